This design comes from an exercise in tuning for small area, a short achievable clock period and few clock cycles per item on the open sky130 flow, not from production work.
Only simulation tests tie the RTL to the original design; equivalence was not proved.
Runs are listed by start time; runs that overlapped did not see each other's results, and the first one shown may already differ from the original design.
The series may have gaps, and a smaller design here may also do less where the tests do not look.

==> flow/run.sh <==
#!/bin/bash
# synth_recipe.tcl (not shown) runs the flow's synth.tcl, then flattens the netlist and writes it again
# the make line also repeats each setting of config.mk as NAME=value (left out here)
make -C /OpenROAD-flow-scripts/flow DESIGN_CONFIG=/design/flow/config.mk WORK_HOME=/design/flow/orfs CLKGATE_MAP_FILE= SYNTH_SCRIPT=/design/flow/synth_recipe.tcl finish
==> flow/config.mk <==
export PLATFORM = sky130hd
export DESIGN_NAME = SCPU
export DESIGN_NICKNAME = SCPU
export VERILOG_FILES = /design/flow/design.v
export SDC_FILE = /design/flow/constraint.sdc
export NUM_CORES = 4
export LEC_CHECK = 0
export CAP_MARGIN = 40
export CORE_MARGIN = 2
export CORE_UTILIZATION = 40
export SLEW_MARGIN = 40
==> flow/constraint.sdc <==
create_clock -name core_clock -period 7.5 [get_ports {clk}]
set_input_delay 1.5000 -clock core_clock [delete_from_list [all_inputs] [get_ports {clk}]]
set_output_delay 1.5000 -clock core_clock [all_outputs]
set_load 0.01 [all_outputs]
==> flow/design.v <==
module SCPU(
    clk,
    rst_n,
    in_valid,
    instruction,
    MEM_out,
    busy,
    out_valid,
    out0,
    out1,
    out2,
    out3,
    out4,
    out5,
    out6,
    out7,
    out8,
    out9,
    out10,
    out11,
    out12,
    out13,
    out14,
    out15,
    WEN,
    ADDR,
    MEM_in
);
input clk, rst_n, in_valid;
input [18:0] instruction;
output busy;
output reg out_valid;
output reg signed [15:0] out0, out1, out2, out3, out4, out5, out6, out7,
                         out8, out9, out10, out11, out12, out13, out14, out15;
input signed [15:0] MEM_out;
output reg WEN;
output reg signed [15:0] MEM_in;    
output reg [12:0] ADDR;             
localparam OP_R    = 3'b000;
localparam OP_MULT = 3'b001;
localparam OP_BEQ  = 3'b010;
localparam OP_ADDI = 3'b011;
localparam OP_SUBI = 3'b100;
localparam OP_SW   = 3'b101;
localparam OP_LW   = 3'b110;
localparam OP_SLT  = 3'b111;
reg signed [15:0] Reg [0:15];
reg        wb_en_d, wb_en_l;
reg  [3:0] wb_d, wb_l;
reg [15:0] wb_val_d, wb_val_l;
function [15:0] rd_reg;
    input [3:0] idx;
    begin
        rd_reg = Reg[idx];
        if (wb_en_d && wb_d == idx) rd_reg = wb_val_d;
        if (wb_en_l && wb_l == idx) rd_reg = wb_val_l;
    end
endfunction
wire [2:0] opcode = instruction[18:16];
wire [3:0] rs     = instruction[15:12];
wire [3:0] rt     = instruction[11:8];
reg        IFID_valid;
reg [18:0] IFID_inst;
reg signed [15:0] IFIDrs_value, IFIDrt_value;
reg  [1:0] DH_counter;
wire [2:0] IFID_opcode = IFID_inst[18:16];
wire [3:0] IFID_rs     = IFID_inst[15:12];
wire [3:0] IFID_rt     = IFID_inst[11:8];
wire [3:0] IFID_rd     = IFID_inst[7:4];
wire [3:0] IFID_rl     = IFID_inst[3:0];
wire [3:0] IFID_func   = IFID_inst[3:0];
wire [7:0] IFID_imm    = IFID_inst[7:0];
reg        IDEX_valid;
reg  [2:0] IDEX_opcode;
reg  [3:0] IDEX_rt, IDEX_rd, IDEX_rl;
reg signed [31:0] IDEX_ALUresult;
reg        EXMEM_valid;
reg  [2:0] EXMEM_opcode;
reg  [3:0] EXMEM_rt, EXMEM_rd, EXMEM_rl;
reg signed [31:0] EXMEM_ALUresult;
reg        MEMWB_valid;
function writes;
    input [2:0] op;
    input [3:0] t, d, l, r;
    begin
        case (op)
            OP_R:                   writes = (d == r);
            OP_MULT, OP_BEQ, OP_SLT: writes = (d == r) || (l == r);
            OP_ADDI, OP_SUBI, OP_LW: writes = (t == r);
            default:                writes = 1'b0;
        endcase
    end
endfunction
wire IFID_go = IFID_valid && DH_counter == 2'd0;    
assign busy  = IFID_valid && DH_counter != 2'd0;     
wire accept  = in_valid && !busy;
wire dep2 = IFID_go &&
            (writes(IFID_opcode, IFID_rt, IFID_rd, IFID_rl, rs) ||
             writes(IFID_opcode, IFID_rt, IFID_rd, IFID_rl, rt));
wire dep1 = IDEX_valid &&
            (writes(IDEX_opcode, IDEX_rt, IDEX_rd, IDEX_rl, rs) ||
             writes(IDEX_opcode, IDEX_rt, IDEX_rd, IDEX_rl, rt));
reg signed [31:0] ALUresult;
wire signed [15:0] simm = {{8{IFID_imm[7]}}, IFID_imm};
wire [12:0] mem_addr = IFIDrs_value[12:0] + {5'd0, IFID_imm};
always @(*) begin
    ALUresult = 32'sd0;
    case (IFID_opcode)
        OP_R: begin
            case (IFID_func)
                4'b0000: ALUresult = IFIDrs_value & IFIDrt_value;
                4'b0001: ALUresult = IFIDrs_value | IFIDrt_value;
                4'b0010: ALUresult = IFIDrs_value ^ IFIDrt_value;
                4'b0011: ALUresult = IFIDrs_value + IFIDrt_value;
                4'b0100: ALUresult = IFIDrs_value - IFIDrt_value;
                default: ALUresult = 32'sd0;
            endcase
        end
        OP_MULT: ALUresult = IFIDrs_value * IFIDrt_value;
        OP_BEQ:  ALUresult = (IFIDrs_value == IFIDrt_value) ? 32'sd1 : 32'sd0;
        OP_SLT:  ALUresult = (IFIDrs_value <  IFIDrt_value) ? 32'sd1 : 32'sd0;
        OP_ADDI: ALUresult = IFIDrs_value + simm;
        OP_SUBI: ALUresult = IFIDrs_value - simm;
        default: ALUresult = 32'sd0;
    endcase
end
always @(*) begin
    wb_en_d  = 1'b0;
    wb_en_l  = 1'b0;
    wb_d     = EXMEM_rd;
    wb_l     = EXMEM_rl;
    wb_val_d = EXMEM_ALUresult[15:0];
    wb_val_l = EXMEM_ALUresult[15:0];
    if (EXMEM_valid) begin
        case (EXMEM_opcode)
            OP_R: begin
                wb_en_d = 1'b1;
            end
            OP_MULT: begin
                wb_en_d  = 1'b1;
                wb_en_l  = 1'b1;
                wb_val_d = EXMEM_ALUresult[31:16];
            end
            OP_BEQ, OP_SLT: begin
                wb_en_d  = 1'b1;
                wb_en_l  = 1'b1;
                wb_val_d = {15'd0,  EXMEM_ALUresult[0]};
                wb_val_l = {15'd0, ~EXMEM_ALUresult[0]};
            end
            OP_ADDI, OP_SUBI: begin
                wb_en_l = 1'b1;
                wb_l    = EXMEM_rt;
            end
            OP_LW: begin
                wb_en_l  = 1'b1;
                wb_l     = EXMEM_rt;
                wb_val_l = MEM_out;
            end
            default: ;
        endcase
    end
end
integer i;
always @(posedge clk or negedge rst_n) begin
    if (!rst_n) begin
        IFID_valid      <= 1'b0;
        IFID_inst       <= 19'd0;
        IFIDrs_value    <= 16'sd0;
        IFIDrt_value    <= 16'sd0;
        DH_counter      <= 2'd0;
        IDEX_valid      <= 1'b0;
        IDEX_opcode     <= 3'd0;
        IDEX_rt         <= 4'd0;
        IDEX_rd         <= 4'd0;
        IDEX_rl         <= 4'd0;
        IDEX_ALUresult  <= 32'sd0;
        EXMEM_valid     <= 1'b0;
        EXMEM_opcode    <= 3'd0;
        EXMEM_rt        <= 4'd0;
        EXMEM_rd        <= 4'd0;
        EXMEM_rl        <= 4'd0;
        EXMEM_ALUresult <= 32'sd0;
        MEMWB_valid     <= 1'b0;
        out_valid       <= 1'b0;
        WEN             <= 1'b1;
        ADDR            <= 13'd0;
        MEM_in          <= 16'sd0;
        for (i = 0; i < 16; i = i + 1) Reg[i] <= 16'sd0;
        out0  <= 0; out1  <= 0; out2  <= 0; out3  <= 0;
        out4  <= 0; out5  <= 0; out6  <= 0; out7  <= 0;
        out8  <= 0; out9  <= 0; out10 <= 0; out11 <= 0;
        out12 <= 0; out13 <= 0; out14 <= 0; out15 <= 0;
    end
    else begin
        if (accept) begin
            IFID_valid   <= 1'b1;
            IFID_inst    <= instruction;
            IFIDrs_value <= rd_reg(rs);
            IFIDrt_value <= rd_reg(rt);
            DH_counter   <= dep2 ? 2'd2 : (dep1 ? 2'd1 : 2'd0);
        end
        else if (busy) begin
            IFIDrs_value <= rd_reg(IFID_rs);
            IFIDrt_value <= rd_reg(IFID_rt);
            DH_counter   <= DH_counter - 2'd1;
        end
        else begin
            IFID_valid   <= 1'b0;
        end
        IDEX_valid     <= IFID_go;
        IDEX_opcode    <= IFID_opcode;
        IDEX_rt        <= IFID_rt;
        IDEX_rd        <= IFID_rd;
        IDEX_rl        <= IFID_rl;
        IDEX_ALUresult <= ALUresult;
        WEN            <= 1'b1;
        if (IFID_go && IFID_opcode == OP_SW) begin
            WEN    <= 1'b0;              
            ADDR   <= mem_addr;
            MEM_in <= IFIDrt_value;
        end
        if (IFID_go && IFID_opcode == OP_LW) begin
            ADDR   <= mem_addr;
        end
        EXMEM_valid     <= IDEX_valid;
        EXMEM_opcode    <= IDEX_opcode;
        EXMEM_rt        <= IDEX_rt;
        EXMEM_rd        <= IDEX_rd;
        EXMEM_rl        <= IDEX_rl;
        EXMEM_ALUresult <= IDEX_ALUresult;
        MEMWB_valid <= EXMEM_valid;
        if (wb_en_d) Reg[wb_d] <= wb_val_d;
        if (wb_en_l) Reg[wb_l] <= wb_val_l;
        out_valid <= MEMWB_valid;
        out0  <= Reg[0];  out1  <= Reg[1];  out2  <= Reg[2];  out3  <= Reg[3];
        out4  <= Reg[4];  out5  <= Reg[5];  out6  <= Reg[6];  out7  <= Reg[7];
        out8  <= Reg[8];  out9  <= Reg[9];  out10 <= Reg[10]; out11 <= Reg[11];
        out12 <= Reg[12]; out13 <= Reg[13]; out14 <= Reg[14]; out15 <= Reg[15];
    end
end
endmodule
==> results of run 1 <==
==> worst max-delay path, cell delays in order (launching register included) <==
cell       delay (ns)
dfrtp_1          0.51
inv_1            0.58
nor2_1           0.13
fa_1             0.56
fa_1             0.44
fa_1             0.52
fa_1             0.51
fa_1             0.55
inv_1            0.07
fa_1             0.53
inv_1            0.07
ha_1             0.35
a21o_1           0.22
a21o_1           0.18
a2111oi_0        0.40
or3_1            0.21
o21ai_0          0.12
a311oi_1         0.30
o41ai_2          0.14
xor2_1           0.15
a21o_1           0.19
==> placed cells by master (no fill, tap or decap), types with 15 or more instances in the layout <==
| cell type | instances |
|---|---|
| a21o_1 | 27 |
| xor2_1 | 42 |
| o21ai_0 | 417 |
| nor2b_1 | 29 |
| a221oi_1 | 62 |
| fa_1 | 266 |
| a22o_1 | 68 |
| o21a_1 | 15 |
| xnor2_1 | 95 |
| diode_2 | 24 |
| buf_4 | 233 |
| dfrtp_1 | 692 |
| nor2_1 | 311 |
| mux2_2 | 40 |
| mux2i_1 | 77 |
| clkbuf_16 | 78 |
| o22a_1 | 20 |
| ha_1 | 165 |
| a211oi_1 | 31 |
| clkbuf_8 | 16 |
| a21oi_1 | 192 |
| nand3_1 | 74 |
| a31oi_1 | 29 |
| nand4_1 | 65 |
| o22ai_1 | 42 |
| clkbuf_1 | 19 |
| a222oi_1 | 34 |
| and3_1 | 22 |
| a22oi_1 | 250 |
| nand2_1 | 572 |
| o211ai_1 | 268 |
| nor3_1 | 44 |
| inv_1 | 369 |
| clkdlybuf4s50_1 | 316 |
| nand2b_1 | 25 |
==> final timing paths <==
kind	end	slack, ns	cells past startpoint	start
worst max register to register	IDEX_ALUresult[30]	0.65	20	IFIDrt_value[6]
worst max-delay path	IDEX_ALUresult[30]	0.65	20	IFIDrt_value[6]
worst min register to register	EXMEM_ALUresult[16]	0.35	0	IDEX_ALUresult[16]
worst min-delay path	EXMEM_ALUresult[16]	0.35	0	IDEX_ALUresult[16]
max in group asynchronous	Reg[15][13]	5.16	4	rst_n
min in group asynchronous	Reg[12][8]	0.81	1	rst_n
==> Yosys cell counts, drive strengths merged (53+ instances only) <==
cell    count  area, um2
dfrtp     693      17300
nand2     578       2170
o21ai     426       2140
inv       370       1390
clkbuf    338       1270
nor2      331       1240
o211ai    268       2010
fa        266       5330
a22oi     251       1880
a21oi     192        961
ha        165       2060
xnor2      95        832
buf        94        455
mux2i      82        846
nand3      74        370
a22o       68        596
nand4      65        407
a221oi     64        573
nor3       53        270
==> flip-flops by register name (all words and copies together) (netlist names), 19 cells and up <==
register         flops
IFID_inst           19
IDEX_ALUresult      32
Reg                256
EXMEM_ALUresult     32
==> cell type report <==
| cell class | count | area [um2] |
|---|---|---|
| Fill cell | 11200 | 61800 |
| Multi-Input combinational cell | 3627 | 27600 |
| Sequential cell | 694 | 17400 |
| Timing Repair Buffer | 567 | 5200 |
| Clock buffer | 113 | 2240 |
| Tap cell | 1536 | 1920 |
| Inverter | 384 | 1440 |
| Clock inverter | 28 | 509 |
| Antenna cell | 24 | 60.1 |
==> through the flow <==
step / setup slack (ns) / hold WS, ns
after floorplan: 1.29 / 0.331
after global placement: 0.796 / 0.332
after detailed placement: 0.782 / 0.335
after CTS: 0.760 / 0.348
after global routing: 0.421 / 0.355
final: 0.650 / 0.347
==> logic make-up after synthesis <==
family | count (synthesis) | share of synthesized area
AO/OA/AOI/OAI | 1627 | 0.233
AND/OR/NAND/NOR | 1307 | 0.127
buffers and inverters | 816 | 0.0665
flip-flops | 694 | 0.365
adder cells (fa/ha/maj) | 433 | 0.156
XOR/XNOR | 137 | 0.0252
multiplexers | 123 | 0.0275
==> metal layers <==
layer / track usage / up-vias / routed length [um] / share of wire
met2: 0.637 / 3731 / 113000 / 0.42
met5: 0 / - / 27 / 0.00010
li1: - / 18800 / - / -
met1: 0.537 / 23600 / 99100 / 0.37
met3: 0.139 / 1112 / 30900 / 0.12
met4: 0.322 / 4 / 24700 / 0.092
==> impl_metrics.env, run 1 <==
export IMPL_status="no timing/DRC/antenna violations"
export IMPL_core_area_um2=118000
export IMPL_async_reset_ff_frac=1.00
export IMPL_place_area_um2=53500
export IMPL_root_buffer="clkbuf_16"
export IMPL_nNetsFinal=5821
export IMPL_syn_area_um2=47600
export IMPL_path_class="reg -> reg"
export IMPL_ys_seq_area_frac=0.365
export IMPL_gp_congestion=1.13
export IMPL_final_util=0.477
export IMPL_port_buffers=325
export IMPL_cp_start_kind="flip-flop"
export IMPL_route_detailed_drc=0
export IMPL_wl_per_cell_um=38.4
export IMPL_skew_ns=0.0586
export IMPL_die_w_um=349
export IMPL_viasPerCell=6.78
export IMPL_dpl_hpwl_um=197000
export IMPL_worstSkewPairLatency_ns=0.70
export IMPL_worstPathMaxFanout=15
export IMPL_synth_seq_cells=694
export IMPL_critPathArrivalTime_ns=7.43
export IMPL_cts_buffer_depth=3
export IMPL_grt_pass1_vias=45300
export IMPL_layout_drive_gt1_share=0.0987
export IMPL_initial_core_util=0.403
export IMPL_grt_overflow_total=0
export IMPL_max_cap_violations=0
export IMPL_drtAntennaViolNets=0
export IMPL_fin_cells=6973
export IMPL_cts_hold_repair_buffers=0
export IMPL_hold_viol=0
export IMPL_cts_buffers=78
export IMPL_vias=47300
export IMPL_grt_usage=0.435
export IMPL_grt_pass1_wl_um=371000
export IMPL_drt_iter0_drc=7179
export IMPL_setup_viol_count_final=0
export IMPL_ys_types=95
export IMPL_drt_pass1_iterations=8
export IMPL_grt_max_degree=103
export IMPL_drt_total_wl_um=268000
export IMPL_stdcell_area_um2=56300
export IMPL_hold_class="reg -> reg"
export IMPL_synthCells=5137
export IMPL_dp_cells=6808
export IMPL_cp_required_ns=8.08
export IMPL_die_area_um2=122000
export IMPL_relSlewSlack=0.325
export IMPL_cts_setup_buffers=0
export IMPL_finalCritPeriodShare=0.913
export IMPL_finalMaxSlewViolations=0
export IMPL_rsz0062_at_grt="false"
export IMPL_setup_tns_final_ns=0
export IMPL_cts_sinks=694
export IMPL_yosys_warnings=2
export IMPL_fp_row_count=126
export IMPL_cts_tree="yes"
export IMPL_fin_crit_ns=6.85
export IMPL_antenna_found_initial=20
export IMPL_synth_ff_type="dfrtp_1"
export IMPL_clk_pin_slew_ns=0.06
export IMPL_htree_levels=3
export IMPL_die_y_um=349
export IMPL_ios=326
export IMPL_synth_edf_count=0
export IMPL_endpoint_kind="flip-flop"
export IMPL_synth_avg_cell_area_um2=9.27
export IMPL_synth_nets=5606
export IMPL_cts_resized=0
export IMPL_fmaxAchievable_ghz=0.146
export IMPL_area_growth_pct=18.3
export IMPL_tightest_slew_ns=1.01
Testbench counts, summed over its fixed seeds: cycles 22,220, instructions 16,000.
Power of run 1 is not shown: default switching activity piles up to over one toggle a cycle in this logic, so the estimate is an artifact.
==> inputs of run 2 (changes only) <==
==> flow/design.v (replaced) <==
module SCPU(
    clk,
    rst_n,
    in_valid,
    instruction,
    MEM_out,
    busy,
    out_valid,
    out0,
    out1,
    out2,
    out3,
    out4,
    out5,
    out6,
    out7,
    out8,
    out9,
    out10,
    out11,
    out12,
    out13,
    out14,
    out15,
    WEN,
    ADDR,
    MEM_in
);
input clk, rst_n, in_valid;
input [18:0] instruction;
output busy;
output reg out_valid;
output signed [15:0] out0, out1, out2, out3, out4, out5, out6, out7,
                     out8, out9, out10, out11, out12, out13, out14, out15;
input signed [15:0] MEM_out;
output reg WEN;
output signed [15:0] MEM_in;    
output reg [12:0] ADDR;         
localparam OP_R    = 3'b000;
localparam OP_MULT = 3'b001;
localparam OP_BEQ  = 3'b010;
localparam OP_ADDI = 3'b011;
localparam OP_SUBI = 3'b100;
localparam OP_SW   = 3'b101;
localparam OP_LW   = 3'b110;
localparam OP_SLT  = 3'b111;
reg [255:0] RF;
assign out0  = RF[ 0*16 +: 16]; assign out1  = RF[ 1*16 +: 16];
assign out2  = RF[ 2*16 +: 16]; assign out3  = RF[ 3*16 +: 16];
assign out4  = RF[ 4*16 +: 16]; assign out5  = RF[ 5*16 +: 16];
assign out6  = RF[ 6*16 +: 16]; assign out7  = RF[ 7*16 +: 16];
assign out8  = RF[ 8*16 +: 16]; assign out9  = RF[ 9*16 +: 16];
assign out10 = RF[10*16 +: 16]; assign out11 = RF[11*16 +: 16];
assign out12 = RF[12*16 +: 16]; assign out13 = RF[13*16 +: 16];
assign out14 = RF[14*16 +: 16]; assign out15 = RF[15*16 +: 16];
function wr_l;
    input [2:0] op;
    wr_l = (op != OP_SW);
endfunction
function [3:0] dst_l;
    input [18:0] w;
    case (w[18:16])
        OP_R:                     dst_l = w[7:4];
        OP_MULT, OP_BEQ, OP_SLT:  dst_l = w[3:0];
        default:                  dst_l = w[11:8];
    endcase
endfunction
function wr_d;
    input [2:0] op;
    wr_d = (op == OP_MULT) || (op == OP_BEQ) || (op == OP_SLT);
endfunction
function uses_rt;
    input [2:0] op;
    uses_rt = (op == OP_R) || (op == OP_MULT) || (op == OP_BEQ) ||
              (op == OP_SLT) || (op == OP_SW);
endfunction
function is_mem;
    input [2:0] op;
    is_mem = (op == OP_SW) || (op == OP_LW);
endfunction
function is_slow;
    input [2:0] op;
    is_slow = (op == OP_MULT) || (op == OP_LW);
endfunction
reg        ir_v;
reg [18:0] ir;
reg        stall;             
reg        ex_v;
reg        ex_wl, ex_wd;      
reg  [3:0] ex_dl, ex_dd;
reg        ex_mult, ex_load;
reg        ex_sub, ex_and, ex_or, ex_xor, ex_arith, ex_cmp, ex_slt;
reg [15:0] A, B;
reg        wb_v;
reg        wb_wl, wb_wd;
reg  [3:0] wb_dl, wb_dd;
reg        wb_mult, wb_load;
reg [15:0] wb_res;
reg [31:0] wb_s, wb_c;        
assign busy   = stall;
assign MEM_in = B;
wire accept = in_valid && !stall;
wire [2:0] ir_op = ir[18:16];
wire [3:0] ir_rs = ir[15:12];
wire [3:0] ir_rt = ir[11:8];
wire [7:0] ir_imm = ir[7:0];
wire [3:0] ir_func = ir[3:0];
wire       ir_wl = ir_v && wr_l(ir_op);
wire       ir_wd = ir_v && wr_d(ir_op);
wire [3:0] ir_dl = dst_l(ir);
wire [3:0] ir_dd = ir[7:4];
wire [15:0] ex_vl;
wire        ex_c;
wire [15:0] ex_vd = {15'd0, ex_c};
wire [31:0] prod = wb_s + wb_c;
wire [15:0] wb_vl = wb_mult ? prod[15:0] : (wb_load ? MEM_out : wb_res);
wire [15:0] wb_vd = wb_mult ? prod[31:16] : {15'd0, ~wb_res[0]};
function [15:0] rf_rd;
    input [255:0] rf;
    input [3:0] idx;
    rf_rd = rf[idx*16 +: 16];
endfunction
wire [15:0] rf_rs = rf_rd(RF, ir_rs);
wire [15:0] rf_rt = rf_rd(RF, ir_rt);
wire ex_l_rs = ex_wl && ex_dl == ir_rs;
wire ex_d_rs = ex_wd && ex_dd == ir_rs;
wire wb_l_rs = wb_wl && wb_dl == ir_rs;
wire wb_d_rs = wb_wd && wb_dd == ir_rs;
wire ex_l_rt = ex_wl && ex_dl == ir_rt;
wire ex_d_rt = ex_wd && ex_dd == ir_rt;
wire wb_l_rt = wb_wl && wb_dl == ir_rt;
wire wb_d_rt = wb_wd && wb_dd == ir_rt;
wire [15:0] val_rs = ex_l_rs ? ex_vl : ex_d_rs ? ex_vd :
                     wb_l_rs ? wb_vl : wb_d_rs ? wb_vd : rf_rs;
wire [15:0] val_rt = ex_l_rt ? ex_vl : ex_d_rt ? ex_vd :
                     wb_l_rt ? wb_vl : wb_d_rt ? wb_vd : rf_rt;
wire [15:0] adr_rs = wb_l_rs ? (wb_load ? MEM_out : wb_res) :
                     wb_d_rs ? {15'd0, ~wb_res[0]} : rf_rs;
wire go = ir_v && !stall;
wire [2:0] in_op = instruction[18:16];
wire [3:0] in_rs = instruction[15:12];
wire [3:0] in_rt = instruction[11:8];
wire ir_w_inrs = (ir_wl && ir_dl == in_rs) || (ir_wd && ir_dd == in_rs);
wire ir_w_inrt = (ir_wl && ir_dl == in_rt) || (ir_wd && ir_dd == in_rt);
wire ex_w_inrs = (ex_wl && ex_dl == in_rs) || (ex_wd && ex_dd == in_rs);
wire ir_slow   = is_slow(ir_op);
wire haz_new = (ir_w_inrs && (ir_slow || is_mem(in_op))) ||
               (ir_w_inrt && ir_slow && uses_rt(in_op)) ||
               (ex_w_inrs && ex_mult && is_mem(in_op));
wire haz_hold = is_mem(ir_op) && ex_mult && (ex_l_rs || ex_d_rs);
wire stall_next = stall ? haz_hold : (accept && haz_new);
wire [15:0] Bx  = B ^ {16{ex_sub}};
wire [15:0] sum = A + Bx + {15'd0, ex_sub};
wire        eq  = (A == B);
wire        lt  = (A[15] ^ B[15]) ? A[15] : sum[15];
assign      ex_c = ex_slt ? lt : eq;
assign ex_vl = ({16{ex_and}}   & (A & B)) |
               ({16{ex_or}}    & (A | B)) |
               ({16{ex_xor}}   & (A ^ B)) |
               ({16{ex_arith}} & sum) |
               {15'd0, ex_cmp & ~ex_c};
wire [16:0] bx = {B, 1'b0};
wire [31:0] pp [0:8];
wire  [7:0] bneg;
genvar gi;
generate
    for (gi = 0; gi < 8; gi = gi + 1) begin : g_booth
        wire [2:0] t   = bx[2*gi+2 : 2*gi];
        wire       one = t[1] ^ t[0];
        wire       two = (t[2] & ~t[1] & ~t[0]) | (~t[2] & t[1] & t[0]);
        wire       neg = t[2] & ~(t[1] & t[0]);
        wire [16:0] m  = ({17{one}} & {A[15], A}) | ({17{two}} & {A, 1'b0});
        wire [16:0] e  = m ^ {17{neg}};
        wire [31:0] r  = {15'd0, ~e[16], e[15:0]};
        assign bneg[gi] = neg;
        if (gi == 0) begin : g_first
            assign pp[gi] = r;
        end else begin : g_rest
            assign pp[gi] = (r << (2*gi)) | ({31'd0, bneg[gi-1]} << (2*gi-2));
        end
    end
endgenerate
assign pp[8] = 32'hAAAB0000 | ({31'd0, bneg[7]} << 14);
function [63:0] csa;
    input [31:0] x, y, z;
    reg [31:0] s, c;
    begin
        s = x ^ y ^ z;
        c = (x & y) | (x & z) | (y & z);
        csa = {c[30:0], 1'b0, s};
    end
endfunction
wire [63:0] l1a = csa(pp[0], pp[1], pp[2]);
wire [63:0] l1b = csa(pp[3], pp[4], pp[5]);
wire [63:0] l1c = csa(pp[6], pp[7], pp[8]);
wire [63:0] l2a = csa(l1a[31:0], l1a[63:32], l1b[31:0]);
wire [63:0] l2b = csa(l1b[63:32], l1c[31:0], l1c[63:32]);
wire [63:0] l3a = csa(l2a[31:0], l2a[63:32], l2b[31:0]);
wire [63:0] l4a = csa(l3a[31:0], l3a[63:32], l2b[63:32]);
always @(posedge clk or negedge rst_n) begin
    if (!rst_n) begin
        ir_v      <= 1'b0;
        stall     <= 1'b0;
        ex_v      <= 1'b0;
        ex_wl     <= 1'b0;
        ex_wd     <= 1'b0;
        wb_v      <= 1'b0;
        wb_wl     <= 1'b0;
        wb_wd     <= 1'b0;
        out_valid <= 1'b0;
        WEN       <= 1'b1;
    end
    else begin
        if (accept)      ir_v <= 1'b1;
        else if (!stall) ir_v <= 1'b0;
        stall     <= stall_next;
        ex_v      <= go;
        ex_wl     <= go && ir_wl;
        ex_wd     <= go && ir_wd;
        wb_v      <= ex_v;
        wb_wl     <= ex_wl;
        wb_wd     <= ex_wd;
        out_valid <= wb_v;
        WEN       <= !(go && ir_op == OP_SW);
    end
end
always @(posedge clk) begin
    if (accept) ir <= instruction;
    ex_dl    <= ir_dl;
    ex_dd    <= ir_dd;
    ex_mult  <= ir_op == OP_MULT;
    ex_load  <= ir_op == OP_LW;
    ex_sub   <= ir_op == OP_SUBI || ir_op == OP_BEQ || ir_op == OP_SLT ||
                (ir_op == OP_R && ir_func == 4'd4);
    ex_and   <= ir_op == OP_R && ir_func == 4'd0;
    ex_or    <= ir_op == OP_R && ir_func == 4'd1;
    ex_xor   <= ir_op == OP_R && ir_func == 4'd2;
    ex_arith <= ir_op == OP_ADDI || ir_op == OP_SUBI ||
                (ir_op == OP_R && (ir_func == 4'd3 || ir_func == 4'd4));
    ex_cmp   <= ir_op == OP_BEQ || ir_op == OP_SLT;
    ex_slt   <= ir_op == OP_SLT;
    A        <= val_rs;
    B        <= (ir_op == OP_ADDI || ir_op == OP_SUBI) ?
                {{8{ir_imm[7]}}, ir_imm} : val_rt;
    ADDR     <= adr_rs[12:0] + {5'd0, ir_imm};
    wb_dl    <= ex_dl;
    wb_dd    <= ex_dd;
    wb_mult  <= ex_mult;
    wb_load  <= ex_load;
    wb_res   <= ex_vl;
    wb_s     <= l4a[31:0];
    wb_c     <= l4a[63:32];
end
genvar gr;
generate
    for (gr = 0; gr < 16; gr = gr + 1) begin : g_rf
        always @(posedge clk or negedge rst_n) begin
            if (!rst_n)
                RF[gr*16 +: 16] <= 16'd0;
            else if (wb_wl && wb_dl == gr)
                RF[gr*16 +: 16] <= wb_vl;
            else if (wb_wd && wb_dd == gr)
                RF[gr*16 +: 16] <= wb_vd;
        end
    end
endgenerate
endmodule
==> impl_metrics.env, run 2 <==
export IMPL_ios=326
export IMPL_synth_seq_cells=432
export IMPL_core_area_um2=77200
export IMPL_htree_levels=2
export IMPL_ys_types=86
export IMPL_rsz0062_at_grt="false"
export IMPL_regMostFlops="RF"
export IMPL_viasPerCell=6.29
export IMPL_synth_nets=3616
export IMPL_synthCells=3351
export IMPL_route_detailed_drc=0
export IMPL_gp_congestion=0.969
export IMPL_die_w_um=283
export IMPL_grt_pass1_vias=27900
export IMPL_relSlewSlack=0.394
export IMPL_synth_edf_count=19
export IMPL_multi_input_area_um2=19500
export IMPL_setup_viol_count_final=0
export IMPL_cts_hold_repair_buffers=0
export IMPL_r2r_start="ir[15]"
export IMPL_finalCritPeriodShare=0.593
export IMPL_finalMaxSlewViolations=0
export IMPL_drt_total_wl_um=136000
export IMPL_grt_max_degree=108
export IMPL_synth_common_cells="nand2_1, a21oi_1, nor2_1"
export IMPL_cts_tree="yes"
export IMPL_slowest_stage="edfxtp_1"
export IMPL_yosysTopAreaCellShare=0.213
export IMPL_seq_area_um2=10200
export IMPL_grt_usage=0.331
export IMPL_cpPeakStageDelay_ns=0.73
export IMPL_grt_overflow_total=0
export IMPL_nNetsFinal=3811
export IMPL_skew_ns=0.0423
export IMPL_layout_drive_gt1_share=0.125
export IMPL_hold_class="reg -> reg"
export IMPL_worstHoldStart="ex_load"
export IMPL_synth_ff_type="dfrtp_1"
export IMPL_worstPathMaxFanout=19
export IMPL_cts_resized=0
export IMPL_r2r_slack_ns=3.06
export IMPL_yosys_top_cells_area="dfrtp_1, mux4_2, dfxtp_1, ha_1, fa_1"
export IMPL_port_buffers=325
export IMPL_crit_path_frequent_cell="nor2_1"
export IMPL_syn_area_um2=31100
export IMPL_yosysTopAreaCell="dfrtp_1"
export IMPL_whs_endpoint="wb_load"
export IMPL_cp_num_buf_inv=1
export IMPL_wl_per_cell_um=29.4
export IMPL_vias=29100
export IMPL_fillers=7219
export IMPL_root_buffer="clkbuf_16"
export IMPL_layout_common_cells="nand2_1, clkdlybuf4s50_1, a21oi_1, nor2_1, dfrtp_1"
export IMPL_status="no timing/DRC/antenna violations"
export IMPL_drtAntennaViolNets=0
export IMPL_cp_required_ns=7.98
export IMPL_reg2reg_depth=17
export IMPL_clk_pin_slew_ns=0.06
export IMPL_tightest_slew_ns=0.908
export IMPL_drt_iter0_drc=3652
export IMPL_max_cap_violations=0
export IMPL_cts_buffers=50
export IMPL_synth_most_common_cell="nand2_1"
export IMPL_min_path_cells=0
export IMPL_fin_crit_ns=4.44
export IMPL_reg_top3="RF (256), wb_s (32), wb_c (27)"
export IMPL_worstSkewPairLatency_ns=0.65
export IMPL_cts_sinks=432
export IMPL_cp_start_kind="flip-flop"
export IMPL_setup_tns_final_ns=0
export IMPL_synth_avg_cell_area_um2=9.29
export IMPL_grt_pass1_wl_um=198000
export IMPL_area_growth_pct=19.9
export IMPL_cp_cell_sequence="buf_4 > mux4_2 > mux4_2 > nor2_1 > a211oi_1 > a21o_1 > ha_1 > fa_1 > a21oi_1 > nor2_1 > nor2_1 > o21ai_0 > o21ai_0 > nand2b_1 > a21oi_1 > nor2_1 > xor2_1"
export IMPL_async_reset_ff_frac=0.616
export IMPL_antenna_found_initial=4
export IMPL_cts_setup_buffers=0
export IMPL_path_class="reg -> reg"
export IMPL_crit_family="compound AO/OA/AOI/OAI gates"
export IMPL_critPathArrivalTime_ns=4.92
export IMPL_die_area_um2=80100
export IMPL_fp_row_count=102
export IMPL_fmaxAchievable_ghz=0.225
export IMPL_cts_buffer_depth=3
export IMPL_drt_pass1_iterations=7
export IMPL_endpoint_kind="flip-flop"
export IMPL_largest_register_ffs=256
export IMPL_initial_core_util=0.403
export IMPL_final_common_cell="nand2_1"
export IMPL_ys_seq_area_frac=0.327
export IMPL_dpl_hpwl_um=97300
export IMPL_hold_viol=0
export IMPL_r2r_end="ADDR[10]"
export IMPL_die_y_um=283
export IMPL_yosys_warnings=1
[run 2: cell types whose count changed after synthesis, moves of 83 or more]
cell / delta
clkbuf_1: -123
dfxtp_1: +147
o211ai_1: -232
a22oi_1: -105
nand2_1: -150
o21ai_0: -279
a21oi_1: +96
fa_1: -181
dfrtp_1: -428
mux4_2: +160
xor2_1: +83
inv_1: -200
[run 2: cells by family (layout without fill, tap and decap cells)]
kind of cell	after synthesis	count (layout)	synth area share
simple gates	905	905	0.122
fa+ha+maj	227	227	0.112
compound gates	895	895	0.185
flops	432	432	0.327
mux	199	199	0.129
buf+inv	450	685	0.0573
other cells	0	3	0
xor+xnor	243	243	0.0689
[run 2: final cells by class]
cell class,instances,share of cell area
Inverter,170,0.0171
Antenna cell,3,0.000201
Clock buffer,64,0.0371
Clock inverter,28,0.00781
Sequential cell,432,0.273
Timing Repair Buffer,423,0.108
Multi-Input combinational cell,2469,0.522
Tap cell,1040,0.0349
[run 2: through the flow]
step                setup slack [ns]  instance area, um2  utilization  hold WS [ns]  std cells
floorplan                       3.49               31100            -         0.310       3351
global placement                3.03               35400        0.458         0.318       4528
detailed placement              3.05               35600        0.461         0.321       4532
CTS                             3.08               37300        0.483         0.336       4624
global route                    2.71               37300        0.483         0.353       4626
finish                          3.06               37300        0.483         0.332       4629
[run 2: layer usage]
layer  share of wire  vias to the layer above  global-route usage
met5         0.00095                        -              0.0101
met4           0.056                        4               0.157
met3            0.12                      449               0.103
met2            0.44                     2074               0.500
met1            0.38                    14200               0.432
li1                -                    12400                   -
[run 2: how the worst max path moves through the flow]
stage | depth (start not counted) | slack, ns | start | end
after global placement | 14 | 3.03 | MEM_out[0] | ADDR[10]
after detailed placement | 14 | 3.05 | MEM_out[0] | ADDR[10]
after CTS | 17 | 3.08 | ir[15] | ADDR[10]
after global routing | 17 | 2.71 | ir[12] | ADDR[10]
after floorplan | 19 | 3.49 | ir[12] | ADDR[10]
final | 17 | 3.06 | ir[15] | ADDR[10]
Testbench counts for the RTL of run 2, summed over its fixed seeds: cycles 16,887, instructions 16,000.
Power of run 2 is left out for the same reason.
==> inputs of run 3 (changes only) <==
--- a/flow/design.v
+++ b/flow/design.v
@@ -82,8 +82,32 @@
     input [2:0] op;
     is_slow = (op == OP_MULT) || (op == OP_LW);
 endfunction
+function is_mult;
+    input [2:0] op;
+    is_mult = (op == OP_MULT);
+endfunction
+function [31:0] ks_add;
+    input [31:0] a, b;
+    input        cin;
+    reg   [31:0] g, p, p0;
+    integer d, i;
+    begin
+        p0 = a ^ b;
+        g  = (a & b) | {31'd0, p0[0] & cin};
+        p  = p0;
+        for (d = 1; d < 32; d = d * 2) begin
+            for (i = 31; i >= d; i = i - 1) begin
+                g[i] = g[i] | (p[i] & g[i-d]);
+                p[i] = p[i] & p[i-d];
+            end
+        end
+        ks_add = p0 ^ {g[30:0], cin};
+    end
+endfunction
 reg        ir_v;
 reg [18:0] ir;
+reg [15:0] rs_oh, rt_oh;      
+reg  [3:0] h_rs, h_rt;
 reg        stall;             
 reg        ex_v;
 reg        ex_wl, ex_wd;      
@@ -91,6 +115,7 @@
 reg        ex_mult, ex_load;
 reg        ex_sub, ex_and, ex_or, ex_xor, ex_arith, ex_cmp, ex_slt;
 reg [15:0] A, B;
+reg  [7:0] bk_one, bk_two, bk_neg;    
 reg        wb_v;
 reg        wb_wl, wb_wd;
 reg  [3:0] wb_dl, wb_dd;
@@ -112,45 +137,71 @@
 wire [15:0] ex_vl;
 wire        ex_c;
 wire [15:0] ex_vd = {15'd0, ex_c};
-wire [31:0] prod = wb_s + wb_c;
-wire [15:0] wb_vl = wb_mult ? prod[15:0] : (wb_load ? MEM_out : wb_res);
+wire [31:0] prod = ks_add(wb_s, wb_c, 1'b0);
+wire [15:0] wb_ld = wb_load ? MEM_out : wb_res;       
+wire [15:0] wb_vl = wb_mult ? prod[15:0] : wb_ld;
 wire [15:0] wb_vd = wb_mult ? prod[31:16] : {15'd0, ~wb_res[0]};
+wire s_exl_rs = h_rs[3];
+wire s_exd_rs = !h_rs[3] && h_rs[2];
+wire s_wbl_rs = !h_rs[3] && !h_rs[2] && h_rs[1];
+wire s_wbd_rs = !h_rs[3] && !h_rs[2] && !h_rs[1] && h_rs[0];
+wire s_rf_rs  = !(|h_rs);
+wire s_exl_rt = h_rt[3];
+wire s_exd_rt = !h_rt[3] && h_rt[2];
+wire s_wbl_rt = !h_rt[3] && !h_rt[2] && h_rt[1];
+wire s_wbd_rt = !h_rt[3] && !h_rt[2] && !h_rt[1] && h_rt[0];
+wire s_rf_rt  = !(|h_rt);
 function [15:0] rf_rd;
     input [255:0] rf;
-    input [3:0] idx;
-    rf_rd = rf[idx*16 +: 16];
+    input [15:0] oh;
+    integer k;
+    begin
+        rf_rd = 16'd0;
+        for (k = 0; k < 16; k = k + 1)
+            rf_rd = rf_rd | (rf[k*16 +: 16] & {16{oh[k]}});
+    end
 endfunction
-wire [15:0] rf_rs = rf_rd(RF, ir_rs);
-wire [15:0] rf_rt = rf_rd(RF, ir_rt);
-wire ex_l_rs = ex_wl && ex_dl == ir_rs;
-wire ex_d_rs = ex_wd && ex_dd == ir_rs;
-wire wb_l_rs = wb_wl && wb_dl == ir_rs;
-wire wb_d_rs = wb_wd && wb_dd == ir_rs;
-wire ex_l_rt = ex_wl && ex_dl == ir_rt;
-wire ex_d_rt = ex_wd && ex_dd == ir_rt;
-wire wb_l_rt = wb_wl && wb_dl == ir_rt;
-wire wb_d_rt = wb_wd && wb_dd == ir_rt;
-wire [15:0] val_rs = ex_l_rs ? ex_vl : ex_d_rs ? ex_vd :
-                     wb_l_rs ? wb_vl : wb_d_rs ? wb_vd : rf_rs;
-wire [15:0] val_rt = ex_l_rt ? ex_vl : ex_d_rt ? ex_vd :
-                     wb_l_rt ? wb_vl : wb_d_rt ? wb_vd : rf_rt;
-wire [15:0] adr_rs = wb_l_rs ? (wb_load ? MEM_out : wb_res) :
-                     wb_d_rs ? {15'd0, ~wb_res[0]} : rf_rs;
+wire [15:0] rf_rs = rf_rd(RF, rs_oh);
+wire [15:0] rf_rt = rf_rd(RF, rt_oh);
+wire [15:0] slow_rs = ({16{s_rf_rs}}  & rf_rs) |
+                      ({16{s_wbl_rs & !wb_mult}} & wb_ld) |
+                      {15'd0, s_wbd_rs & !wb_mult & ~wb_res[0]};
+wire [15:0] slow_rt = ({16{s_rf_rt}}  & rf_rt) |
+                      ({16{s_wbl_rt & !wb_mult}} & wb_ld) |
+                      {15'd0, s_wbd_rt & !wb_mult & ~wb_res[0]};
+wire [15:0] val_rs = slow_rs |
+                     ({16{s_exl_rs}} & ex_vl) | ({16{s_exd_rs}} & ex_vd) |
+                     ({16{s_wbl_rs & wb_mult}} & prod[15:0]) |
+                     ({16{s_wbd_rs & wb_mult}} & prod[31:16]);
+wire [15:0] val_rt = slow_rt |
+                     ({16{s_exl_rt}} & ex_vl) | ({16{s_exd_rt}} & ex_vd) |
+                     ({16{s_wbl_rt & wb_mult}} & prod[15:0]) |
+                     ({16{s_wbd_rt & wb_mult}} & prod[31:16]);
+wire [15:0] adr_rs = ({16{s_rf_rs}}  & rf_rs) |
+                     ({16{s_wbl_rs}} & wb_res) |
+                     {15'd0, s_wbd_rs & ~wb_res[0]};
+wire [31:0] adr_sum = ks_add({19'd0, adr_rs[12:0]}, {24'd0, ir_imm}, 1'b0);
 wire go = ir_v && !stall;
 wire [2:0] in_op = instruction[18:16];
 wire [3:0] in_rs = instruction[15:12];
 wire [3:0] in_rt = instruction[11:8];
-wire ir_w_inrs = (ir_wl && ir_dl == in_rs) || (ir_wd && ir_dd == in_rs);
-wire ir_w_inrt = (ir_wl && ir_dl == in_rt) || (ir_wd && ir_dd == in_rt);
-wire ex_w_inrs = (ex_wl && ex_dl == in_rs) || (ex_wd && ex_dd == in_rs);
-wire ir_slow   = is_slow(ir_op);
-wire haz_new = (ir_w_inrs && (ir_slow || is_mem(in_op))) ||
-               (ir_w_inrt && ir_slow && uses_rt(in_op)) ||
-               (ex_w_inrs && ex_mult && is_mem(in_op));
-wire haz_hold = is_mem(ir_op) && ex_mult && (ex_l_rs || ex_d_rs);
+wire [3:0] hn_rs = {ir_wl && ir_dl == in_rs, ir_wd && ir_dd == in_rs,
+                    ex_wl && ex_dl == in_rs, ex_wd && ex_dd == in_rs};
+wire [3:0] hn_rt = {ir_wl && ir_dl == in_rt, ir_wd && ir_dd == in_rt,
+                    ex_wl && ex_dl == in_rt, ex_wd && ex_dd == in_rt};
+wire [3:0] hh_rs = {2'b00, h_rs[3:2]};
+wire [3:0] hh_rt = {2'b00, h_rt[3:2]};
+wire ir_slow = ir_v && is_slow(ir_op);
+wire haz_new = ((|hn_rs[3:2]) && (ir_slow || is_mem(in_op))) ||
+               ((|hn_rt[3:2]) && ((ir_slow && uses_rt(in_op)) || is_mult(in_op))) ||
+               ((|hn_rs[1:0]) && (ex_mult || ex_load) && is_mem(in_op)) ||
+               ((|hn_rt[1:0]) && ex_mult && is_mult(in_op));
+wire haz_hold = ((|h_rs[3:2]) && (ex_mult || ex_load) && is_mem(ir_op)) ||
+                ((|h_rt[3:2]) && ex_mult && is_mult(ir_op));
 wire stall_next = stall ? haz_hold : (accept && haz_new);
 wire [15:0] Bx  = B ^ {16{ex_sub}};
-wire [15:0] sum = A + Bx + {15'd0, ex_sub};
+wire [31:0] sum32 = ks_add({16'd0, A}, {16'd0, Bx}, ex_sub);
+wire [15:0] sum = sum32[15:0];
 wire        eq  = (A == B);
 wire        lt  = (A[15] ^ B[15]) ? A[15] : sum[15];
 assign      ex_c = ex_slt ? lt : eq;
@@ -159,44 +210,265 @@
                ({16{ex_xor}}   & (A ^ B)) |
                ({16{ex_arith}} & sum) |
                {15'd0, ex_cmp & ~ex_c};
-wire [16:0] bx = {B, 1'b0};
-wire [31:0] pp [0:8];
-wire  [7:0] bneg;
+wire [16:0] bx = {slow_rt, 1'b0};
+wire  [7:0] bn_one, bn_two, bn_neg;
 genvar gi;
 generate
     for (gi = 0; gi < 8; gi = gi + 1) begin : g_booth
-        wire [2:0] t   = bx[2*gi+2 : 2*gi];
-        wire       one = t[1] ^ t[0];
-        wire       two = (t[2] & ~t[1] & ~t[0]) | (~t[2] & t[1] & t[0]);
-        wire       neg = t[2] & ~(t[1] & t[0]);
-        wire [16:0] m  = ({17{one}} & {A[15], A}) | ({17{two}} & {A, 1'b0});
-        wire [16:0] e  = m ^ {17{neg}};
-        wire [31:0] r  = {15'd0, ~e[16], e[15:0]};
-        assign bneg[gi] = neg;
-        if (gi == 0) begin : g_first
-            assign pp[gi] = r;
-        end else begin : g_rest
-            assign pp[gi] = (r << (2*gi)) | ({31'd0, bneg[gi-1]} << (2*gi-2));
-        end
+        wire [2:0] t = bx[2*gi+2 : 2*gi];
+        assign bn_one[gi] = t[1] ^ t[0];
+        assign bn_two[gi] = (t[2] & ~t[1] & ~t[0]) | (~t[2] & t[1] & t[0]);
+        assign bn_neg[gi] = t[2] & ~(t[1] & t[0]);
     end
 endgenerate
-assign pp[8] = 32'hAAAB0000 | ({31'd0, bneg[7]} << 14);
-function [63:0] csa;
-    input [31:0] x, y, z;
-    reg [31:0] s, c;
-    begin
-        s = x ^ y ^ z;
-        c = (x & y) | (x & z) | (y & z);
-        csa = {c[30:0], 1'b0, s};
-    end
+wire [16:0] pp0_m = ({17{bk_one[0]}} & {A[15], A}) | ({17{bk_two[0]}} & {A, 1'b0});
+wire [16:0] pp0 = pp0_m ^ {17{bk_neg[0]}};
+wire [16:0] pp1_m = ({17{bk_one[1]}} & {A[15], A}) | ({17{bk_two[1]}} & {A, 1'b0});
+wire [16:0] pp1 = pp1_m ^ {17{bk_neg[1]}};
+wire [16:0] pp2_m = ({17{bk_one[2]}} & {A[15], A}) | ({17{bk_two[2]}} & {A, 1'b0});
+wire [16:0] pp2 = pp2_m ^ {17{bk_neg[2]}};
+wire [16:0] pp3_m = ({17{bk_one[3]}} & {A[15], A}) | ({17{bk_two[3]}} & {A, 1'b0});
+wire [16:0] pp3 = pp3_m ^ {17{bk_neg[3]}};
+wire [16:0] pp4_m = ({17{bk_one[4]}} & {A[15], A}) | ({17{bk_two[4]}} & {A, 1'b0});
+wire [16:0] pp4 = pp4_m ^ {17{bk_neg[4]}};
+wire [16:0] pp5_m = ({17{bk_one[5]}} & {A[15], A}) | ({17{bk_two[5]}} & {A, 1'b0});
+wire [16:0] pp5 = pp5_m ^ {17{bk_neg[5]}};
+wire [16:0] pp6_m = ({17{bk_one[6]}} & {A[15], A}) | ({17{bk_two[6]}} & {A, 1'b0});
+wire [16:0] pp6 = pp6_m ^ {17{bk_neg[6]}};
+wire [16:0] pp7_m = ({17{bk_one[7]}} & {A[15], A}) | ({17{bk_two[7]}} & {A, 1'b0});
+wire [16:0] pp7 = pp7_m ^ {17{bk_neg[7]}};
+wire ds0 = pp0[10] ^ pp1[8];
+wire dc0 = pp0[10] & pp1[8];
+wire ds1 = pp0[11] ^ pp1[9];
+wire dc1 = pp0[11] & pp1[9];
+wire ds2 = pp0[12] ^ pp1[10] ^ pp2[8];
+wire dc2 = (pp0[12] & pp1[10]) | (pp0[12] & pp2[8]) | (pp1[10] & pp2[8]);
+wire ds3 = pp3[6] ^ pp4[4];
+wire dc3 = pp3[6] & pp4[4];
+wire ds4 = pp0[13] ^ pp1[11] ^ pp2[9];
+wire dc4 = (pp0[13] & pp1[11]) | (pp0[13] & pp2[9]) | (pp1[11] & pp2[9]);
+wire ds5 = pp3[7] ^ pp4[5];
+wire dc5 = pp3[7] & pp4[5];
+wire ds6 = pp0[14] ^ pp1[12] ^ pp2[10];
+wire dc6 = (pp0[14] & pp1[12]) | (pp0[14] & pp2[10]) | (pp1[12] & pp2[10]);
+wire ds7 = pp3[8] ^ pp4[6] ^ pp5[4];
+wire dc7 = (pp3[8] & pp4[6]) | (pp3[8] & pp5[4]) | (pp4[6] & pp5[4]);
+wire ds8 = pp6[2] ^ pp7[0];
+wire dc8 = pp6[2] & pp7[0];
+wire ds9 = pp0[15] ^ pp1[13] ^ pp2[11];
+wire dc9 = (pp0[15] & pp1[13]) | (pp0[15] & pp2[11]) | (pp1[13] & pp2[11]);
+wire ds10 = pp3[9] ^ pp4[7] ^ pp5[5];
+wire dc10 = (pp3[9] & pp4[7]) | (pp3[9] & pp5[5]) | (pp4[7] & pp5[5]);
+wire ds11 = pp6[3] ^ pp7[1];
+wire dc11 = pp6[3] & pp7[1];
+wire ds12 = pp0[16] ^ pp1[14] ^ pp2[12];
+wire dc12 = (pp0[16] & pp1[14]) | (pp0[16] & pp2[12]) | (pp1[14] & pp2[12]);
+wire ds13 = pp3[10] ^ pp4[8] ^ pp5[6];
+wire dc13 = (pp3[10] & pp4[8]) | (pp3[10] & pp5[6]) | (pp4[8] & pp5[6]);
+wire ds14 = pp6[4] ^ pp7[2];
+wire dc14 = pp6[4] & pp7[2];
+wire ds15 = pp0[16] ^ pp1[15] ^ pp2[13];
+wire dc15 = (pp0[16] & pp1[15]) | (pp0[16] & pp2[13]) | (pp1[15] & pp2[13]);
+wire ds16 = pp3[11] ^ pp4[9] ^ pp5[7];
+wire dc16 = (pp3[11] & pp4[9]) | (pp3[11] & pp5[7]) | (pp4[9] & pp5[7]);
+wire ds17 = pp6[5] ^ pp7[3];
+wire dc17 = pp6[5] & pp7[3];
+wire ds18 = ~pp0[16] ^ ~pp1[16] ^ pp2[14];
+wire dc18 = (~pp0[16] & ~pp1[16]) | (~pp0[16] & pp2[14]) | (~pp1[16] & pp2[14]);
+wire ds19 = pp3[12] ^ pp4[10] ^ pp5[8];
+wire dc19 = (pp3[12] & pp4[10]) | (pp3[12] & pp5[8]) | (pp4[10] & pp5[8]);
+wire ds20 = pp6[6] ^ pp7[4];
+wire dc20 = pp6[6] & pp7[4];
+wire ds21 = 1'b1 ^ pp2[15] ^ pp3[13];
+wire dc21 = (1'b1 & pp2[15]) | (1'b1 & pp3[13]) | (pp2[15] & pp3[13]);
+wire ds22 = pp4[11] ^ pp5[9] ^ pp6[7];
+wire dc22 = (pp4[11] & pp5[9]) | (pp4[11] & pp6[7]) | (pp5[9] & pp6[7]);
+wire ds23 = ~pp2[16] ^ pp3[14] ^ pp4[12];
+wire dc23 = (~pp2[16] & pp3[14]) | (~pp2[16] & pp4[12]) | (pp3[14] & pp4[12]);
+wire ds24 = 1'b1 ^ pp3[15];
+wire dc24 = 1'b1 & pp3[15];
+wire ds25 = pp0[6] ^ pp1[4];
+wire dc25 = pp0[6] & pp1[4];
+wire ds26 = pp0[7] ^ pp1[5];
+wire dc26 = pp0[7] & pp1[5];
+wire ds27 = pp0[8] ^ pp1[6] ^ pp2[4];
+wire dc27 = (pp0[8] & pp1[6]) | (pp0[8] & pp2[4]) | (pp1[6] & pp2[4]);
+wire ds28 = pp3[2] ^ pp4[0];
+wire dc28 = pp3[2] & pp4[0];
+wire ds29 = pp0[9] ^ pp1[7] ^ pp2[5];
+wire dc29 = (pp0[9] & pp1[7]) | (pp0[9] & pp2[5]) | (pp1[7] & pp2[5]);
+wire ds30 = pp3[3] ^ pp4[1];
+wire dc30 = pp3[3] & pp4[1];
+wire ds31 = pp2[6] ^ pp3[4] ^ pp4[2];
+wire dc31 = (pp2[6] & pp3[4]) | (pp2[6] & pp4[2]) | (pp3[4] & pp4[2]);
+wire ds32 = pp5[0] ^ bk_neg[5] ^ ds0;
+wire dc32 = (pp5[0] & bk_neg[5]) | (pp5[0] & ds0) | (bk_neg[5] & ds0);
+wire ds33 = pp2[7] ^ pp3[5] ^ pp4[3];
+wire dc33 = (pp2[7] & pp3[5]) | (pp2[7] & pp4[3]) | (pp3[5] & pp4[3]);
+wire ds34 = pp5[1] ^ ds1 ^ dc0;
+wire dc34 = (pp5[1] & ds1) | (pp5[1] & dc0) | (ds1 & dc0);
+wire ds35 = pp5[2] ^ pp6[0] ^ bk_neg[6];
+wire dc35 = (pp5[2] & pp6[0]) | (pp5[2] & bk_neg[6]) | (pp6[0] & bk_neg[6]);
+wire ds36 = ds2 ^ ds3 ^ dc1;
+wire dc36 = (ds2 & ds3) | (ds2 & dc1) | (ds3 & dc1);
+wire ds37 = pp5[3] ^ pp6[1] ^ ds4;
+wire dc37 = (pp5[3] & pp6[1]) | (pp5[3] & ds4) | (pp6[1] & ds4);
+wire ds38 = ds5 ^ dc2 ^ dc3;
+wire dc38 = (ds5 & dc2) | (ds5 & dc3) | (dc2 & dc3);
+wire ds39 = bk_neg[7] ^ ds6 ^ ds7;
+wire dc39 = (bk_neg[7] & ds6) | (bk_neg[7] & ds7) | (ds6 & ds7);
+wire ds40 = ds8 ^ dc4 ^ dc5;
+wire dc40 = (ds8 & dc4) | (ds8 & dc5) | (dc4 & dc5);
+wire ds41 = ds9 ^ ds10 ^ ds11;
+wire dc41 = (ds9 & ds10) | (ds9 & ds11) | (ds10 & ds11);
+wire ds42 = dc6 ^ dc7 ^ dc8;
+wire dc42 = (dc6 & dc7) | (dc6 & dc8) | (dc7 & dc8);
+wire ds43 = ds12 ^ ds13 ^ ds14;
+wire dc43 = (ds12 & ds13) | (ds12 & ds14) | (ds13 & ds14);
+wire ds44 = dc9 ^ dc10 ^ dc11;
+wire dc44 = (dc9 & dc10) | (dc9 & dc11) | (dc10 & dc11);
+wire ds45 = ds15 ^ ds16 ^ ds17;
+wire dc45 = (ds15 & ds16) | (ds15 & ds17) | (ds16 & ds17);
+wire ds46 = dc12 ^ dc13 ^ dc14;
+wire dc46 = (dc12 & dc13) | (dc12 & dc14) | (dc13 & dc14);
+wire ds47 = ds18 ^ ds19 ^ ds20;
+wire dc47 = (ds18 & ds19) | (ds18 & ds20) | (ds19 & ds20);
+wire ds48 = dc15 ^ dc16 ^ dc17;
+wire dc48 = (dc15 & dc16) | (dc15 & dc17) | (dc16 & dc17);
+wire ds49 = pp7[5] ^ ds21 ^ ds22;
+wire dc49 = (pp7[5] & ds21) | (pp7[5] & ds22) | (ds21 & ds22);
+wire ds50 = dc18 ^ dc19 ^ dc20;
+wire dc50 = (dc18 & dc19) | (dc18 & dc20) | (dc19 & dc20);
+wire ds51 = pp5[10] ^ pp6[8] ^ pp7[6];
+wire dc51 = (pp5[10] & pp6[8]) | (pp5[10] & pp7[6]) | (pp6[8] & pp7[6]);
+wire ds52 = ds23 ^ dc21 ^ dc22;
+wire dc52 = (ds23 & dc21) | (ds23 & dc22) | (dc21 & dc22);
+wire ds53 = pp4[13] ^ pp5[11] ^ pp6[9];
+wire dc53 = (pp4[13] & pp5[11]) | (pp4[13] & pp6[9]) | (pp5[11] & pp6[9]);
+wire ds54 = pp7[7] ^ ds24 ^ dc23;
+wire dc54 = (pp7[7] & ds24) | (pp7[7] & dc23) | (ds24 & dc23);
+wire ds55 = ~pp3[16] ^ pp4[14] ^ pp5[12];
+wire dc55 = (~pp3[16] & pp4[14]) | (~pp3[16] & pp5[12]) | (pp4[14] & pp5[12]);
+wire ds56 = pp6[10] ^ pp7[8] ^ dc24;
+wire dc56 = (pp6[10] & pp7[8]) | (pp6[10] & dc24) | (pp7[8] & dc24);
+wire ds57 = 1'b1 ^ pp4[15] ^ pp5[13];
+wire dc57 = (1'b1 & pp4[15]) | (1'b1 & pp5[13]) | (pp4[15] & pp5[13]);
+wire ds58 = pp6[11] ^ pp7[9];
+wire dc58 = pp6[11] & pp7[9];
+wire ds59 = ~pp4[16] ^ pp5[14] ^ pp6[12];
+wire dc59 = (~pp4[16] & pp5[14]) | (~pp4[16] & pp6[12]) | (pp5[14] & pp6[12]);
+wire ds60 = 1'b1 ^ pp5[15];
+wire dc60 = 1'b1 & pp5[15];
+wire ds61 = pp0[4] ^ pp1[2];
+wire dc61 = pp0[4] & pp1[2];
+wire ds62 = pp0[5] ^ pp1[3];
+wire dc62 = pp0[5] & pp1[3];
+wire ds63 = pp2[2] ^ pp3[0] ^ bk_neg[3];
+wire dc63 = (pp2[2] & pp3[0]) | (pp2[2] & bk_neg[3]) | (pp3[0] & bk_neg[3]);
+wire ds64 = pp2[3] ^ pp3[1] ^ ds26;
+wire dc64 = (pp2[3] & pp3[1]) | (pp2[3] & ds26) | (pp3[1] & ds26);
+wire ds65 = bk_neg[4] ^ ds27 ^ ds28;
+wire dc65 = (bk_neg[4] & ds27) | (bk_neg[4] & ds28) | (ds27 & ds28);
+wire ds66 = ds29 ^ ds30 ^ dc27;
+wire dc66 = (ds29 & ds30) | (ds29 & dc27) | (ds30 & dc27);
+wire ds67 = ds31 ^ ds32 ^ dc29;
+wire dc67 = (ds31 & ds32) | (ds31 & dc29) | (ds32 & dc29);
+wire ds68 = ds33 ^ ds34 ^ dc31;
+wire dc68 = (ds33 & ds34) | (ds33 & dc31) | (ds34 & dc31);
+wire ds69 = ds35 ^ ds36 ^ dc33;
+wire dc69 = (ds35 & ds36) | (ds35 & dc33) | (ds36 & dc33);
+wire ds70 = ds37 ^ ds38 ^ dc35;
+wire dc70 = (ds37 & ds38) | (ds37 & dc35) | (ds38 & dc35);
+wire ds71 = ds39 ^ ds40 ^ dc37;
+wire dc71 = (ds39 & ds40) | (ds39 & dc37) | (ds40 & dc37);
+wire ds72 = ds41 ^ ds42 ^ dc39;
+wire dc72 = (ds41 & ds42) | (ds41 & dc39) | (ds42 & dc39);
+wire ds73 = ds43 ^ ds44 ^ dc41;
+wire dc73 = (ds43 & ds44) | (ds43 & dc41) | (ds44 & dc41);
+wire ds74 = ds45 ^ ds46 ^ dc43;
+wire dc74 = (ds45 & ds46) | (ds45 & dc43) | (ds46 & dc43);
+wire ds75 = ds47 ^ ds48 ^ dc45;
+wire dc75 = (ds47 & ds48) | (ds47 & dc45) | (ds48 & dc45);
+wire ds76 = ds49 ^ ds50 ^ dc47;
+wire dc76 = (ds49 & ds50) | (ds49 & dc47) | (ds50 & dc47);
+wire ds77 = ds51 ^ ds52 ^ dc49;
+wire dc77 = (ds51 & ds52) | (ds51 & dc49) | (ds52 & dc49);
+wire ds78 = ds53 ^ ds54 ^ dc51;
+wire dc78 = (ds53 & ds54) | (ds53 & dc51) | (ds54 & dc51);
+wire ds79 = ds55 ^ ds56 ^ dc53;
+wire dc79 = (ds55 & ds56) | (ds55 & dc53) | (ds56 & dc53);
+wire ds80 = ds57 ^ ds58 ^ dc55;
+wire dc80 = (ds57 & ds58) | (ds57 & dc55) | (ds58 & dc55);
+wire ds81 = pp7[10] ^ ds59 ^ dc57;
+wire dc81 = (pp7[10] & ds59) | (pp7[10] & dc57) | (ds59 & dc57);
+wire ds82 = pp6[13] ^ pp7[11] ^ ds60;
+wire dc82 = (pp6[13] & pp7[11]) | (pp6[13] & ds60) | (pp7[11] & ds60);
+wire ds83 = ~pp5[16] ^ pp6[14] ^ pp7[12];
+wire dc83 = (~pp5[16] & pp6[14]) | (~pp5[16] & pp7[12]) | (pp6[14] & pp7[12]);
+wire ds84 = 1'b1 ^ pp6[15];
+wire dc84 = 1'b1 & pp6[15];
+wire ds85 = pp0[2] ^ pp1[0];
+wire dc85 = pp0[2] & pp1[0];
+wire ds86 = pp0[3] ^ pp1[1];
+wire dc86 = pp0[3] & pp1[1];
+wire ds87 = pp2[0] ^ bk_neg[2] ^ ds61;
+wire dc87 = (pp2[0] & bk_neg[2]) | (pp2[0] & ds61) | (bk_neg[2] & ds61);
+wire ds88 = pp2[1] ^ ds62 ^ dc61;
+wire dc88 = (pp2[1] & ds62) | (pp2[1] & dc61) | (ds62 & dc61);
+wire ds89 = ds25 ^ ds63 ^ dc62;
+wire dc89 = (ds25 & ds63) | (ds25 & dc62) | (ds63 & dc62);
+wire ds90 = dc25 ^ ds64 ^ dc63;
+wire dc90 = (dc25 & ds64) | (dc25 & dc63) | (ds64 & dc63);
+wire ds91 = dc26 ^ ds65 ^ dc64;
+wire dc91 = (dc26 & ds65) | (dc26 & dc64) | (ds65 & dc64);
+wire ds92 = dc28 ^ ds66 ^ dc65;
+wire dc92 = (dc28 & ds66) | (dc28 & dc65) | (ds66 & dc65);
+wire ds93 = dc30 ^ ds67 ^ dc66;
+wire dc93 = (dc30 & ds67) | (dc30 & dc66) | (ds67 & dc66);
+wire ds94 = dc32 ^ ds68 ^ dc67;
+wire dc94 = (dc32 & ds68) | (dc32 & dc67) | (ds68 & dc67);
+wire ds95 = dc34 ^ ds69 ^ dc68;
+wire dc95 = (dc34 & ds69) | (dc34 & dc68) | (ds69 & dc68);
+wire ds96 = dc36 ^ ds70 ^ dc69;
+wire dc96 = (dc36 & ds70) | (dc36 & dc69) | (ds70 & dc69);
+wire ds97 = dc38 ^ ds71 ^ dc70;
+wire dc97 = (dc38 & ds71) | (dc38 & dc70) | (ds71 & dc70);
+wire ds98 = dc40 ^ ds72 ^ dc71;
+wire dc98 = (dc40 & ds72) | (dc40 & dc71) | (ds72 & dc71);
+wire ds99 = dc42 ^ ds73 ^ dc72;
+wire dc99 = (dc42 & ds73) | (dc42 & dc72) | (ds73 & dc72);
+wire ds100 = dc44 ^ ds74 ^ dc73;
+wire dc100 = (dc44 & ds74) | (dc44 & dc73) | (ds74 & dc73);
+wire ds101 = dc46 ^ ds75 ^ dc74;
+wire dc101 = (dc46 & ds75) | (dc46 & dc74) | (ds75 & dc74);
+wire ds102 = dc48 ^ ds76 ^ dc75;
+wire dc102 = (dc48 & ds76) | (dc48 & dc75) | (ds76 & dc75);
+wire ds103 = dc50 ^ ds77 ^ dc76;
+wire dc103 = (dc50 & ds77) | (dc50 & dc76) | (ds77 & dc76);
+wire ds104 = dc52 ^ ds78 ^ dc77;
+wire dc104 = (dc52 & ds78) | (dc52 & dc77) | (ds78 & dc77);
+wire ds105 = dc54 ^ ds79 ^ dc78;
+wire dc105 = (dc54 & ds79) | (dc54 & dc78) | (ds79 & dc78);
+wire ds106 = dc56 ^ ds80 ^ dc79;
+wire dc106 = (dc56 & ds80) | (dc56 & dc79) | (ds80 & dc79);
+wire ds107 = dc58 ^ ds81 ^ dc80;
+wire dc107 = (dc58 & ds81) | (dc58 & dc80) | (ds81 & dc80);
+wire ds108 = dc59 ^ ds82 ^ dc81;
+wire dc108 = (dc59 & ds82) | (dc59 & dc81) | (ds82 & dc81);
+wire ds109 = dc60 ^ ds83 ^ dc82;
+wire dc109 = (dc60 & ds83) | (dc60 & dc82) | (ds83 & dc82);
+wire ds110 = pp7[13] ^ ds84 ^ dc83;
+wire dc110 = (pp7[13] & ds84) | (pp7[13] & dc83) | (ds84 & dc83);
+wire ds111 = ~pp6[16] ^ pp7[14] ^ dc84;
+wire dc111 = (~pp6[16] & pp7[14]) | (~pp6[16] & dc84) | (pp7[14] & dc84);
+wire ds112 = 1'b1 ^ pp7[15];
+wire dc112 = 1'b1 & pp7[15];
+wire [31:0] mt_s = {1'b1, ~pp7[16], ds112, ds111, ds110, ds109, ds108, ds107, ds106, ds105, ds104, ds103, ds102, ds101, ds100, ds99, ds98, ds97, ds96, ds95, ds94, ds93, ds92, ds91, ds90, ds89, ds88, ds87, ds86, bk_neg[1], pp0[1], pp0[0]};
+wire [31:0] mt_c = {1'b0, dc112, dc111, dc110, dc109, dc108, dc107, dc106, dc105, dc104, dc103, dc102, dc101, dc100, dc99, dc98, dc97, dc96, dc95, dc94, dc93, dc92, dc91, dc90, dc89, dc88, dc87, dc86, dc85, ds85, 1'b0, bk_neg[0]};
+function [15:0] onehot;
+    input [3:0] idx;
+    onehot = 16'd1 << idx;
 endfunction
-wire [63:0] l1a = csa(pp[0], pp[1], pp[2]);
-wire [63:0] l1b = csa(pp[3], pp[4], pp[5]);
-wire [63:0] l1c = csa(pp[6], pp[7], pp[8]);
-wire [63:0] l2a = csa(l1a[31:0], l1a[63:32], l1b[31:0]);
-wire [63:0] l2b = csa(l1b[63:32], l1c[31:0], l1c[63:32]);
-wire [63:0] l3a = csa(l2a[31:0], l2a[63:32], l2b[31:0]);
-wire [63:0] l4a = csa(l3a[31:0], l3a[63:32], l2b[63:32]);
 always @(posedge clk or negedge rst_n) begin
     if (!rst_n) begin
         ir_v      <= 1'b0;
@@ -225,7 +497,17 @@
     end
 end
 always @(posedge clk) begin
-    if (accept) ir <= instruction;
+    if (!stall) begin
+        ir    <= instruction;
+        rs_oh <= onehot(in_rs);
+        rt_oh <= onehot(in_rt);
+        h_rs  <= hn_rs;
+        h_rt  <= hn_rt;
+    end
+    else begin
+        h_rs  <= hh_rs;
+        h_rt  <= hh_rt;
+    end
     ex_dl    <= ir_dl;
     ex_dd    <= ir_dd;
     ex_mult  <= ir_op == OP_MULT;
@@ -242,14 +524,17 @@
     A        <= val_rs;
     B        <= (ir_op == OP_ADDI || ir_op == OP_SUBI) ?
                 {{8{ir_imm[7]}}, ir_imm} : val_rt;
-    ADDR     <= adr_rs[12:0] + {5'd0, ir_imm};
+    bk_one   <= bn_one;
+    bk_two   <= bn_two;
+    bk_neg   <= bn_neg;
+    ADDR     <= adr_sum[12:0];
     wb_dl    <= ex_dl;
     wb_dd    <= ex_dd;
     wb_mult  <= ex_mult;
     wb_load  <= ex_load;
     wb_res   <= ex_vl;
-    wb_s     <= l4a[31:0];
-    wb_c     <= l4a[63:32];
+    wb_s     <= mt_s;
+    wb_c     <= mt_c;
 end
 genvar gr;
 generate
==> flow/flow/run.sh (new file) <==
#!/bin/bash
# Standard ORFS layout (standard.sh), with the port buffers taken from
# the plain buffer family (buf_1) so that the resizer may size them freely.
set -euo pipefail
bash standard.sh "BUFFER_PORTS_ARGS=-buffer_cell sky130_fd_sc_hd__buf_1" finish > orfs_make.log 2>&1
==> flow/standard.sh (new file) <==
#!/bin/bash
# synth_recipe.tcl (not shown) runs the flow's synth.tcl, then flattens the netlist and writes it again
# the make line also repeats each setting of config.mk as NAME=value (left out here)
make -C /OpenROAD-flow-scripts/flow DESIGN_CONFIG=/design/flow/config.mk WORK_HOME=/design/flow/orfs CLKGATE_MAP_FILE= SYNTH_SCRIPT=/design/flow/synth_recipe.tcl "${@:-finish}"
--- a/flow/config.mk
+++ b/flow/config.mk
@@ -7,5 +7,6 @@
 export LEC_CHECK = 0
 export CAP_MARGIN = 40
 export CORE_MARGIN = 2
-export CORE_UTILIZATION = 40
+export CORE_UTILIZATION = 55
+export SETUP_SLACK_MARGIN = 4.3
 export SLEW_MARGIN = 40
removed: flow/run.sh
==> impl_metrics.env, run 3 <==
export IMPL_ys_types=89
export IMPL_yosysTopAreaCellShare=0.209
export IMPL_regMostFlops="RF"
export IMPL_gp_congestion=1.06
export IMPL_wl_per_cell_um=36.5
export IMPL_grt_pass1_wl_um=230000
export IMPL_drtAntennaViolNets=0
export IMPL_die_y_um=244
export IMPL_yosys_warnings=1
export IMPL_core_area_um2=57400
export IMPL_whs_endpoint="wb_v"
export IMPL_vias=35200
export IMPL_ios=326
export IMPL_die_area_um2=59700
export IMPL_postLayoutSetupSlackWorst_ns=4.13
export IMPL_max_cap_violations=0
export IMPL_htree_levels=2
export IMPL_setup_tns_final_ns=0
export IMPL_initial_core_util=0.554
export IMPL_cts_tree="yes"
export IMPL_synth_seq_cells=494
export IMPL_fillers=4530
export IMPL_reg_top3="RF (256), wb_s (31), wb_c (30)"
export IMPL_synth_common_cells="nor2_1, a22oi_1, clkbuf_1"
export IMPL_fin_crit_ns=3.37
export IMPL_layout_common_cells="nor2_1, buf_1, a22oi_1, dfrtp_1, nand2_1"
export IMPL_rsz0062_at_grt="true"
export IMPL_worstHoldStart="ex_v"
export IMPL_clk_pin_slew_ns=0.06
export IMPL_async_reset_ff_frac=0.538
export IMPL_antenna_found_initial=8
export IMPL_root_buffer="clkbuf_16"
export IMPL_cp_required_ns=8.06
export IMPL_yosysTopAreaCell="dfrtp_1"
export IMPL_path_class="reg -> reg"
export IMPL_grt_max_degree=76
export IMPL_dpl_hpwl_um=115000
export IMPL_port_buffers=325
export IMPL_setup_viol_count_final=0
export IMPL_reg2reg_depth=12
export IMPL_cts_hold_repair_buffers=0
export IMPL_cts_buffers=55
export IMPL_critPathArrivalTime_ns=3.93
export IMPL_worstSkewPairLatency_ns=0.68
export IMPL_min_path_cells=0
export IMPL_nNetsFinal=4065
export IMPL_area_growth_pct=17.9
export IMPL_hold_viol=0
export IMPL_cts_sinks=494
export IMPL_final_common_cell="nor2_1"
export IMPL_drt_iter0_drc=5907
export IMPL_relSlewSlack=0.380
export IMPL_endpoint_kind="flip-flop"
export IMPL_finalMaxSlewViolations=0
export IMPL_synthCells=3535
export IMPL_hold_class="reg -> reg"
export IMPL_r2r_slack_ns=4.13
export IMPL_viasPerCell=7.57
export IMPL_tightest_slew_ns=0.920
export IMPL_die_w_um=244
export IMPL_ys_seq_area_frac=0.368
export IMPL_synth_most_common_cell="nor2_1"
export IMPL_drt_total_wl_um=170000
export IMPL_cp_start_kind="flip-flop"
export IMPL_fp_row_count=88
export IMPL_status="no timing/DRC/antenna violations"
export IMPL_synth_nets=3772
export IMPL_grt_overflow_total=0
export IMPL_route_detailed_drc=0
export IMPL_layout_drive_gt1_share=0.137
export IMPL_yosys_top_cells_area="dfrtp_1, dfxtp_1, a22oi_1, fa_1, a221oi_1"
export IMPL_synth_ff_type="dfrtp_1"
export IMPL_fmaxAchievable_ghz=0.297
export IMPL_largest_register_ffs=256
export IMPL_finalCritPeriodShare=0.449
export IMPL_grt_usage=0.535
export IMPL_worstPathMaxFanout=5
export IMPL_r2r_start="rs_oh[0]"
export IMPL_synth_avg_cell_area_um2=8.99
export IMPL_syn_area_um2=31800
export IMPL_final_util=0.653
export IMPL_r2r_end="ADDR[12]"
export IMPL_grt_pass1_vias=32500
export IMPL_synth_edf_count=47
export IMPL_drt_pass1_iterations=7
export IMPL_cts_buffer_depth=3
export IMPL_skew_ns=0.0438
export IMPL_dpl_worst_slack_ns=3.68
## run 3: cell types whose count changed after synthesis, sizes merged, moves of 56 or more
cell,change
nand2,-176
mux4,-160
nor2,+97
a21oi,-56
a22oi,+170
a221oi,+163
clkbuf,+67
## run 3: area by class of cell
class,count,area (um2),area share
inverters,145,547,0.0146
clock inverters,26,243,0.00648
well taps,765,957,0.0256
diodes,7,17.5,0.000468
flip-flops and latches,494,11800,0.314
multi-input cells,2581,19100,0.509
clock buffers,77,1570,0.0419
repair buffers,551,3270,0.0872
## run 3: logic make-up after synthesis
kind of cell,share of synthesized area
buffers and inverters,0.0566
and+or+nand+nor,0.129
AOI/OAI and AO/OA,0.262
xor gates and xnor gates,0.0646
DFF,0.368
muxes,0.0204
adders and majority gates,0.0990
## run 3: worst max-delay path, stage by stage (launching register included)
cell	delay [ns]
edfxtp_1	0.43
buf_12	0.16
buf_4	0.16
buf_4	0.18
a221oi_2	0.54
a31oi_1	0.36
a21o_1	0.25
ha_1	0.43
nand2_1	0.11
o21ai_2	0.17
and3_4	0.22
nand3_2	0.08
xnor2_1	0.14
## run 3: timing repair
item / in CTS / in global routing
pin swaps: 23 / 38
gates cloned: 0 / 4
resized for setup: 103 / 110
endpoints found under the setup margin: 173 / 254
setup buffers: 39 / 61
## run 3: worst max path at each step
stage             start        to  slack [ns]
3_5_place_dp     ex_sub      B[6]        3.68
3_3_place_gp   rs_oh[1]  ADDR[11]        3.72
6_report       rs_oh[0]  ADDR[12]        4.13
4_1_cts          ex_sub      B[6]        4.25
5_1_grt        rs_oh[0]  ADDR[12]        4.14
2_1_floorplan      A[3]  wb_s[14]        4.26
## run 3: through the flow
step                      hold WS, ns  area, um2  std cells
after detailed placement        0.339      33800       4430
final                           0.353      37500       4646
after floorplan                 0.329      31800       3535
after global placement          0.337      33600       4427
after CTS                       0.353      36300       4572
after global routing            0.355      37400       4641
## run 3: per-layer routing
| metal | up-vias | GRT usage | part of all wire |
|---|---|---|---|
| li1 | 13500 | - | - |
| met2 | 3668 | 0.751 | 0.40 |
| met1 | 16800 | 0.658 | 0.34 |
| met3 | 1164 | 0.231 | 0.17 |
| met5 | - | 0.0147 | 0.0011 |
| met4 | 14 | 0.372 | 0.094 |
Testbench counts for the RTL of run 3, summed over its fixed seeds: cycles 17,116, instructions 16,000.
Power of run 3 is not shown: the default activity estimate is doubtful for this run.
==> inputs of run 4 (changes only) <==
--- a/flow/config.mk
+++ b/flow/config.mk
@@ -8,5 +8,7 @@
 export CAP_MARGIN = 40
 export CORE_MARGIN = 2
 export CORE_UTILIZATION = 55
+export CTS_CLUSTER_DIAMETER = 80
+export CTS_CLUSTER_SIZE = 24
 export SETUP_SLACK_MARGIN = 4.3
 export SLEW_MARGIN = 40
==> impl_metrics.env, run 4 <==
export IMPL_yosysTopAreaCell="dfrtp_1"
export IMPL_drt_total_wl_um=167000
export IMPL_cp_start_kind="flip-flop"
export IMPL_synth_common_cells="nor2_1, a22oi_1, clkbuf_1"
export IMPL_final_common_cell="nor2_1"
export IMPL_route_detailed_drc=0
export IMPL_die_y_um=244
export IMPL_multi_input_area_um2=19000
export IMPL_synth_nets=3772
export IMPL_cts_tree="yes"
export IMPL_synth_edf_count=47
export IMPL_r2r_slack_ns=4.20
export IMPL_finalCritPeriodShare=0.440
export IMPL_cts_sinks=494
export IMPL_finalMaxSlewViolations=0
export IMPL_ys_types=89
export IMPL_synthCells=3535
export IMPL_fmaxAchievable_ghz=0.303
export IMPL_root_buffer="clkbuf_16"
export IMPL_grt_pass1_wl_um=229000
export IMPL_synth_xor_area_share=0.0646
export IMPL_worstHoldStart="ex_v"
export IMPL_worstPathMaxFanout=3
export IMPL_ios=326
export IMPL_drtAntennaViolNets=0
export IMPL_cp_required_ns=8.08
export IMPL_syn_area_um2=31800
export IMPL_vias=34600
export IMPL_area_growth_pct=14.5
export IMPL_layout_drive_gt1_share=0.117
export IMPL_tightest_slew_ns=1.13
export IMPL_min_path_cells=0
export IMPL_antenna_found_initial=11
export IMPL_grt_overflow_total=0
export IMPL_synth_compound_area_frac=0.262
export IMPL_critPathArrivalTime_ns=3.88
export IMPL_gp_congestion=1.06
export IMPL_layout_common_cells="nor2_1, buf_1, a22oi_1, dfrtp_1, nand2_1"
export IMPL_rsz0062_at_grt="true"
export IMPL_yosysTopAreaCellShare=0.209
export IMPL_drt_iter0_drc=5763
export IMPL_worstSkewPairLatency_ns=0.66
export IMPL_cpPeakStageDelay_ns=0.43
export IMPL_core_area_um2=57400
export IMPL_synth_most_common_cell="nor2_1"
export IMPL_grt_pass1_vias=31900
export IMPL_status="no timing/DRC/antenna violations"
export IMPL_viasPerCell=7.58
export IMPL_path_class="reg -> reg"
export IMPL_grt_usage=0.530
export IMPL_setup_viol_count_final=0
export IMPL_endpoint_kind="flip-flop"
export IMPL_dpl_hpwl_um=115000
export IMPL_yosys_top_cells_area="dfrtp_1, dfxtp_1, a22oi_1, fa_1, a221oi_1"
export IMPL_hold_viol=0
export IMPL_reg_top3="RF (256), wb_s (31), wb_c (30)"
export IMPL_fin_crit_ns=3.30
export IMPL_regMostFlops="RF"
export IMPL_initial_core_util=0.554
export IMPL_synth_top_family_by_area="compound AO/OA/AOI/OAI gates"
export IMPL_ys_seq_area_frac=0.368
export IMPL_nNetsFinal=4010
export IMPL_async_reset_ff_frac=0.538
export IMPL_max_cap_violations=0
export IMPL_wl_per_cell_um=36.6
export IMPL_clk_pin_slew_ns=0.10
export IMPL_port_buffers=325
export IMPL_fp_row_count=88
export IMPL_synth_ff_type="dfrtp_1"
export IMPL_synthAdderAreaFrac=0.0990
export IMPL_synth_seq_cells=494
export IMPL_cts_buffer_depth=3
export IMPL_relSlewSlack=0.240
export IMPL_cts_buffers=31
export IMPL_whs_endpoint="wb_v"
export IMPL_setup_tns_final_ns=0
export IMPL_skew_ns=0.0287
export IMPL_largest_register_ffs=256
export IMPL_fillers=4698
export IMPL_grt_max_degree=76
export IMPL_r2r_start="rs_oh[0]"
export IMPL_slowest_stage="edfxtp_1"
export IMPL_htree_levels=1
export IMPL_synth_avg_cell_area_um2=8.99
export IMPL_yosys_warnings=1
export IMPL_die_area_um2=59700
export IMPL_synthSimpleGateAreaFrac=0.129
export IMPL_muxShareOfSynthArea=0.0204
export IMPL_cp_cell_sequence="buf_12 > a22o_1 > a221oi_2 > and3_4 > a31oi_4 > a211o_1 > ha_4 > fa_2 > a21o_1 > a21oi_2 > o21bai_1 > a21oi_2 > o21ai_2 > and3_4 > nand3_2 > xnor2_1"
export IMPL_reg2reg_depth=16
export IMPL_hold_class="reg -> reg"
export IMPL_seq_area_um2=11800
export IMPL_r2r_end="ADDR[12]"
export IMPL_drt_pass1_iterations=7
export IMPL_die_w_um=244
run 4: cell counts after synthesis:
No cell type changed its count.
run 4: final cells by class:
cell class                      count  area share
Clock buffer                       40      0.0246
Multi-Input combinational cell   2582       0.522
Antenna cell                        7    0.000482
Tap cell                          765      0.0263
Timing Repair Buffer              519      0.0822
Clock inverter                     16     0.00571
Inverter                          145      0.0150
Sequential cell                   494       0.324
run 4: layer usage:
layer	track usage	wire [um]
met2	0.755	67400
met1	0.659	56700
met5	0.00654	98
met4	0.332	14800
met3	0.230	28000
run 4: what timing repair did:
item                                    CTS  global route
resized for setup                        95            94
hold buffers                              0             0
pin swaps                                19            30
cloned                                    0             3
buffers inserted                         26            45
endpoints found under the setup margin  168           226
run 4: worst max-delay path by stage:
stage / endpoint / slack, ns / cells past startpoint / from
after floorplan: wb_s[14] / 4.26 / 11 / A[3]
after global placement: ADDR[11] / 3.72 / 15 / rs_oh[1]
after detailed placement: B[6] / 3.68 / 10 / ex_sub
after CTS: ADDR[12] / 4.25 / 16 / rs_oh[0]
after global routing: ADDR[12] / 4.12 / 16 / rs_oh[0]
final: ADDR[12] / 4.20 / 16 / rs_oh[0]
run 4: kinds of logic after synthesis:
family                   count (synthesis)
AO/OA/AOI/OAI                         1164
AND/OR/NAND/NOR                        925
flip-flops                             494
buffers and inverters                  460
XOR/XNOR                               230
adder cells (fa/ha/maj)                199
multiplexers                            63
run 4: worst max-delay path: cells and delay by family (launching register included):
kind,cells,cell delay (ns)
fa+ha+maj,2,0.53
compound gates,9,1.47
simple gates,3,0.50
xor+xnor,1,0.12
buf+inv,1,0.16
flops,1,0.43
run 4: metrics by stage:
step                utilization  setup WS (ns)  instance area [um2]  std cells  hold WS, ns
floorplan                     -           4.26                31800       3535        0.329
global placement          0.587           3.72                33600       4427        0.337
detailed placement        0.589           3.68                33800       4430        0.339
CTS                       0.618           4.25                35400       4512        0.363
global route              0.634           4.12                36400       4562        0.362
finish                    0.634           4.20                36400       4568        0.362
Power of run 4 is not shown: the default activity estimate is doubtful for this run.
==> inputs of run 5 (changes only) <==
--- a/flow/design.v
+++ b/flow/design.v
@@ -497,17 +497,11 @@
     end
 end
 always @(posedge clk) begin
-    if (!stall) begin
-        ir    <= instruction;
-        rs_oh <= onehot(in_rs);
-        rt_oh <= onehot(in_rt);
-        h_rs  <= hn_rs;
-        h_rt  <= hn_rt;
-    end
-    else begin
-        h_rs  <= hh_rs;
-        h_rt  <= hh_rt;
-    end
+    if (!stall) ir <= instruction;
+    rs_oh <= onehot(stall ? ir_rs : in_rs);
+    rt_oh <= onehot(stall ? ir_rt : in_rt);
+    h_rs  <= stall ? hh_rs : hn_rs;
+    h_rt  <= stall ? hh_rt : hn_rt;
     ex_dl    <= ir_dl;
     ex_dd    <= ir_dd;
     ex_mult  <= ir_op == OP_MULT;
==> impl_metrics.env, run 5 <==
export IMPL_fin_crit_ns=3.30
export IMPL_cts_buffers=31
export IMPL_yosysTopAreaCellShare=0.211
export IMPL_async_reset_ff_frac=0.534
export IMPL_htree_levels=1
export IMPL_drt_total_wl_um=159000
export IMPL_yosysTopAreaCell="dfrtp_1"
export IMPL_cp_cell_sequence="o21ai_0 > xor2_1 > fa_1 > fa_1 > inv_1 > fa_1 > inv_1 > fa_1"
export IMPL_fillers=4458
export IMPL_grt_usage=0.505
export IMPL_layout_common_cells="a22oi_1, buf_1, nand2_1, dfrtp_1, a21oi_1"
export IMPL_grt_overflow_total=0
export IMPL_synthCells=3530
export IMPL_synth_seq_cells=498
export IMPL_relSlewSlack=0.367
export IMPL_finalCritPeriodShare=0.440
export IMPL_ios=326
export IMPL_die_w_um=243
export IMPL_worstHoldStart="ex_v"
export IMPL_cp_start_kind="flip-flop"
export IMPL_tightest_slew_ns=0.946
export IMPL_endpoint_kind="flip-flop"
export IMPL_root_buffer="clkbuf_16"
export IMPL_cts_buffer_depth=3
export IMPL_drt_iter0_drc=5546
export IMPL_critPathLaunch="bk_one[2]"
export IMPL_route_detailed_drc=0
export IMPL_regMostFlops="RF"
export IMPL_clk_pin_slew_ns=0.09
export IMPL_skew_ns=0.0523
export IMPL_dp_cells=4405
export IMPL_hold_slack_ns=0.368
export IMPL_die_y_um=243
export IMPL_hold_class="reg -> reg"
export IMPL_multi_input_area_um2=19000
export IMPL_ys_types=84
export IMPL_nNetsFinal=3991
export IMPL_reg_top3="RF (256), wb_s (31), wb_c (30)"
export IMPL_fp_row_count=87
export IMPL_cts_tree="yes"
export IMPL_setup_viol_count_final=0
export IMPL_yosys_warnings=1
export IMPL_fmaxAchievable_ghz=0.303
export IMPL_critPathArrivalTime_ns=3.79
export IMPL_setup_tns_final_ns=0
export IMPL_viasPerCell=7.54
export IMPL_synth_common_cells="a22oi_1, nand2_1, clkbuf_1"
export IMPL_final_common_cell="a22oi_1"
export IMPL_synth_ff_type="dfrtp_1"
export IMPL_largest_register_ffs=256
export IMPL_path_class="reg -> reg"
export IMPL_cp_required_ns=7.99
export IMPL_crit_path_frequent_cell="fa_1"
export IMPL_initial_core_util=0.557
export IMPL_synth_edf_count=19
export IMPL_wl_per_cell_um=35.0
export IMPL_cts_sinks=498
export IMPL_core_area_um2=56500
export IMPL_synth_nets=3767
export IMPL_drtAntennaViolNets=0
export IMPL_vias=34200
export IMPL_grt_pass1_vias=32200
export IMPL_worstSkewPairLatency_ns=0.67
export IMPL_antenna_found_initial=7
export IMPL_grt_pass1_wl_um=222000
export IMPL_status="no timing/DRC/antenna violations"
export IMPL_fin_cells=4540
export IMPL_synth_most_common_cell="a22oi_1"
export IMPL_worstPathMaxFanout=17
export IMPL_gp_congestion=1.07
export IMPL_slowest_stage="fa_1"
export IMPL_hold_viol=0
export IMPL_synth_avg_cell_area_um2=8.92
export IMPL_port_buffers=325
export IMPL_grt_max_degree=91
export IMPL_max_cap_violations=0
export IMPL_cpPeakStageDelay_ns=0.51
export IMPL_yosys_top_cells_area="dfrtp_1, dfxtp_1, a22oi_1, fa_1, ha_1"
export IMPL_area_growth_pct=14.5
export IMPL_seq_area_um2=11600
export IMPL_drt_pass1_iterations=9
export IMPL_ys_seq_area_frac=0.365
export IMPL_r2r_start="bk_one[2]"
export IMPL_finalMaxSlewViolations=0
export IMPL_rsz0062_at_grt="true"
export IMPL_layout_drive_gt1_share=0.117
export IMPL_cts_hold_repair_buffers=0
export IMPL_syn_area_um2=31500
export IMPL_die_area_um2=59200
export IMPL_dpl_hpwl_um=112000
## run 5: cell count changes after synthesis, moves of 30 or more
cell | previous run | this run
nor2_1 | 386 | 221
o21ai_0 | 98 | 149
a22oi_1 | 316 | 359
nand2_1 | 252 | 295
dfxtp_1 | 181 | 213
a31oi_1 | 52 | 83
a211oi_1 | 48 | 18
## run 5: final timing paths
check                      depth (start not counted)  endpoint  slack, ns
hold reg to reg                                    0      wb_v       0.37
setup / recovery                                   8  wb_s[20]       4.20
setup reg to reg                                   8  wb_s[20]       4.20
hold / removal                                     0      wb_v       0.37
min in group asynchronous                          1   RF[218]       0.90
max in group asynchronous                          3       WEN       5.23
## run 5: layout make-up
type,count,area share
sequential,498,0.322
antenna,6,0.000416
inverter,159,0.0167
tap,756,0.0262
clock inverter,20,0.00753
multi-input combinational,2562,0.527
timing repair buffer,502,0.0786
clock buffer,37,0.0221
## run 5: through the flow
step	setup slack [ns]	util	area [um2]
detailed placement	3.58	0.593	33500
finish	4.20	0.638	36100
CTS	4.23	0.619	35000
global placement	3.74	0.591	33400
global route	4.16	0.638	36100
floorplan	4.26	-	31500
## run 5: timing repair
action,in CTS,in global routing
buffers inserted,14,56
gates resized for setup,95,128
endpoints found under the setup margin,144,148
pin swaps,10,34
## run 5: kinds of logic after synthesis
| kind of cell | after synthesis | synth area share |
|---|---|---|
| compound gates | 1263 | 0.278 |
| simple gates | 827 | 0.121 |
| flops | 498 | 0.365 |
| buf+inv | 470 | 0.0576 |
| xor+xnor | 223 | 0.0620 |
| fa+ha+maj | 199 | 0.0998 |
| mux | 50 | 0.0163 |
## run 5: critical path, delay by kind of cell, from the launching register on
| kind | cells | cell delay, ns |
|---|---|---|
| fa+ha+maj | 4 | 1.97 |
| flops | 1 | 0.44 |
| compound gates | 1 | 0.36 |
| xor+xnor | 1 | 0.24 |
| buf+inv | 2 | 0.13 |
## run 5: routing by layer
| metal | vias up | wire length, um | track usage |
|---|---|---|---|
| met1 | 16400 | 54600 | 0.638 |
| li1 | 13500 | - | - |
| met5 | - | 51 | 0 |
| met4 | 8 | 14100 | 0.324 |
| met2 | 3410 | 67800 | 0.762 |
| met3 | 970 | 22200 | 0.142 |
Testbench counts for the RTL of run 5, summed over its fixed seeds: cycles 17,116, instructions 16,000.
Power of run 5 is not shown: the default activity estimate is doubtful for this run.
==> inputs of run 6 (changes only) <==
--- a/flow/design.v
+++ b/flow/design.v
@@ -142,15 +142,13 @@
 wire [15:0] wb_vl = wb_mult ? prod[15:0] : wb_ld;
 wire [15:0] wb_vd = wb_mult ? prod[31:16] : {15'd0, ~wb_res[0]};
 wire s_exl_rs = h_rs[3];
-wire s_exd_rs = !h_rs[3] && h_rs[2];
-wire s_wbl_rs = !h_rs[3] && !h_rs[2] && h_rs[1];
-wire s_wbd_rs = !h_rs[3] && !h_rs[2] && !h_rs[1] && h_rs[0];
-wire s_rf_rs  = !(|h_rs);
+wire s_exd_rs = h_rs[2];
+wire s_wbl_rs = h_rs[1];
+wire s_wbd_rs = h_rs[0];
 wire s_exl_rt = h_rt[3];
-wire s_exd_rt = !h_rt[3] && h_rt[2];
-wire s_wbl_rt = !h_rt[3] && !h_rt[2] && h_rt[1];
-wire s_wbd_rt = !h_rt[3] && !h_rt[2] && !h_rt[1] && h_rt[0];
-wire s_rf_rt  = !(|h_rt);
+wire s_exd_rt = h_rt[2];
+wire s_wbl_rt = h_rt[1];
+wire s_wbd_rt = h_rt[0];
 function [15:0] rf_rd;
     input [255:0] rf;
     input [15:0] oh;
@@ -163,10 +161,10 @@
 endfunction
 wire [15:0] rf_rs = rf_rd(RF, rs_oh);
 wire [15:0] rf_rt = rf_rd(RF, rt_oh);
-wire [15:0] slow_rs = ({16{s_rf_rs}}  & rf_rs) |
+wire [15:0] slow_rs = rf_rs |
                       ({16{s_wbl_rs & !wb_mult}} & wb_ld) |
                       {15'd0, s_wbd_rs & !wb_mult & ~wb_res[0]};
-wire [15:0] slow_rt = ({16{s_rf_rt}}  & rf_rt) |
+wire [15:0] slow_rt = rf_rt |
                       ({16{s_wbl_rt & !wb_mult}} & wb_ld) |
                       {15'd0, s_wbd_rt & !wb_mult & ~wb_res[0]};
 wire [15:0] val_rs = slow_rs |
@@ -177,7 +175,7 @@
                      ({16{s_exl_rt}} & ex_vl) | ({16{s_exd_rt}} & ex_vd) |
                      ({16{s_wbl_rt & wb_mult}} & prod[15:0]) |
                      ({16{s_wbd_rt & wb_mult}} & prod[31:16]);
-wire [15:0] adr_rs = ({16{s_rf_rs}}  & rf_rs) |
+wire [15:0] adr_rs = rf_rs |
                      ({16{s_wbl_rs}} & wb_res) |
                      {15'd0, s_wbd_rs & ~wb_res[0]};
 wire [31:0] adr_sum = ks_add({19'd0, adr_rs[12:0]}, {24'd0, ir_imm}, 1'b0);
@@ -199,6 +197,12 @@
 wire haz_hold = ((|h_rs[3:2]) && (ex_mult || ex_load) && is_mem(ir_op)) ||
                 ((|h_rt[3:2]) && ex_mult && is_mult(ir_op));
 wire stall_next = stall ? haz_hold : (accept && haz_new);
+function [3:0] first_hit;
+    input [3:0] h;
+    first_hit = h[3] ? 4'b1000 : h[2] ? 4'b0100 : h[1] ? 4'b0010 : {3'b000, h[0]};
+endfunction
+wire [3:0] h_rs_n = stall ? hh_rs : first_hit(hn_rs);
+wire [3:0] h_rt_n = stall ? hh_rt : first_hit(hn_rt);
 wire [15:0] Bx  = B ^ {16{ex_sub}};
 wire [31:0] sum32 = ks_add({16'd0, A}, {16'd0, Bx}, ex_sub);
 wire [15:0] sum = sum32[15:0];
@@ -498,10 +502,10 @@
 end
 always @(posedge clk) begin
     if (!stall) ir <= instruction;
-    rs_oh <= onehot(stall ? ir_rs : in_rs);
-    rt_oh <= onehot(stall ? ir_rt : in_rt);
-    h_rs  <= stall ? hh_rs : hn_rs;
-    h_rt  <= stall ? hh_rt : hn_rt;
+    rs_oh <= onehot(stall ? ir_rs : in_rs) & {16{~|h_rs_n}};
+    rt_oh <= onehot(stall ? ir_rt : in_rt) & {16{~|h_rt_n}};
+    h_rs  <= h_rs_n;
+    h_rt  <= h_rt_n;
     ex_dl    <= ir_dl;
     ex_dd    <= ir_dd;
     ex_mult  <= ir_op == OP_MULT;
==> impl_metrics.env, run 6 <==
export IMPL_core_area_um2=56200
export IMPL_critPathArrivalTime_ns=3.65
export IMPL_worstSkewPairLatency_ns=0.61
export IMPL_port_buffers=325
export IMPL_area_growth_pct=15.9
export IMPL_cp_start_kind="flip-flop"
export IMPL_synth_avg_cell_area_um2=9.02
export IMPL_synthAdderAreaFrac=0.102
export IMPL_yosysTopAreaCell="dfrtp_1"
export IMPL_synth_most_common_cell="a22oi_1"
export IMPL_grt_overflow_total=0
export IMPL_postLayoutSetupSlackWorst_ns=4.32
export IMPL_cts_sinks=498
export IMPL_ios=326
export IMPL_synth_seq_cells=498
export IMPL_fillers=4684
export IMPL_setup_viol_count_final=0
export IMPL_synth_top_family_by_area="compound AO/OA/AOI/OAI gates"
export IMPL_antennaDiodeCount=0
export IMPL_drt_pass1_iterations=7
export IMPL_synth_compound_area_frac=0.266
export IMPL_final_common_cell="a22oi_1"
export IMPL_fp_row_count=87
export IMPL_finalCritPeriodShare=0.424
export IMPL_dpl_worst_slack_ns=3.71
export IMPL_cts_hold_repair_buffers=0
export IMPL_endpoint_kind="flip-flop"
export IMPL_syn_area_um2=31100
export IMPL_htree_levels=2
export IMPL_cts_buffers=35
export IMPL_rsz0062_at_grt="true"
export IMPL_drt_iter0_drc=5004
export IMPL_vias=32700
export IMPL_synth_edf_count=19
export IMPL_hold_class="reg -> reg"
export IMPL_synthCells=3444
export IMPL_ys_types=90
export IMPL_grt_pass1_vias=31400
export IMPL_yosysTopAreaCellShare=0.213
export IMPL_synth_nets=3682
export IMPL_status="no timing/DRC/antenna violations"
export IMPL_cp_required_ns=7.97
export IMPL_layout_drive_gt1_share=0.129
export IMPL_hold_viol=0
export IMPL_muxShareOfSynthArea=0.0176
export IMPL_synth_ff_type="dfrtp_1"
export IMPL_skew_ns=0.0348
export IMPL_drtAntennaViolNets=0
export IMPL_dpl_hpwl_um=107000
export IMPL_clk_pin_slew_ns=0.09
export IMPL_fmaxAchievable_ghz=0.314
export IMPL_cts_tree="yes"
export IMPL_grt_pass1_wl_um=213000
export IMPL_regMostFlops="RF"
export IMPL_fin_crit_ns=3.18
export IMPL_worstPathMaxFanout=16
export IMPL_viasPerCell=7.30
export IMPL_yosys_top_cells_area="dfrtp_1, dfxtp_1, a22oi_1, fa_1, ha_1"
export IMPL_largest_register_ffs=256
export IMPL_tightest_slew_ns=0.932
export IMPL_hold_slack_ns=0.366
export IMPL_initial_core_util=0.553
export IMPL_seq_area_um2=11600
export IMPL_yosys_warnings=1
export IMPL_gp_congestion=1.09
export IMPL_max_cap_violations=0
export IMPL_ys_seq_area_frac=0.370
export IMPL_route_detailed_drc=0
export IMPL_reg_top3="RF (256), wb_s (31), wb_c (30)"
export IMPL_grt_usage=0.488
export IMPL_synth_xor_area_share=0.0683
export IMPL_die_w_um=242
export IMPL_die_area_um2=58400
export IMPL_relSlewSlack=0.376
export IMPL_die_y_um=242
export IMPL_drt_total_wl_um=149000
export IMPL_synth_common_cells="a22oi_1, nor2_1, clkbuf_1"
export IMPL_path_class="reg -> reg"
export IMPL_root_buffer="clkbuf_16"
export IMPL_wl_per_cell_um=33.1
export IMPL_setup_tns_final_ns=0
export IMPL_finalMaxSlewViolations=0
export IMPL_nNetsFinal=3943
export IMPL_cts_buffer_depth=3
export IMPL_multi_input_area_um2=18700
export IMPL_antenna_found_initial=2
export IMPL_async_reset_ff_frac=0.534
export IMPL_synthSimpleGateAreaFrac=0.120
export IMPL_layout_common_cells="a22oi_1, buf_1, nor2_1, nand2_1, dfrtp_1"
export IMPL_grt_max_degree=126
-- run 6: cell types whose count changed after synthesis, moves of 29 or more --
cell / delta
nor2_1: +66
o21ai_0: -56
nand4_1: +39
a22o_1: -38
nor3_1: -31
a31oi_1: -29
-- run 6: final cells by class --
class                   count  share of cell area
clock buffers              42              0.0259
multi-input cells        2487               0.519
clock inverters            21             0.00684
flip-flops and latches    498               0.322
well taps                 756              0.0263
inverters                 155              0.0162
repair buffers            528              0.0843
-- run 6: metal layers --
layer	vias up	track usage	part of all wire
met5	-	0.00490	0.00045
met4	6	0.307	0.084
met3	839	0.153	0.14
met2	2965	0.718	0.42
met1	15800	0.624	0.35
li1	13200	-	-
-- run 6: what timing repair did --
item	in CTS	in global routing
endpoints found under the hold margin	0	0
pin swaps	35	61
endpoints found under the setup margin	197	222
setup buffers	25	63
resized for setup	87	145
cloned	1	0
-- run 6: logic make-up after synthesis --
kind of cell | Yosys count
fa+ha+maj | 200
buf+inv | 460
xor+xnor | 238
flops | 498
simple gates | 829
compound gates | 1166
mux | 53
-- run 6: through the flow --
step	util	cells	cell area [um2]
2_1_floorplan	-	3444	31100
3_3_place_gp	0.587	4332	33000
3_5_place_dp	0.589	4334	33100
4_1_cts	0.620	4423	34800
5_1_grt	0.641	4487	36000
6_report	0.641	4487	36000
-- run 6: final timing paths --
path / startpoint / endpoint / slack [ns] / cells past startpoint
hold / removal: ex_v / wb_v / 0.37 / 0
setup reg to reg: wb_s[6] / RF[141] / 4.32 / 12
min in group asynchronous: rst_n / RF[109] / 0.83 / 1
setup / recovery: wb_s[6] / RF[141] / 4.32 / 12
max in group asynchronous: rst_n / RF[55] / 5.58 / 2
hold reg to reg: ex_v / wb_v / 0.37 / 0
-- run 6: critical path, cell delays in order (launching register included) --
cell and delay, ns:
dfxtp_2 0.34, ha_4 0.26, a21o_1 0.20, a31o_1 0.24, o211ai_1 0.29, nand4_1 0.19, buf_4 0.18, a2111oi_4 0.44
a21oi_2 0.13, xor2_2 0.22, buf_12 0.18, a221oi_4 0.27, a21oi_1 0.08
Testbench counts for the RTL of run 6, summed over its fixed seeds: cycles 17,116, instructions 16,000.
Power of run 6 is not shown: the default activity estimate is doubtful for this run.
==> inputs of run 7 (changes only) <==
--- a/flow/config.mk
+++ b/flow/config.mk
@@ -10,5 +10,5 @@
 export CORE_UTILIZATION = 55
 export CTS_CLUSTER_DIAMETER = 80
 export CTS_CLUSTER_SIZE = 24
-export SETUP_SLACK_MARGIN = 4.3
+export SETUP_SLACK_MARGIN = 4.45
 export SLEW_MARGIN = 40
==> impl_metrics.env, run 7 <==
export IMPL_yosys_warnings=1
export IMPL_hold_viol=0
export IMPL_wl_per_cell_um=33.9
export IMPL_die_y_um=242
export IMPL_grt_overflow_total=0
export IMPL_critPathLaunch="wb_s[0]"
export IMPL_worstSkewPairLatency_ns=0.67
export IMPL_cp_required_ns=8.06
export IMPL_syn_area_um2=31100
export IMPL_drt_pass1_iterations=9
export IMPL_endpoint_kind="flip-flop"
export IMPL_r2r_end="RF[244]"
export IMPL_ys_types=90
export IMPL_route_detailed_drc=0
export IMPL_grt_pass1_wl_um=215000
export IMPL_vias=33600
export IMPL_cts_buffers=31
export IMPL_antenna_found_initial=6
export IMPL_synth_nets=3682
export IMPL_port_buffers=325
export IMPL_cp_cell_sequence="ha_4 > ha_4 > a211oi_4 > o211ai_1 > a221oi_4 > buf_6 > o21bai_4 > a221o_1 > a21oi_4 > xnor2_4 > nand2_2 > buf_8 > o31ai_2"
export IMPL_grt_max_degree=156
export IMPL_fin_crit_ns=3.26
export IMPL_die_w_um=242
export IMPL_synth_compound_area_frac=0.266
export IMPL_r2r_slack_ns=4.24
export IMPL_worstHoldStart="ex_v"
export IMPL_clk_pin_slew_ns=0.10
export IMPL_ios=326
export IMPL_relSlewSlack=0.306
export IMPL_regMostFlops="RF"
export IMPL_synth_ff_type="dfrtp_1"
export IMPL_synthCells=3444
export IMPL_hold_class="reg -> reg"
export IMPL_layout_drive_gt1_share=0.190
export IMPL_path_class="reg -> reg"
export IMPL_skew_ns=0.0537
export IMPL_grt_usage=0.494
export IMPL_core_area_um2=56200
export IMPL_root_buffer="clkbuf_16"
export IMPL_slowest_stage="a221o_1"
export IMPL_htree_levels=1
export IMPL_synth_common_cells="a22oi_1, nor2_1, clkbuf_1"
export IMPL_synthSimpleGateAreaFrac=0.120
export IMPL_finalMaxSlewViolations=0
export IMPL_finalCritPeriodShare=0.435
export IMPL_synth_most_common_cell="a22oi_1"
export IMPL_die_area_um2=58400
export IMPL_cp_start_kind="flip-flop"
export IMPL_fillers=4429
export IMPL_max_cap_violations=0
export IMPL_drt_total_wl_um=155000
export IMPL_worstPathMaxFanout=5
export IMPL_critPathArrivalTime_ns=3.82
export IMPL_synthAdderAreaFrac=0.102
export IMPL_fp_row_count=87
export IMPL_reg2reg_depth=13
export IMPL_ys_seq_area_frac=0.370
export IMPL_gp_congestion=1.07
export IMPL_synth_edf_count=19
export IMPL_initial_core_util=0.553
export IMPL_layout_common_cells="a22oi_1, buf_1, nor2_1, dfrtp_1, nand2_1"
export IMPL_synth_xor_area_share=0.0683
export IMPL_cts_tree="yes"
export IMPL_cts_buffer_depth=3
export IMPL_status="no timing/DRC/antenna violations"
export IMPL_cts_sinks=498
export IMPL_drt_iter0_drc=5164
export IMPL_crit_end="RF[244]"
export IMPL_final_common_cell="a22oi_1"
export IMPL_muxShareOfSynthArea=0.0176
export IMPL_yosysTopAreaCell="dfrtp_1"
export IMPL_yosysTopAreaCellShare=0.213
export IMPL_largest_register_ffs=256
export IMPL_viasPerCell=7.37
export IMPL_place_area_um2=33100
export IMPL_grt_pass1_vias=31500
export IMPL_synth_seq_cells=498
export IMPL_crit_path_frequent_cell="ha_4"
export IMPL_drtAntennaViolNets=0
export IMPL_fmaxAchievable_ghz=0.306
export IMPL_reg_top3="RF (256), wb_s (31), wb_c (30)"
export IMPL_area_growth_pct=22.6
export IMPL_synth_avg_cell_area_um2=9.02
export IMPL_setup_tns_final_ns=0
export IMPL_nNetsFinal=4018
export IMPL_setup_viol_count_final=0
export IMPL_dpl_hpwl_um=105000
export IMPL_cpPeakStageDelay_ns=0.41
export IMPL_async_reset_ff_frac=0.534
export IMPL_stdcell_area_um2=38100
export IMPL_synth_top_family_by_area="compound AO/OA/AOI/OAI gates"
export IMPL_yosys_top_cells_area="dfrtp_1, dfxtp_1, a22oi_1, fa_1, ha_1"
export IMPL_rsz0062_at_grt="true"
export IMPL_tightest_slew_ns=1.04
export IMPL_r2r_start="wb_s[0]"
==> run 7: timing repair <==
action,in CTS,in global routing
gates resized for setup,235,223
gates cloned,5,8
hold buffers,0,0
buffers inserted,109,50
endpoints found under the setup margin,275,226
pin swaps,89,142
==> run 7: worst min path at each step <==
| stage | to | depth (start not counted) |
|---|---|---|
| 6_report | wb_v | 0 |
| 2_1_floorplan | wb_c[0] | 0 |
| 4_1_cts | wb_v | 0 |
| 5_1_grt | wb_v | 0 |
| 3_3_place_gp | out_valid | 0 |
| 3_5_place_dp | wb_v | 0 |
==> run 7: cell type report <==
type | instances | area, um2 | area share
clock buffers | 41 | 876 | 0.0230
well taps | 756 | 946 | 0.0248
multi-input cells | 2489 | 19800 | 0.521
diodes | 1 | 2.50 | 0.0000657
clock inverters | 17 | 211 | 0.00555
inverters | 155 | 583 | 0.0153
flip-flops and latches | 498 | 11600 | 0.304
repair buffers | 605 | 4060 | 0.107
==> run 7: through the flow <==
stage	hold slack (ns)	cells	setup WS, ns	utilization
floorplan	0.330	3444	4.41	-
finish	0.357	4562	4.24	0.678
detailed placement	0.336	4328	3.61	0.589
CTS	0.358	4500	4.37	0.644
global route	0.365	4561	4.17	0.678
global placement	0.334	4328	3.65	0.587
==> run 7: cells by family (layout without fill, tap and decap cells) <==
logic type | after synthesis | count (layout)
AOI/OAI and AO/OA | 1166 | 1166
xor gates and xnor gates | 238 | 240
adders and majority gates | 200 | 200
buffers and inverters | 460 | 818
DFF | 498 | 498
muxes | 53 | 53
other | 0 | 1
and+or+nand+nor | 829 | 830
==> run 7: per-layer routing <==
layer,share of wire,global-route usage,up-vias,routed length [um]
met5,0.00038,0,-,59
met4,0.087,0.299,10,13400
met3,0.14,0.151,896,22200
met2,0.42,0.739,3134,65700
met1,0.34,0.628,16200,53300
li1,-,-,13300,-
==> run 7: critical path, delay by kind of cell, from the launching register on <==
kind / cells / cell delay [ns]
AO/OA/AOI/OAI: 7 / 1.76
flip-flops: 1 / 0.34
adder cells (fa/ha/maj): 2 / 0.34
buffers and inverters: 2 / 0.34
XOR/XNOR: 1 / 0.24
AND/OR/NAND/NOR: 1 / 0.14
Power of run 7 is not shown: the default activity estimate is doubtful for this run.
==> inputs of run 8 (changes only) <==
--- a/flow/config.mk
+++ b/flow/config.mk
@@ -7,8 +7,8 @@
 export LEC_CHECK = 0
 export CAP_MARGIN = 40
 export CORE_MARGIN = 2
-export CORE_UTILIZATION = 55
+export CORE_UTILIZATION = 62
 export CTS_CLUSTER_DIAMETER = 80
 export CTS_CLUSTER_SIZE = 24
-export SETUP_SLACK_MARGIN = 4.45
+export SETUP_SLACK_MARGIN = 4.3
 export SLEW_MARGIN = 40
==> impl_metrics.env, run 8 <==
export IMPL_rsz0062_at_grt="true"
export IMPL_clk_pin_slew_ns=0.09
export IMPL_dpl_hpwl_um=103000
export IMPL_cts_sinks=498
export IMPL_layout_common_cells="a22oi_1, buf_1, nor2_1, nand2_1, dfrtp_1"
export IMPL_ys_seq_area_frac=0.370
export IMPL_hold_class="reg -> reg"
export IMPL_yosysTopAreaCell="dfrtp_1"
export IMPL_setup_tns_final_ns=0
export IMPL_reg_top3="RF (256), wb_s (31), wb_c (30)"
export IMPL_seq_area_um2=11600
export IMPL_cp_cell_sequence="buf_4 > a22oi_1 > nand4_1 > nor2_4 > nand2_2 > ha_1 > a21o_1 > a21o_1 > a21oi_2 > nor2_1 > o21ai_1 > a21boi_1 > o21a_1 > o2111ai_2 > xnor2_1"
export IMPL_grt_pass1_vias=31600
export IMPL_grt_usage=0.533
export IMPL_synth_nets=3682
export IMPL_endpoint_kind="flip-flop"
export IMPL_nNetsFinal=3932
export IMPL_fillers=3627
export IMPL_synth_edf_count=19
export IMPL_final_util=0.718
export IMPL_final_common_cell="a22oi_1"
export IMPL_ys_types=90
export IMPL_drt_pass1_iterations=11
export IMPL_drt_iter0_drc=6557
export IMPL_status="no timing/DRC/antenna violations"
export IMPL_cts_hold_repair_buffers=0
export IMPL_antenna_found_initial=3
export IMPL_vias=33700
export IMPL_crit_path_frequent_cell="a21o_1"
export IMPL_port_buffers=325
export IMPL_finalCritPeriodShare=0.438
export IMPL_synth_common_cells="a22oi_1, nor2_1, clkbuf_1"
export IMPL_synth_seq_cells=498
export IMPL_critPathLaunch="rs_oh[2]"
export IMPL_root_buffer="clkbuf_16"
export IMPL_initial_core_util=0.623
export IMPL_largest_register_ffs=256
export IMPL_drt_total_wl_um=148000
export IMPL_worstPathMaxFanout=16
export IMPL_slowest_stage="nor2_4"
export IMPL_synth_ff_type="dfrtp_1"
export IMPL_grt_overflow_total=0
export IMPL_fp_row_count=82
export IMPL_multi_input_area_um2=18700
export IMPL_wl_per_cell_um=33.6
export IMPL_area_growth_pct=15.2
export IMPL_die_w_um=228
export IMPL_async_reset_ff_frac=0.534
export IMPL_cpPeakStageDelay_ns=0.32
export IMPL_gp_congestion=1.06
export IMPL_cts_buffer_depth=3
export IMPL_fmaxAchievable_ghz=0.304
export IMPL_dpl_worst_slack_ns=3.66
export IMPL_path_class="reg -> reg"
export IMPL_worstSkewPairLatency_ns=0.65
export IMPL_synthCells=3444
export IMPL_r2r_start="rs_oh[2]"
export IMPL_critPathArrivalTime_ns=3.86
export IMPL_drtAntennaViolNets=0
export IMPL_yosys_warnings=1
export IMPL_hold_viol=0
export IMPL_viasPerCell=7.69
export IMPL_setup_viol_count_final=0
export IMPL_finalMaxSlewViolations=0
export IMPL_yosys_top_cells_area="dfrtp_1, dfxtp_1, a22oi_1, fa_1, ha_1"
export IMPL_r2r_end="ADDR[11]"
export IMPL_r2r_slack_ns=4.22
export IMPL_reg2reg_depth=15
export IMPL_synth_avg_cell_area_um2=9.02
export IMPL_htree_levels=1
export IMPL_tightest_slew_ns=0.931
export IMPL_layout_drive_gt1_share=0.127
export IMPL_core_area_um2=49900
export IMPL_die_y_um=228
export IMPL_postLayoutSetupSlackWorst_ns=4.22
export IMPL_cts_buffers=29
export IMPL_regMostFlops="RF"
export IMPL_max_cap_violations=0
export IMPL_die_area_um2=51900
export IMPL_yosysTopAreaCellShare=0.213
export IMPL_synth_most_common_cell="a22oi_1"
export IMPL_ios=326
export IMPL_fin_crit_ns=3.28
export IMPL_cp_required_ns=8.08
export IMPL_grt_max_degree=127
export IMPL_grt_pass1_wl_um=208000
export IMPL_relSlewSlack=0.378
export IMPL_cts_tree="yes"
export IMPL_cp_start_kind="flip-flop"
export IMPL_route_detailed_drc=0
export IMPL_skew_ns=0.0380
export IMPL_syn_area_um2=31100
export IMPL_crit_end="ADDR[11]"
run 8: worst min path at each step:
stage / start / endpoint / slack [ns] / cells after the start
6_report: ex_v / wb_v / 0.37 / 0
5_1_grt: ex_v / wb_v / 0.38 / 0
4_1_cts: ex_v / wb_v / 0.38 / 0
3_5_place_dp: ex_v / wb_v / 0.36 / 0
3_3_place_gp: ex_v / wb_v / 0.33 / 0
2_1_floorplan: bk_neg[0] / wb_c[0] / 0.33 / 0
run 8: layout make-up:
type / instances / area share
Tap cell: 672 / 0.0235
Multi-Input combinational cell: 2486 / 0.522
Clock buffer: 41 / 0.0239
Inverter: 155 / 0.0163
Sequential cell: 498 / 0.323
Timing Repair Buffer: 524 / 0.0870
Antenna cell: 2 / 0.000140
Clock inverter: 13 / 0.00416
run 8: logic make-up (layout without fill, tap and decap cells):
group / count (synthesis) / in the layout / share of synthesized area
adder cells (fa/ha/maj): 200 / 200 / 0.102
buffers and inverters: 460 / 733 / 0.0567
AO/OA/AOI/OAI: 1166 / 1166 / 0.266
flip-flops: 498 / 498 / 0.370
other: 0 / 2 / 0
AND/OR/NAND/NOR: 829 / 829 / 0.120
multiplexers: 53 / 53 / 0.0176
XOR/XNOR: 238 / 238 / 0.0683
run 8: per-stage QoR:
step,cells,cell area (um2),hold WS [ns]
floorplan,3444,31100,0.329
detailed placement,4246,33000,0.355
CTS,4335,34600,0.377
global route,4389,35800,0.375
finish,4391,35800,0.371
global placement,4243,32900,0.334
run 8: what timing repair did:
item                       CTS  global route
gates cloned                 0             2
pin swaps                   25            62
gates resized for setup     86           147
buffers inserted            35            51
setup endpoints to repair  200           253
run 8: worst max-delay path: cells and delay by family, from the launching register on:
kind                     cells  cell delay (ns)
AO/OA/AOI/OAI                8             1.41
XOR/XNOR                     1             0.14
adder cells (fa/ha/maj)      1             0.29
buffers and inverters        1             0.24
flip-flops                   1             0.31
AND/OR/NAND/NOR              4             0.78
run 8: metal layers:
metal | share of wire | vias up | global-route usage | routed length [um]
li1 | - | 13100 | - | -
met1 | 0.33 | 15900 | 0.672 | 48400
met2 | 0.41 | 3565 | 0.772 | 60300
met3 | 0.16 | 1154 | 0.176 | 23500
met4 | 0.10 | 2 | 0.377 | 15300
met5 | 0.000088 | - | 0 | 13
Power of run 8 is not shown: the default activity estimate is doubtful for this run.

## re-timing with driven ports
Ports are ideal in the flow. The routed layouts listed here were re-timed in OpenROAD. Step 1 (the two cells are an assumption about what drives the block):
set clk [get_ports {clk}]
set_driving_cell -lib_cell sky130_fd_sc_hd__clkbuf_16 $clk
set_driving_cell -lib_cell sky130_fd_sc_hd__buf_2 [delete_from_list [all_inputs] $clk]
Step 2 also shifts input and output timing later by t, the mid clock arrival at the registers, as if the neighbouring blocks saw the same clock. Slacks: ideal / step 1 / step 2; pairs: ideal / step 1.
| run | shift t [ns] | setup slack, ns | latest minus earliest clock arrival (ns) | worst register clock-pin slew, ns | worst slew at a driven data input, ns |
|---|---|---|---|---|---|
| run 1 | 0.748 | 0.650 / 0.650 / 0.650 | 0.060 / 0.060 | 0.08 / 0.08 | 0.08 |
| run 2 | 0.691 | 3.056 / 3.056 / 2.971 | 0.043 / 0.043 | 0.07 / 0.07 | 0.05 |
| run 3 | 0.726 | 4.134 / 4.134 / 4.054 | 0.046 / 0.045 | 0.08 / 0.08 | 0.11 |
| run 4 | 0.716 | 4.200 / 4.200 / 4.073 | 0.029 / 0.028 | 0.11 / 0.11 | 0.12 |
| run 5 | 0.705 | 4.198 / 4.198 / 3.863 | 0.052 / 0.053 | 0.11 / 0.11 | 0.13 |
| run 6 | 0.660 | 4.319 / 4.319 / 3.898 | 0.035 / 0.034 | 0.10 / 0.10 | 0.10 |
| run 7 | 0.708 | 4.235 / 4.235 / 3.792 | 0.059 / 0.058 | 0.11 / 0.11 | 0.08 |
| run 8 | 0.699 | 4.215 / 4.215 / 3.975 | 0.038 / 0.038 | 0.10 / 0.10 | 0.10 |
After both steps setup and hold are still met in every run listed. The setup slack of run 7, which loses most, moves by 0.000 ns with the drivers and by -0.443 ns with both steps.
